Background: an optimization exercise with open tools, aiming at small area. Do not read the settings as production practice. Only simulation tests tie the RTL to the original design; equivalence was not proved. Runs are listed by start time; runs that overlapped did not see each other's results, and the first one shown may already differ from the original design. Some runs may be left out. An edit can pass the tests and still lose a function that they never use. The clock cells of run 9 come from the design's own scripts or RTL, not from TritonCTS. The clock port is modelled as an ideal driver, which makes a skipped or thinned clock tree look cheaper than it is; a real chip needs a root buffer or a tree. Power and IR drop assume default switching activity.

<file path="flow/constraint.sdc">
create_clock -name core_clock -period 40.0 [get_ports {Clk_100MHz}]
set_input_delay 8.0000 -clock core_clock [delete_from_list [all_inputs] [get_ports {Clk_100MHz}]]
set_output_delay 8.0000 -clock core_clock [all_outputs]
set_load 0.01 [all_outputs]
</file>
<file path="flow/run.sh">
#!/bin/bash
# synth_recipe.tcl (not shown) runs the flow's synth.tcl, then flattens the netlist and writes it again
# the make line also repeats each setting of config.mk as NAME=value (left out here)
make -C /OpenROAD-flow-scripts/flow DESIGN_CONFIG=/design/flow/config.mk WORK_HOME=/design/flow/orfs CLKGATE_MAP_FILE= SYNTH_SCRIPT=/design/flow/synth_recipe.tcl finish
</file>
<file path="flow/design.v">
`timescale 1ns / 1ps
module clock_divider(
    input wire clock_100MHz,             
    input wire rst,                      
    input wire [31:0] div_count_value,   
    output reg clock_divided,            
    output wire clock_tick               
    );
    integer counter_val;      
    always @(posedge clock_100MHz)
    begin
        if (rst) counter_val <= 0;
        else if (counter_val == div_count_value) counter_val <= 0;
        else counter_val <= counter_val + 1;
    end
    always @(posedge clock_100MHz)
    begin
        if (rst) clock_divided <= 1'b1;
        else if (counter_val == div_count_value) clock_divided <= ~clock_divided;
        else clock_divided <= clock_divided;
    end
    assign clock_tick = (counter_val == div_count_value) & ~clock_divided;
endmodule
`timescale 1ns / 1ps
module ALU(
    input [15:0] switches,
    output [15:0] leds,
    output reg [12:0] result
    );
    wire [5:0] X, Y;
    wire [3:0] Opsw;
    reg [2:0] Op;
    assign Y = switches[5:0];
    assign X = switches[11:6];
    assign Opsw = switches[15:12];
    assign leds = switches;
    always @(*)
    begin
        if (Opsw[3]==1) Op=3'b000;       
        else if (Opsw[2]==1) Op=3'b001;  
        else if (Opsw[1]==1) Op=3'b010;  
        else if (Opsw[0]==1) Op=3'b011;  
        else Op=3'b100;                  
        case (Op)
            3'b000: result <= X+Y;
            3'b001: result <= X-Y;
            3'b010: result <= (Y == 0) ? 13'h1FFF : X/Y;  
            3'b011: result <= X*Y;
            3'b100: result <= 0;
            default: result <= 0;
        endcase
    end
endmodule
`timescale 1ns / 1ps
module display_controller(
    input Clk,                   
    input rst,                   
    input en,                    
    input wire [12:0] number,    
    output reg [3:0] Anode,      
    output reg [6:0] LED_o       
    );
    reg [1:0] LED_sel;           
    reg [3:0] LED_BCD;           
    always @(posedge Clk)
    begin
        if (rst) begin
        LED_sel <= 2'b00;
        Anode <= 4'b1111;        
        LED_BCD <= 4'b0000;
        end
        else if (en) begin
        LED_sel <= LED_sel + 2'b01;
        case (LED_sel)
        2'b00:begin
            Anode <= 4'b0111;  
            LED_BCD <= number/1000;  
            end
        2'b01:begin
            Anode <= 4'b1011;  
            LED_BCD <= (number % 1000)/100;  
            end
        2'b10:begin
            Anode <= 4'b1101;  
            LED_BCD <= ((number % 1000)%100)/10;  
            end
        2'b11:begin
            Anode <= 4'b1110;  
            LED_BCD <= ((number % 1000)%100)%10;  
            end
        default:begin
            Anode <= 4'b0111;  
            LED_BCD <= 4'b0000;
            end
        endcase
        end
    end
    always @(*)
    begin
        case(LED_BCD)
        4'b0000: LED_o = 7'b0000001;  
        4'b0001: LED_o = 7'b1001111;  
        4'b0010: LED_o = 7'b0010010;  
        4'b0011: LED_o = 7'b0000110;  
        4'b0100: LED_o = 7'b1001100;  
        4'b0101: LED_o = 7'b0100100;  
        4'b0110: LED_o = 7'b0100000;  
        4'b0111: LED_o = 7'b0001111;  
        4'b1000: LED_o = 7'b0000000;  
        4'b1001: LED_o = 7'b0000100;  
        default: LED_o = 7'b0000001;  
        endcase
    end
endmodule
`timescale 1ns / 1ps
module Top(
    input [15:0] sw,             
    input Clk_100MHz,            
    input rst,                   
    output [15:0] led,           
    output wire [3:0] Anode_A,   
    output wire [6:0] LED_out    
    );
    wire div_Clk;  
    wire div_tick;  
    wire [12:0] results;  
    localparam div_value = 15;  
    clock_divider Cdiv(
    .clock_100MHz(Clk_100MHz), 
    .rst(rst),
    .div_count_value(div_value),
    .clock_divided(div_Clk),
    .clock_tick(div_tick)
    );
    display_controller SDC(
    .Clk(Clk_100MHz), 
    .rst(rst),
    .en(div_tick),
    .number(results), 
    .Anode(Anode_A), 
    .LED_o(LED_out)
    );
    ALU AU(
    .switches(sw), 
    .leds(led),
    .result(results)
    );
endmodule
</file>
<file path="flow/config.mk">
export PLATFORM = sky130hd
export DESIGN_NAME = Top
export DESIGN_NICKNAME = Top
export VERILOG_FILES = /design/flow/design.v
export SDC_FILE = /design/flow/constraint.sdc
export NUM_CORES = 4
export LEC_CHECK = 0
export ABC_AREA = 1
export CAP_MARGIN = 20
export CORE_MARGIN = 2
export CORE_UTILIZATION = 40
export SLEW_MARGIN = 20
</file>
==> summary.md, run 1 <==
| Metric | Value |
|---|---|
| Status | `no timing/DRC/antenna violations` |
| WHS Path Cells | `1` |
| Max-cap violations | `0` |
| Setup Skew | `9.57 ps` |
| Worst Reg-to-Reg Cells | `26` |
| WP data required | `40170 ps` |
| Die width | `158 um` |
| N_diodes | `0` |
| Yosys Warn Count | `3` |
| H-tree depth | `2` |
| Ys async rst share | `0%` |
| Register bit total from synthesis | `50` |
| RSZ-0062 raised after global routing | `false` |
| Final Cycle Share | `70.0%` |
| Worst Hold Launch | `Cdiv.counter_val[0]$_SDFF_PP0_` |
| Die Height | `158 um` |
| Arrival time worst endpoint | `28180 ps` |
| Post-synth EDFFs | `0` |
| Area Overhead vs Synth | `8.83%` |
| Io pins | `45` |
| CP Launch Type | `input port` |
| Final Max Slew Viols | `0` |
| Worst-margin pin slew | `950 ps` |
| Root Driver | `clkbuf_16` |
| Initial Utilization | `40.6%` |
| Count of cell types in the netlist | `62` |
| Core Area | `23300 um^2` |
| Largest net degree at the start of global routing | `18` |
| Ys flop type | `dfxtp_1` |
| Worst Hold Class | `reg -> reg` |
| GRT overflow | `0` |
| Latest clock arrival within the worst-skew pair | `290 ps` |
| CP Capture Type | `register` |
| Max Root-Sink Buffers | `2` |
| Worst-path maximum fanout | `14` |
| Mapped Cells | `1518` |
| Worst r2r src | `Cdiv.counter_val[0]$_SDFF_PP0_` |
| Setup Viol. Count Final | `0` |
| FMAX | `35.7 MHz` |
| Setup bufs post-CTS | `0` |
| Slowest CP cell | `clkdlybuf4s50_1` |
| Post-DP HPWL | `18.9 mm` |
| Register-to-register setup slack | `36120 ps` |
| Fin nets | `1694` |
| Rows | `56` |
| Die area | `24900 um^2` |
| CTS Hold Bufs | `0` |
| Post-route DRC | `0` |
| Cts repair resizes | `0` |
| Rel. slew slack | `36.7%` |
| 1st-pass router iterations | `5` |
| Cell mode on critical path | `nand2_1` |
| First-pass GRT wire length | `39.9 mm` |
| DRT iter0 DRCs | `525` |
| CTS buffer count | `5` |
| CP Class | `in -> reg` |
| Hold path endpoint | `Cdiv.counter_val[0]$_SDFF_PP0_` |
| Post-layout minimum cycle time | `28010 ps` |
| Final hold vios | `0` |
| CTS sink count | `50` |
| Antenna violations before repair | `0` |
| PortBufs | `44` |
| GRT Util Overall | `19.2%` |
| Routability-driven placement congestion ratio | `0.882` |
| Mapped Area | `9470 um^2` |
| Total Routed Length | `22.8 mm` |
| Worst R2R End | `Cdiv.counter_val[30]$_SDFF_PP0_` |
| Via-to-Cell Ratio | `4.91` |
| Number of global-route vias before repair | `8759` |
| Sequential area share after synthesis | `10.6%` |
| Syn Area/Cell | `6.24 um^2` |
| Layout cells sized above 1 | `10.4%` |
| Per-cell routed wire length | `12.2 um` |
| Final ANT Viol Nets | `0` |
| Crit-path max cell delay | `770 ps` |
| Clock transition at path regs | `70 ps` |
| Via count | `9172` |
| CTS tree | `built` |
| Setup TNS | `0 ps` |
worst max path at each step:
stage                             to  start  slack (ps)  cells past startpoint
2_1_floorplan  LED_out[3]$_SDFF_PP0_  sw[1]       14510                    143
3_3_place_gp   LED_out[3]$_SDFF_PP0_  sw[1]       12280                    137
3_5_place_dp   LED_out[6]$_SDFF_PP0_  sw[1]       11760                    140
4_1_cts        LED_out[6]$_SDFF_PP0_  sw[1]       12000                    141
5_1_grt        LED_out[6]$_SDFF_PP0_  sw[1]        9180                    143
6_report       LED_out[6]$_SDFF_PP0_  sw[1]       11990                    141
Yosys cell counts, types with 3 or more instances:
cell type	count	share of area [%]
nand2_2	36	2.4
inv_1	253	10
nand3b_1	3	0.24
clkbuf_1	9	0.36
a31oi_1	6	0.40
or2_2	7	0.46
nand2_4	12	1.4
o21a_1	8	0.63
xnor2_1	23	2.1
inv_2	29	1.1
nor2_4	10	1.2
a21oi_1	61	3.2
dfxtp_1	50	11
o21bai_1	12	0.95
nand2_1	362	14
clkinv_1	6	0.24
and2_1	3	0.20
o21ai_2	8	0.74
nor2_2	6	0.40
nand3_2	18	1.9
o21ai_1	13	0.69
xor2_1	22	2.0
o211ai_1	5	0.40
a21o_1	11	0.87
o31ai_1	5	0.40
a221oi_1	4	0.37
o21ai_0	69	3.6
nand3_1	90	4.8
nand3_4	3	0.56
nand4_1	36	2.4
ha_1	109	14
nor4_1	10	0.66
fa_1	19	4.0
a21oi_4	3	0.52
nor3_1	24	1.3
buf_4	18	1.4
nor2_1	123	4.9
critical path: cells and delay by family:
kind	cells	cell delay [ps]
adders and majority gates	13	4000
AOI/OAI and AO/OA	38	6370
and+or+nand+nor	67	6660
buffers and inverters	23	3110
cells in the final DEF, fill, tap and decap left out, types with 22 or more instances in the layout:
cell / netlist / layout
nand2_1: 362 / 362
inv_1: 253 / 253
nor2_1: 123 / 123
ha_1: 109 / 109
nand3_1: 90 / 90
o21ai_0: 69 / 69
a21oi_1: 61 / 61
dfxtp_1: 50 / 50
clkdlybuf4s50_1: 0 / 44
nand4_1: 36 / 36
nand2_2: 36 / 36
inv_2: 29 / 29
nor3_1: 24 / 24
xnor2_1: 23 / 23
xor2_1: 22 / 22
kinds of logic (layout without fill, tap and decap cells):
| logic type | count (synthesis) | count (layout) | synth area share [%] |
|---|---|---|---|
| AND/OR/NAND/NOR | 753 | 753 | 38.4 |
| buffers and inverters | 320 | 346 | 13.7 |
| AO/OA/AOI/OAI | 220 | 220 | 14.5 |
| adder cells (fa/ha/maj) | 128 | 128 | 18.4 |
| flip-flops | 50 | 50 | 10.6 |
| XOR/XNOR | 46 | 46 | 4.34 |
| other | 1 | 6 | 0.0396 |
state kept, by name, indices dropped and copies added (netlist names):
signal and count:
Cdiv.counter_val 32, Cdiv.clock_divided 1, LED_out 7, SDC.Anode 4, SDC.LED_BCD 4, SDC.LED_sel 2
layout make-up:
| class | count | area [um^2] |
|---|---|---|
| clock inverters | 2 | 13.8 |
| flip-flops and latches | 50 | 1000 |
| inverters | 292 | 1120 |
| multi-input cells | 1153 | 7180 |
| repair buffers | 46 | 455 |
| fillers | 2528 | 13000 |
| well taps | 319 | 399 |
| clock buffers | 6 | 129 |
metrics by stage:
stage                     area, um^2  utilization (%)  std cells  hold WS (ps)  worst slack [ps]
after floorplan                 9480                -       1523           418             14510
after global placement         10200             43.5       1860           429             12280
after detailed placement       10200             43.5       1860           439             11760
after CTS                      10300             44.1       1868           453             12000
after global routing           10300             44.1       1868           478              9180
final                          10300             44.1       1868           448             11990
metal layers:
layer	vias to the layer above	global-route usage (%)	routed length (um)
li1	4925	-	-
met1	4072	25.4	11200
met2	149	33.7	10400
met3	26	1.37	644
met4	0	4.63	541
met5	-	0	0
Power of run 1 is not shown: the default activity estimate is doubtful for this run.
==> run 2, diff against run 1 <==
==> flow/design.v (replaced) <==
`timescale 1ns / 1ps
module Top(
    input  [15:0] sw,
    input         Clk_100MHz,
    input         rst,
    output [15:0] led,
    output [3:0]  Anode_A,
    output [6:0]  LED_out
    );
    assign led = sw;
    wire [5:0] X = sw[11:6];
    wire [5:0] Y = sw[5:0];
    wire op_add = sw[15];
    wire op_sub = ~sw[15] & sw[14];
    wire op_div = ~sw[15] & ~sw[14] & sw[13];
    wire op_mul = ~sw[15] & ~sw[14] & ~sw[13] & sw[12];
    reg  [6:0]  cnt;         
    reg  [12:0] B;           
    reg  [2:0]  Q;           
    reg  [3:0]  D;           
    wire [4:0] c = cnt[4:0];
    wire [1:0] p = cnt[6:5];
    reg ybit;
    always @(*) begin
        case (c[2:0])
            3'd0: ybit = Y[5];
            3'd1: ybit = Y[4];
            3'd2: ybit = Y[3];
            3'd3: ybit = Y[2];
            3'd4: ybit = Y[1];
            default: ybit = Y[0];
        endcase
    end
    wire ld    = (c == 5'd0);
    wire mstep = op_mul & ~c[4] & ~c[3] & (c[2:0] != 3'd0) & (c[2:0] != 3'd6) & (c[2:0] != 3'd7);
    wire dstep = op_div & ~c[4] & ~c[3] & (c[2:0] != 3'd0) & (c[2:0] != 3'd7);
    wire clr   = op_div & (c == 5'd7);
    wire [2:0] jp = {1'b0, c[3:2]} + {1'b0, p};
    wire cv    = c[4] & (jp[2] | (jp[1:0] == 2'b11));
    wire [1:0] lvl = jp[1:0] + 2'd1;
    wire dbz   = (Y == 6'd0);
    reg [12:0] K;
    always @(*) begin
        case ({lvl, c[1:0]})
            4'h0: K = 13'd8000;  4'h1: K = 13'd4000;  4'h2: K = 13'd2000;  4'h3: K = 13'd1000;
            4'h4: K = 13'd800;   4'h5: K = 13'd400;   4'h6: K = 13'd200;   4'h7: K = 13'd100;
            4'h8: K = 13'd80;    4'h9: K = 13'd40;    4'hA: K = 13'd20;    4'hB: K = 13'd10;
            4'hC: K = 13'd8;     4'hD: K = 13'd4;     4'hE: K = 13'd2;     default: K = 13'd1;
        endcase
    end
    wire aX  = ld & (op_add | op_sub | op_div);
    wire aSh = mstep | dstep;
    wire aB  = ~ld & ~aSh;
    wire mb  = (ld | mstep) & op_mul & ybit;
    wire [12:0] Bsh = {B[11:0], 1'b0};
    wire [12:0] A, Bop;
    genvar gi;
    generate for (gi = 0; gi < 13; gi = gi + 1) begin : g_op
        if (gi < 6) begin : g_lo
            assign A[gi] = (aX & X[gi]) | (aSh & Bsh[gi]) | (aB & B[gi]);
            assign Bop[gi] = (ld & op_add & Y[gi]) | (ld & op_sub & ~Y[gi]) | (mb & X[gi])
                           | dstep | (cv & ~K[gi]);
        end else begin : g_hi
            assign A[gi] = (aSh & Bsh[gi]) | (aB & ~clr & B[gi]);
            assign Bop[gi] = (ld & op_sub) | (dstep & ~(gi < 12 ? Y[gi-6] : 1'b0)) | (clr & dbz)
                           | (cv & ~K[gi]);
        end
    end endgenerate
    wire cin = (ld & op_sub) | dstep | cv;
    wire [13:0] cy;
    wire [12:0] sum;
    assign cy[0] = cin;
    generate for (gi = 0; gi < 13; gi = gi + 1) begin : g_add
        assign sum[gi] = A[gi] ^ Bop[gi] ^ cy[gi];
        assign cy[gi+1] = (A[gi] & Bop[gi]) | (cy[gi] & (A[gi] ^ Bop[gi]));
    end endgenerate
    wire cout = cy[13];
    wire keep = (dstep | cv) & ~cout;    
    always @(posedge Clk_100MHz) begin
        if (rst) cnt <= 7'd0;
        else cnt <= cnt + 7'd1;
        B[12:1] <= keep ? A[12:1] : sum[12:1];
        B[0] <= dstep ? cout : (keep ? A[0] : sum[0]);
        Q <= {Q[1:0], cout};
        if (rst) D <= 4'b1111;
        else if (c == 5'd31) D <= {Q, cout};
    end
    wire blank = D[3] & D[2];
    assign Anode_A[3] = blank | (p != 2'd1);
    assign Anode_A[2] = blank | (p != 2'd2);
    assign Anode_A[1] = blank | (p != 2'd3);
    assign Anode_A[0] = blank | (p != 2'd0);
    reg [6:0] seg;
    always @(*) begin
        seg = 7'b0000001;
        if (D == 4'd1) seg = 7'b1001111;
        if (D == 4'd2) seg = 7'b0010010;
        if (D == 4'd3) seg = 7'b0000110;
        if (D == 4'd4) seg = 7'b1001100;
        if (D == 4'd5) seg = 7'b0100100;
        if (D == 4'd6) seg = 7'b0100000;
        if (D == 4'd7) seg = 7'b0001111;
        if (D == 4'd8) seg = 7'b0000000;
        if (D == 4'd9) seg = 7'b0000100;
    end
    assign LED_out = seg;
endmodule
==> summary.md, run 2 <==
| Metric | Value |
|---|---|
| Status | `no timing/DRC/antenna violations` |
| DRT iter0 DRCs | `105` |
| CP Launch Type | `input port` |
| Clock transition at path regs | `110 ps` |
| Synth top cells by count | `nand2_1, inv_1, nand3_1, nor2_1, dfxtp_1` |
| Final hold vios | `0` |
| Antenna violations before repair | `0` |
| Crit-path max cell delay | `630 ps` |
| Max Root-Sink Buffers | `2` |
| Setup Viol. Count Final | `0` |
| Fillers | `637` |
| Top Metal Used | `met4` |
| M1 WL | `2.94 mm` |
| Mapped Cells | `380` |
| Syn Area/Cell | `6.62 um^2` |
| Area Overhead vs Synth | `16.2%` |
| Commonest non-fill, non-tap cells in the layout | `nand2_1, inv_1, clkdlybuf4s50_1` |
| Commonest non-fill, non-tap cell in the layout | `nand2_1` |
| Final ANT Viol Nets | `0` |
| Share of the synthesized area in the top cell type | `21.5%` |
| CP Capture Type | `output pin` |
| Sequential area share after synthesis | `21.5%` |
| H-tree depth | `1` |
| Die Height | `83.3 um` |
| CP Class | `in -> out` |
| Per-cell routed wire length | `12.3 um` |
| Number of global-route vias before repair | `2247` |
| 1st-pass router iterations | `4` |
| Die area | `6940 um^2` |
| Setup Skew | `6.18 ps` |
| PortBufs | `44` |
| Setup bufs post-CTS | `0` |
| Routability-driven placement congestion ratio | `0.856` |
| Final core occ | `48.8%` |
| Max-cap violations | `0` |
| Io pins | `45` |
| Pwr dens | `33.0 nW/um^2` |
| Post-layout minimum cycle time | `17230 ps` |
| Count of cell types in the netlist | `33` |
| WP data required | `32000 ps` |
| Via-to-Cell Ratio | `4.91` |
| Ys async rst share | `0%` |
| LEAKAGE | `1.38 nW` |
| Post-route DRC | `0` |
| Worst vdd ir | `17.6 uV` |
| Post-synth EDFFs | `0` |
| CTS Hold Bufs | `0` |
| N_diodes | `0` |
| Buf/Inv on CP | `2` |
| First-pass GRT wire length | `10.4 mm` |
| Slowest CP cell | `clkdlybuf4s50_1` |
| Die width | `83.3 um` |
| Latest clock arrival within the worst-skew pair | `280 ps` |
| GRT Util Overall | `17.7%` |
| RSZ-0062 raised after global routing | `false` |
| Met2 WL | `2.65 mm` |
| Largest Register | `B` |
| Mapped Area | `2520 um^2` |
| Initial Utilization | `42.0%` |
| Arrival time worst endpoint | `9230 ps` |
| Worst-margin pin slew | `541 ps` |
| Fin nets | `447` |
| CTS tree | `built` |
| Final Max Slew Viols | `0` |
| Post-DP HPWL | `4.53 mm` |
| Via count | `2347` |
| Largest net degree at the start of global routing | `27` |
| Layout cells sized above 1 | `7.44%` |
| Root Driver | `clkbuf_8` |
| Final Cycle Share | `43.1%` |
| Area leader, netlist | `dfxtp_1` |
| Yosys Warn Count | `1` |
| CP top delay family | `buffers and inverters` |
| Cts repair resizes | `0` |
| FMAX | `58.0 MHz` |
| Ys flop type | `dfxtp_1` |
| Multi-input gate area | `1610 um^2` |
| GRT overflow | `0` |
| Setup TNS | `0 ps` |
| Max FFs per register | `13` |
| Rows | `28` |
| Cell mode on critical path | `clkdlybuf4s50_1` |
| Met3 wire length | `161 um` |
| CTS buffer count | `3` |
| CTS sink count | `27` |
| Worst-path maximum fanout | `6` |
| Tot Pwr | `96.3 uW` |
| Core Area | `5990 um^2` |
| Most frequent cell after synthesis | `nand2_1` |
| Worst Hold Class | `reg -> reg` |
| Register bit total from synthesis | `27` |
| Total Routed Length | `5.86 mm` |
| CP cell instances | `clkdlybuf4s50_1 > clkdlybuf4s50_1` |
| Area contributors post-synth | `dfxtp_1, nand2_1, fa_1` |
| Rel. slew slack | `63.8%` |
| FF+latch area | `541 um^2` |
## run 2: changes by cell type in the layout (fill, tap and decap cells not counted), sizes merged, moves of 24 or more
cell   before  now
nand3     111   38
a21oi      66   10
o21ai      90   27
nor2      140   36
nand4      39    1
xnor2      24    0
inv       284   49
ha        109   11
nand2     410  111
## run 2: worst paths after layout
| path | start | to | slack [ps] | depth (start not counted) |
|---|---|---|---|---|
| max | sw[1] | led[1] | 22770 | 2 |
| min | Q[0]$_DFF_P_ | Q[1]$_DFF_P_ | 350 | 0 |
| max reg2reg | cnt[1]$_SDFF_PP0_ | B[7]$_DFF_P_ | 32500 | 28 |
| min reg2reg | Q[0]$_DFF_P_ | Q[1]$_DFF_P_ | 350 | 0 |
## run 2: where the power goes
group / total (mW) / internal [mW] / leakage [nW] / switching [mW]
Sequential: 0.0378 / 0.0343 / 0.223 / 0.00359
Combinational: 0.0418 / 0.0188 / 1.14 / 0.0230
Clock: 0.0167 / 0.00709 / 0.0217 / 0.00960
Total: 0.0963 / 0.0602 / 1.38 / 0.0362
## run 2: kinds of logic (layout without fill, tap and decap cells)
| group | count (synthesis) | count (layout) | synth area share, % |
|---|---|---|---|
| adder cells (fa/ha/maj) | 25 | 25 | 16.6 |
| buffers and inverters | 75 | 98 | 14.5 |
| AND/OR/NAND/NOR | 205 | 205 | 36.4 |
| flip-flops | 27 | 27 | 21.5 |
| AO/OA/AOI/OAI | 48 | 48 | 11.0 |
## run 2: routing by layer
layer	vias up	GRT usage [%]
met5	-	0
met1	1061	25.3
met4	0	4.92
met3	10	2.39
met2	45	28.0
li1	1231	-
## run 2: final cells by class
class | instances | area share, %
multi-input combinational | 278 | 55.1
sequential | 27 | 18.5
timing repair buffer | 44 | 15.1
inverter | 50 | 6.42
tap | 75 | 3.21
clock buffer | 3 | 1.41
clock inverter | 1 | 0.257
## run 2: through the flow
step                      hold WS (ps)  instances  setup slack, ps  instance area [um^2]
after floorplan                    331        380            23880                  2520
after global placement             340        474            22770                  2870
after detailed placement           339        474            22770                  2870
after CTS                          357        478            22770                  2920
after global routing               371        478            22760                  2920
final                              353        478            22770                  2920
==> run 3, diff against run 2 <==
==> flow/flow/run.sh (new file) <==
#!/bin/bash
set -euo pipefail
W=$(pwd)
export MY_ABC_SCRIPT=$W/flow/area.abc
export BUFFER_PORTS_ARGS="-buffer_cell sky130_fd_sc_hd__buf_1"
sed "s#\(SYNTH_SCRIPT=\)'\?[^ ']*synth_recipe\.tcl'\?#\1$W/flow/synth.tcl#" standard.sh > own_standard.sh
grep -q "SYNTH_SCRIPT=$W/flow/synth.tcl" own_standard.sh
bash own_standard.sh synth > synth.log 2>&1
bash own_standard.sh floorplan > floorplan.log 2>&1
bash own_standard.sh place > place.log 2>&1
bash own_standard.sh cts > cts.log 2>&1
bash own_standard.sh route > route.log 2>&1
bash own_standard.sh finish > finish.log 2>&1
==> flow/flow/area.abc (new file) <==
strash
&get -n
&dch
&nf -R 1000
&put
topo
==> flow/flow/synth.tcl (new file) <==
# Synthesis as synth_recipe.tcl, with an area-oriented ABC script in place of ORFS's.
proc synth {args} { yosys synth -nofsm -noshare {*}$args }
proc abc {args} {
  set i [lsearch -exact $args -script]
  if { $i >= 0 && [info exists ::env(MY_ABC_SCRIPT)] } {
    lset args [expr {$i + 1}] $::env(MY_ABC_SCRIPT)
  }
  puts "abc override: $args"
  yosys abc {*}$args
}
source $::env(SCRIPTS_DIR)/synth.tcl
# left out here: clear keep_hierarchy, flatten, clean up, hide names made inside functions, write 1_2_yosys.v
==> flow/standard.sh (new file) <==
#!/bin/bash
# synth_recipe.tcl (not shown) runs the flow's synth.tcl, then flattens the netlist and writes it again
# the make line also repeats each setting of config.mk as NAME=value (left out here)
make -C /OpenROAD-flow-scripts/flow DESIGN_CONFIG=/design/flow/config.mk WORK_HOME=/design/flow/orfs CLKGATE_MAP_FILE= SYNTH_SCRIPT=/design/flow/synth_recipe.tcl "${@:-finish}"
--- a/flow/config.mk
+++ b/flow/config.mk
@@ -9,4 +9,5 @@
 export CAP_MARGIN = 20
 export CORE_MARGIN = 2
 export CORE_UTILIZATION = 40
+export CTS_BUF_LIST = sky130_fd_sc_hd__clkbuf_8
 export SLEW_MARGIN = 20
removed: flow/run.sh
==> summary.md, run 3 <==
| Metric | Value |
|---|---|
| Worst-margin pin slew | `657 ps` |
| Most frequent cell after synthesis | `dfxtp_1` |
| Layout cells sized above 1 | `2.52%` |
| Commonest non-fill, non-tap cell in the layout | `buf_1` |
| Final Cycle Share | `41.1%` |
| Count of cell types in the netlist | `36` |
| Tot Pwr | `84.3 uW` |
| Cts repair resizes | `0` |
| Worst Hold Class | `reg -> reg` |
| Worst vdd ir | `22.4 uV` |
| CP cell instances | `buf_1 > buf_1` |
| Area Overhead vs Synth | `9.47%` |
| H-tree depth | `1` |
| Post-DP HPWL | `3.77 mm` |
| Final ANT Viol Nets | `0` |
| Sequential area share after synthesis | `25.4%` |
| Worst Hold Launch | `Q[1]$_DFF_P_` |
| Worst r2r src | `cnt[0]$_SDFF_PP0_` |
| Setup bufs post-CTS | `0` |
| Latest clock arrival within the worst-skew pair | `270 ps` |
| CP Class | `in -> out` |
| CTS buffer count | `3` |
| Rows | `26` |
| Total Routed Length | `4.74 mm` |
| Largest net degree at the start of global routing | `18` |
| Rel. slew slack | `55.8%` |
| Mapped Cells | `243` |
| PortBufs | `44` |
| Slowest CP cell | `buf_1` |
| Post-layout minimum cycle time | `16440 ps` |
| Ys async rst share | `0%` |
| Mux share of post-synthesis cell area | `7.76%` |
| LEAKAGE | `0.841 nW` |
| Ys flop type | `dfxtp_1` |
| Max FFs per register | `13` |
| Via-to-Cell Ratio | `5.28` |
| CTS sink count | `27` |
| Clock transition at path regs | `90 ps` |
| Die area | `5920 um^2` |
| Fillers | `541` |
| Post-synth EDFFs | `0` |
| Number of global-route vias before repair | `1782` |
| FF+latch area | `541 um^2` |
| N_diodes | `0` |
| Die Height | `76.9 um` |
| Worst Setup SP | `sw[4]` |
| Final hold vios | `0` |
| Area contributors post-synth | `dfxtp_1, fa_1, ha_1` |
| Compound-Gate Fraction of Synth Area | `21.8%` |
| Io pins | `45` |
| Mapped Area | `2130 um^2` |
| Largest Register | `B` |
| Initial Utilization | `41.6%` |
| Core Area | `5110 um^2` |
| Xor and xnor area share after synthesis | `0.824%` |
| Final Max Slew Viols | `0` |
| Multi-input gate area | `1420 um^2` |
| Cell mode on critical path | `buf_1` |
| Arrival time worst endpoint | `8440 ps` |
| Per-cell routed wire length | `13.6 um` |
| Max-cap violations | `0` |
| Syn Area/Cell | `8.75 um^2` |
| Root Driver | `clkbuf_8` |
| Max Root-Sink Buffers | `2` |
| Largest family of logic cells by synthesized area | `compound AO/OA/AOI/OAI gates` |
| Post-Synth Adder-Cell Area | `19.6%` |
| Setup TNS | `0 ps` |
| RSZ-0062 raised after global routing | `false` |
| Via count | `1838` |
| 1st-pass router iterations | `4` |
| Crit-path max cell delay | `230 ps` |
| DRT iter0 DRCs | `73` |
| Die width | `76.9 um` |
| GRT overflow | `0` |
| Antenna violations before repair | `0` |
| Area leader, netlist | `dfxtp_1` |
| Setup Skew | `8.41 ps` |
| WP data required | `32000 ps` |
| Status | `no timing/DRC/antenna violations` |
| CTS Hold Bufs | `0` |
| Setup Viol. Count Final | `0` |
| Buf/Inv on CP | `2` |
| Synth Area in Simple Gates | `16.8%` |
| Synth top cells by count | `dfxtp_1, nor2_1, a21oi_1, buf_4, nand2_1` |
| GRT Util Overall | `17.3%` |
| Pwr dens | `36.2 nW/um^2` |
| Post-route DRC | `0` |
| CP Launch Type | `input port` |
| CP Capture Type | `output pin` |
| First-pass GRT wire length | `8.50 mm` |
| CP top delay family | `buffers and inverters` |
| Register bit total from synthesis | `27` |
| Share of the synthesized area in the top cell type | `25.4%` |
| Routability-driven placement congestion ratio | `0.846` |
| CTS tree | `built` |
| FMAX | `60.8 MHz` |
| Yosys Warn Count | `1` |
| Fin nets | `322` |
| Commonest non-fill, non-tap cells in the layout | `buf_1, dfxtp_1, nor2_1` |
| Worst-path maximum fanout | `6` |
## run 3: changes by cell type after synthesis, sizes merged, moves of 12 or more
cell,delta
o21ai,-19
a21oi,+12
inv,-49
nand3,-32
nand2,-95
mux2i,+12
## run 3: report_power, final
group	internal (mW)	switching, mW	leakage (nW)
logic	0.0136	0.0172	0.592
registers	0.0343	0.00400	0.223
clock network	0.00697	0.00826	0.0255
total	0.0549	0.0294	0.841
## run 3: worst paths after layout
kind                                endpoint  slack, ps  depth (start not counted)
worst max-delay path                  led[4]      23560                          2
worst min-delay path            Q[2]$_DFF_P_        350                          0
worst max register to register  B[0]$_DFF_P_      31450                         27
worst min register to register  Q[2]$_DFF_P_        350                          0
## run 3: cells by family (layout without fill, tap and decap cells)
logic type	count (synthesis)	in the layout
AOI/OAI and AO/OA	70	70
xor gates and xnor gates	2	2
adders and majority gates	25	25
buffers and inverters	28	63
DFF	27	27
muxes	16	16
and+or+nand+nor	75	75
## run 3: layout make-up
| cell class | instances | area share (%) |
|---|---|---|
| inverter | 12 | 1.93 |
| clock inverter | 1 | 0.215 |
| multi-input combinational | 188 | 61.0 |
| sequential | 27 | 23.2 |
| timing repair buffer | 47 | 8.06 |
| tap | 70 | 3.76 |
| clock buffer | 3 | 1.77 |
## run 3: metal layers
metal  part of all wire [%]  vias up  track usage (%)
met2                     47       33             29.6
met3                    4.0        2             2.71
met1                     48      845             23.6
met5                      0        -                0
met4                   0.32        0             2.18
li1                       -      958                -
## run 3: stage by stage
step / utilization, % / setup WS (ps) / std cells / hold slack [ps] / cell area (um^2)
final: 45.6 / 23560 / 348 / 354 / 2330
after floorplan: - / 23880 / 243 / 331 / 2130
after global routing: 45.6 / 23530 / 348 / 368 / 2330
after CTS: 45.6 / 23550 / 348 / 356 / 2330
after global placement: 44.7 / 23560 / 344 / 339 / 2280
after detailed placement: 44.7 / 23550 / 344 / 339 / 2280
==> run 4, diff against run 3 <==
--- a/flow/design.v
+++ b/flow/design.v
@@ -20,15 +20,15 @@
     reg  [3:0]  D;           
     wire [4:0] c = cnt[4:0];
     wire [1:0] p = cnt[6:5];
-    reg ybit;
+    reg xbit;
     always @(*) begin
         case (c[2:0])
-            3'd0: ybit = Y[5];
-            3'd1: ybit = Y[4];
-            3'd2: ybit = Y[3];
-            3'd3: ybit = Y[2];
-            3'd4: ybit = Y[1];
-            default: ybit = Y[0];
+            3'd0: xbit = X[5];
+            3'd1: xbit = X[4];
+            3'd2: xbit = X[3];
+            3'd3: xbit = X[2];
+            3'd4: xbit = X[1];
+            default: xbit = X[0];
         endcase
     end
     wire ld    = (c == 5'd0);
@@ -51,22 +51,22 @@
     wire aX  = ld & (op_add | op_sub | op_div);
     wire aSh = mstep | dstep;
     wire aB  = ~ld & ~aSh;
-    wire mb  = (ld | mstep) & op_mul & ybit;
+    wire eY  = ld & (op_add | op_sub) | (ld | mstep) & op_mul & xbit;
+    wire inv = ld & op_sub;
     wire [12:0] Bsh = {B[11:0], 1'b0};
     wire [12:0] A, Bop;
     genvar gi;
     generate for (gi = 0; gi < 13; gi = gi + 1) begin : g_op
         if (gi < 6) begin : g_lo
             assign A[gi] = (aX & X[gi]) | (aSh & Bsh[gi]) | (aB & B[gi]);
-            assign Bop[gi] = (ld & op_add & Y[gi]) | (ld & op_sub & ~Y[gi]) | (mb & X[gi])
-                           | dstep | (cv & ~K[gi]);
+            assign Bop[gi] = ((eY & Y[gi]) ^ inv) | dstep | (cv & ~K[gi]);
         end else begin : g_hi
             assign A[gi] = (aSh & Bsh[gi]) | (aB & ~clr & B[gi]);
-            assign Bop[gi] = (ld & op_sub) | (dstep & ~(gi < 12 ? Y[gi-6] : 1'b0)) | (clr & dbz)
+            assign Bop[gi] = inv | (dstep & ~(gi < 12 ? Y[gi-6] : 1'b0)) | (clr & dbz)
                            | (cv & ~K[gi]);
         end
     end endgenerate
-    wire cin = (ld & op_sub) | dstep | cv;
+    wire cin = inv | dstep | cv;
     wire [13:0] cy;
     wire [12:0] sum;
     assign cy[0] = cin;
--- a/flow/flow/run.sh
+++ b/flow/flow/run.sh
@@ -1,7 +1,12 @@
 #!/bin/bash
+# Own layout flow: the standard layout (standard.sh) with these changes:
+#  - synthesis runs synth_recipe.tcl's steps, but extracts full adders only and maps with
+#    several area-oriented ABC scripts (flow/abc_*.abc), keeping the smallest result
+#    (flow/synth.tcl); registers, their names and cells are unchanged;
+#  - port buffers are sky130_fd_sc_hd__buf_1 instead of ORFS's default choice;
 set -euo pipefail
 W=$(pwd)
-export MY_ABC_SCRIPT=$W/flow/area.abc
+export MY_ABC_SCRIPTS="$(ls $W/flow/abc_*.abc | tr '\n' ' ')"
 export BUFFER_PORTS_ARGS="-buffer_cell sky130_fd_sc_hd__buf_1"
 sed "s#\(SYNTH_SCRIPT=\)'\?[^ ']*synth_recipe\.tcl'\?#\1$W/flow/synth.tcl#" standard.sh > own_standard.sh
 grep -q "SYNTH_SCRIPT=$W/flow/synth.tcl" own_standard.sh
==> flow/flow/abc_amap.abc (new file) <==
strash
dch
amap
topo
==> flow/flow/abc_amap_f.abc (new file) <==
strash
dch -f
amap
topo
==> flow/flow/abc_c2rs_amap.abc (new file) <==
strash
balance -l; resub -K 6 -l; rewrite -l; resub -K 6 -N 2 -l; refactor -l; resub -K 8 -l; balance -l; resub -K 8 -N 2 -l; rewrite -l; resub -K 10 -l; rewrite -z -l; resub -K 10 -N 2 -l; balance -l; resub -K 12 -l; refactor -z -l; resub -K 12 -N 2 -l; rewrite -z -l; balance -l
dch
amap
topo
==> flow/flow/abc_c2rs_nf.abc (new file) <==
strash
balance -l; resub -K 6 -l; rewrite -l; resub -K 6 -N 2 -l; refactor -l; resub -K 8 -l; balance -l; resub -K 8 -N 2 -l; rewrite -l; resub -K 10 -l; rewrite -z -l; resub -K 10 -N 2 -l; balance -l; resub -K 12 -l; refactor -z -l; resub -K 12 -N 2 -l; rewrite -z -l; balance -l
&get -n
&dch
&nf -R 1000
&put
topo
==> flow/flow/abc_dc2_map.abc (new file) <==
strash
dc2
dch
map -a
topo
==> flow/flow/abc_fr_amap.abc (new file) <==
strash
ifraig
dc2
dch -f
amap
topo
==> flow/flow/abc_map_a.abc (new file) <==
strash
dch
map -a
topo
==> flow/flow/abc_nf.abc (new file) <==
strash
&get -n
&dch
&nf -R 1000
&put
topo
==> flow/flow/abc_nf_f.abc (new file) <==
strash
&get -n
&dch -f
&nf -R 1000
&put
topo
==> flow/flow/abc_resyn_amap.abc (new file) <==
strash
balance; rewrite; refactor; balance; rewrite; rewrite -z; balance; refactor -z; rewrite -z; balance
dch
amap
topo
==> flow/flow/abc_resyn_nf.abc (new file) <==
strash
balance; rewrite; refactor; balance; rewrite; rewrite -z; balance; refactor -z; rewrite -z; balance
&get -n
&dch
&nf -R 1000
&put
topo
==> flow/flow/abc_synch_amap.abc (new file) <==
strash
&get -n
&synch2
&put
dch
amap
topo
==> flow/flow/synth.tcl (replaced) <==
proc synth {args} { yosys synth -nofsm -noshare {*}$args }
proc extract_fa {args} { yosys extract_fa -fa }
proc abc {args} {
  set i [lsearch -exact $args -script]
  set j [lsearch -exact $args -liberty]
  if { $i < 0 || ![info exists ::env(MY_ABC_SCRIPTS)] } {
    yosys abc {*}$args
    return
  }
  set lib [lindex $args [expr {$j + 1}]]
  yosys design -save my_pre_abc
  set best ""
  set best_area 1e30
  foreach script $::env(MY_ABC_SCRIPTS) {
    yosys design -load my_pre_abc
    lset args [expr {$i + 1}] $script
    yosys abc {*}$args
    set st [tee -q -s result.string stat -liberty $lib]
    if { [regexp {Chip area for module[^:]*:\s*([0-9.]+)} $st -> area] } {
      puts "abc script $script: area $area"
      if { $area < $best_area } { set best_area $area; set best $script }
    }
  }
  yosys design -load my_pre_abc
  lset args [expr {$i + 1}] $best
  puts "abc script chosen: $best (area $best_area)"
  yosys abc {*}$args
}
source $::env(SCRIPTS_DIR)/synth.tcl
# left out here: clear keep_hierarchy, flatten, clean up, hide names made inside functions, write 1_2_yosys.v
removed: flow/flow/area.abc
==> summary.md, run 4 <==
| Metric | Value |
|---|---|
| Post-synth EDFFs | `0` |
| Register-to-register setup slack | `30770 ps` |
| Mapped Cells | `243` |
| Status | `no timing/DRC/antenna violations` |
| Most frequent cell after synthesis | `nor2_1` |
| Routability-driven placement congestion ratio | `0.932` |
| CTS sink count | `27` |
| RSZ-0062 raised after global routing | `false` |
| CTS buffer count | `3` |
| Final hold vios | `0` |
| Die width | `73.8 um` |
| Worst r2r src | `cnt[1]$_SDFF_PP0_` |
| Arrival time worst endpoint | `8370 ps` |
| Post-route DRC | `0` |
| Finished Layout Cells | `344` |
| CTS tree | `built` |
| Commonest non-fill, non-tap cells in the layout | `buf_1, nor2_1, clkinv_1` |
| Sequential area share after synthesis | `27.7%` |
| Latest clock arrival within the worst-skew pair | `280 ps` |
| Share of the synthesized area in the top cell type | `27.7%` |
| FMAX | `61.1 MHz` |
| Worst vdd ir | `14.7 uV` |
| DRT iter0 DRCs | `161` |
| Setup bufs post-CTS | `0` |
| Post-DP HPWL | `4.02 mm` |
| Cell mode on critical path | `buf_1` |
| Fin nets | `310` |
| Placed cell count | `340` |
| Final ANT Viol Nets | `0` |
| Antenna violations before repair | `0` |
| 1st-pass router iterations | `5` |
| Rel. slew slack | `18.8%` |
| M1 GR Usage | `30.8%` |
| Multi-input gate area | `1170 um^2` |
| Met2 Usage GRT | `28.2%` |
| Area Overhead vs Synth | `10.1%` |
| Crit-path max cell delay | `190 ps` |
| Buf/Inv on CP | `2` |
| Via-to-Cell Ratio | `5.57` |
| Largest Register | `B` |
| Setup Viol. Count Final | `0` |
| Die Height | `73.8 um` |
| Max-cap violations | `0` |
| Area contributors post-synth | `dfxtp_1, fa_1, nor2_1` |
| Commonest non-fill, non-tap cell in the layout | `buf_1` |
| PortBufs | `44` |
| Worst-margin pin slew | `1190 ps` |
| Io pins | `45` |
| Cts repair resizes | `0` |
| Worst Hold Launch | `Q[0]$_DFF_P_` |
| Worst Setup SP | `sw[6]` |
| Ys async rst share | `0%` |
| Slowest CP cell | `buf_1` |
| CP cell instances | `buf_1 > buf_1` |
| Per-cell routed wire length | `14.4 um` |
| Setup Skew | `8.30 ps` |
| CP top delay family | `buffers and inverters` |
| Yosys Warn Count | `1` |
| Worst Hold Class | `reg -> reg` |
| Pwr dens | `39.1 nW/um^2` |
| Max Root-Sink Buffers | `2` |
| Ys flop type | `dfxtp_1` |
| Busiest grt layer | `met1` |
| Fillers | `488` |
| FF+latch area | `541 um^2` |
| Total Routed Length | `4.96 mm` |
| N_diodes | `0` |
| Layout cells sized above 1 | `2.53%` |
| Largest net degree at the start of global routing | `16` |
| GRT Util Overall | `19.7%` |
| CP Capture Type | `output pin` |
| Clock transition at path regs | `100 ps` |
| Post-layout minimum cycle time | `16370 ps` |
| Mapped Area | `1950 um^2` |
| H-tree depth | `1` |
| Setup TNS | `0 ps` |
| CP Launch Type | `input port` |
| First-pass GRT wire length | `8.22 mm` |
| Max FFs per register | `13` |
| Die area | `5440 um^2` |
| Final Max Slew Viols | `0` |
| Final Cycle Share | `40.9%` |
| CTS Hold Bufs | `0` |
| Area leader, netlist | `dfxtp_1` |
| CP Class | `in -> out` |
| LEAKAGE | `0.686 nW` |
| Synth top cells by count | `nor2_1, clkinv_1, dfxtp_1, buf_4, fa_1` |
| Syn Area/Cell | `8.02 um^2` |
| Number of global-route vias before repair | `1695` |
| WP data required | `32000 ps` |
| GRT overflow | `0` |
| Rows | `25` |
| Register bit total from synthesis | `27` |
| Via count | `1916` |
| Root Driver | `clkbuf_8` |
| Core Area | `4720 um^2` |
| GR Layer Usage met3 | `2.19%` |
| Worst-path maximum fanout | `3` |
| Initial Utilization | `41.2%` |
| Count of cell types in the netlist | `31` |
[run 4: worst paths after layout]
| path | end | cells after the start |
|---|---|---|
| min | Q[1]$_DFF_P_ | 0 |
| min reg2reg | Q[1]$_DFF_P_ | 0 |
| max | led[6] | 2 |
| max reg2reg | B[0]$_DFF_P_ | 32 |
[run 4: final cells by class]
class / instances / share of cell area, %
multi-input cells: 167 / 54.6
flip-flops and latches: 27 / 25.2
repair buffers: 46 / 8.40
inverters: 33 / 5.77
well taps: 67 / 3.91
clock buffers: 3 / 1.92
clock inverters: 1 / 0.233
[run 4: routing by layer]
| metal | up-vias | routed length [um] |
|---|---|---|
| met2 | 95 | 2060 |
| li1 | 951 | - |
| met5 | - | 0 |
| met4 | 0 | 41 |
| met3 | 6 | 327 |
| met1 | 864 | 2540 |
[run 4: cell families after synthesis]
family | count (synthesis) | share of synthesized area (%)
buffers and inverters | 49 | 12.5
adder cells (fa/ha/maj) | 14 | 14.4
AO/OA/AOI/OAI | 82 | 29.2
flip-flops | 27 | 27.7
AND/OR/NAND/NOR | 71 | 16.1
[run 4: power by group]
group	internal [mW]	switching, mW
Combinational	0.0133	0.0168
Sequential	0.0342	0.00374
Clock	0.00699	0.00867
[run 4: metrics by stage]
stage / setup slack [ps] / power (mW) / utilization, % / instance area, um^2 / hold slack (ps)
6_report: 23630 / 0.0838 / 45.4 / 2150 / 355
3_3_place_gp: 23650 / 0.0684 / 44.5 / 2100 / 337
3_5_place_dp: 23640 / 0.0688 / 44.5 / 2100 / 336
5_1_grt: 23590 / 0.0912 / 45.4 / 2150 / 369
2_1_floorplan: 23880 / 0.0618 / - / 1950 / 331
4_1_cts: 23640 / 0.0846 / 45.4 / 2150 / 356
==> run 5, diff against run 4 <==
--- a/flow/design.v
+++ b/flow/design.v
@@ -82,7 +82,7 @@
         B[12:1] <= keep ? A[12:1] : sum[12:1];
         B[0] <= dstep ? cout : (keep ? A[0] : sum[0]);
         Q <= {Q[1:0], cout};
-        if (rst) D <= 4'b1111;
+        if (rst) D <= 4'b1100;
         else if (c == 5'd31) D <= {Q, cout};
     end
     wire blank = D[3] & D[2];
@@ -92,7 +92,8 @@
     assign Anode_A[0] = blank | (p != 2'd0);
     reg [6:0] seg;
     always @(*) begin
-        seg = 7'b0000001;
+        seg = 7'b0001111;
+        if (D == 4'd0) seg = 7'b0000001;
         if (D == 4'd1) seg = 7'b1001111;
         if (D == 4'd2) seg = 7'b0010010;
         if (D == 4'd3) seg = 7'b0000110;
@@ -102,6 +103,11 @@
         if (D == 4'd7) seg = 7'b0001111;
         if (D == 4'd8) seg = 7'b0000000;
         if (D == 4'd9) seg = 7'b0000100;
+        if (D == 4'd10) seg = 7'b0010000;
+        if (D == 4'd11) seg = 7'b0000110;
+        if (D == 4'd12) seg = 7'b0000001;
+        if (D == 4'd13) seg = 7'b0100101;
+        if (D == 4'd14) seg = 7'b0100001;
     end
     assign LED_out = seg;
 endmodule
--- a/flow/flow/run.sh
+++ b/flow/flow/run.sh
@@ -4,9 +4,14 @@
 #    several area-oriented ABC scripts (flow/abc_*.abc), keeping the smallest result
 #    (flow/synth.tcl); registers, their names and cells are unchanged;
 #  - port buffers are sky130_fd_sc_hd__buf_1 instead of ORFS's default choice;
+#  - clock tree of clkbuf_8 only, without dummy loads (CTS_ARGS);
+#  - timing-driven placement does not keep its repair buffers (GPL_KEEP_OVERFLOW=0).
+# Each step's output goes to its own log in the work folder.
 set -euo pipefail
 W=$(pwd)
 export MY_ABC_SCRIPTS="$(ls $W/flow/abc_*.abc | tr '\n' ' ')"
+export CTS_ARGS="-sink_clustering_enable -repair_clock_nets -buf_list sky130_fd_sc_hd__clkbuf_8 -dont_use_dummy_load"
+export GPL_KEEP_OVERFLOW=0
 export BUFFER_PORTS_ARGS="-buffer_cell sky130_fd_sc_hd__buf_1"
 sed "s#\(SYNTH_SCRIPT=\)'\?[^ ']*synth_recipe\.tcl'\?#\1$W/flow/synth.tcl#" standard.sh > own_standard.sh
 grep -q "SYNTH_SCRIPT=$W/flow/synth.tcl" own_standard.sh
==> summary.md, run 5 <==
| Metric | Value |
|---|---|
| Largest net degree at the start of global routing | `16` |
| CTS buffer count | `3` |
| Area contributors post-synth | `dfxtp_1, fa_1, nor2_1` |
| Buf/Inv on CP | `2` |
| Worst Hold Class | `reg -> reg` |
| Die width | `73.7 um` |
| Syn Area/Cell | `7.89 um^2` |
| Die area | `5430 um^2` |
| Clock transition at path regs | `100 ps` |
| Count of cell types in the netlist | `27` |
| Final hold vios | `0` |
| Final Cycle Share | `40.9%` |
| Sequential area share after synthesis | `27.8%` |
| Number of global-route vias before repair | `1737` |
| Largest Register | `B` |
| H-tree depth | `1` |
| CP Launch Type | `input port` |
| Setup TNS | `0 ps` |
| Via count | `1905` |
| Final Max Slew Viols | `0` |
| FMAX | `61.1 MHz` |
| Cts repair resizes | `0` |
| Crit-path max cell delay | `190 ps` |
| Worst-margin pin slew | `899 ps` |
| Xor and xnor area share after synthesis | `0%` |
| Max-cap violations | `0` |
| FF+latch area | `541 um^2` |
| CP Capture Type | `output pin` |
| Max FFs per register | `13` |
| Area leader, netlist | `dfxtp_1` |
| Routability-driven placement congestion ratio | `0.892` |
| Cell mode on critical path | `buf_1` |
| Cell internal pwr | `54.5 uW` |
| Area Overhead vs Synth | `8.96%` |
| Post-synth EDFFs | `0` |
| Ys flop type | `dfxtp_1` |
| N_diodes | `0` |
| Setup Viol. Count Final | `0` |
| Rel. slew slack | `39.4%` |
| WP data required | `32000 ps` |
| Fillers | `488` |
| Fin nets | `313` |
| GRT overflow | `0` |
| Pwr dens | `40.0 nW/um^2` |
| CTS Hold Bufs | `0` |
| CP top delay family | `buffers and inverters` |
| LEAKAGE | `0.680 nW` |
| Slowest CP cell | `buf_1` |
| Via-to-Cell Ratio | `5.72` |
| PortBufs | `44` |
| Compound-Gate Fraction of Synth Area | `27.9%` |
| Antenna violations before repair | `0` |
| Latest clock arrival within the worst-skew pair | `280 ps` |
| Final ANT Viol Nets | `0` |
| Power share of the combinational group | `35.8%` |
| Worst vdd ir | `17.8 uV` |
| Synth top cells by count | `nor2_1, clkinv_1, dfxtp_1, buf_4, o22ai_1` |
| First-pass GRT wire length | `8.38 mm` |
| Initial Utilization | `41.4%` |
| Design area | `2120 um^2` |
| Share of the synthesized area in the top cell type | `27.8%` |
| Register bit total from synthesis | `27` |
| Worst-path maximum fanout | `3` |
| GRT Util Overall | `19.9%` |
| Yosys Warn Count | `1` |
| Status | `no timing/DRC/antenna violations` |
| Setup bufs post-CTS | `0` |
| Multi-input gate area | `1160 um^2` |
| Ys async rst share | `0%` |
| Most frequent cell after synthesis | `nor2_1` |
| Flop pwr share | `45.4%` |
| Commonest non-fill, non-tap cell in the layout | `nor2_1` |
| Post-DP HPWL | `4.02 mm` |
| DRT iter0 DRCs | `184` |
| Max Root-Sink Buffers | `2` |
| Setup Skew | `3.99 ps` |
| Post-layout minimum cycle time | `16370 ps` |
| Switching portion of total power | `35.5%` |
| Final core occ | `45.1%` |
| 1st-pass router iterations | `4` |
| Mux share of post-synthesis cell area | `0%` |
| Post-route DRC | `0` |
| Per-cell routed wire length | `15.2 um` |
| Rows | `25` |
| Dpl cell area | `2070 um^2` |
| CP Class | `in -> out` |
| Arrival time worst endpoint | `8370 ps` |
| Mapped Area | `1940 um^2` |
| Io pins | `45` |
| Tot Pwr | `84.5 uW` |
| CTS tree | `built` |
| Clock share of power | `18.8%` |
| Layout cells sized above 1 | `2.15%` |
| Post-Synth Adder-Cell Area | `14.4%` |
| Total Routed Length | `5.05 mm` |
| CTS sink count | `27` |
| Core Area | `4690 um^2` |
| Net Sw Power | `30.0 uW` |
| Mapped Cells | `246` |
| Commonest non-fill, non-tap cells in the layout | `nor2_1, buf_1, clkinv_1` |
| Largest family of logic cells by synthesized area | `compound AO/OA/AOI/OAI gates` |
| Root Driver | `clkbuf_8` |
| CP cell instances | `buf_1 > buf_1` |
| Die Height | `73.7 um` |
| Synth Area in Simple Gates | `17.3%` |
| RSZ-0062 raised after global routing | `false` |
==> run 5: cell count changes after synthesis, moves of 3 or more <==
cell       change
a2111oi_0      +3
a21oi_1        -5
nor2_1         +9
nor4_1         -3
or2_0          -4
==> run 5: through the flow <==
stage	setup WS (ps)	instances	hold slack [ps]
floorplan	23880	246	331
global placement	22190	328	336
detailed placement	23620	330	356
CTS	23620	333	370
global route	23440	333	385
finish	23630	333	370
==> run 5: cell families (layout without fill, tap and decap cells) <==
family	count (synthesis)	after routing
simple gates	79	79
buf+inv	49	82
compound gates	77	77
flops	27	27
fa+ha+maj	14	14
==> run 5: layout make-up <==
class                           count  area share, %
Inverter                           33           5.85
Sequential cell                    27           25.5
Clock buffer                        3           1.95
Tap cell                           54           3.19
Timing Repair Buffer               46           8.52
Multi-Input combinational cell    170           54.9
==> run 5: per-layer routing <==
metal / part of all wire (%) / vias up / track usage (%)
li1: - / 956 / -
met3: 5.4 / 5 / 1.23
met2: 44 / 73 / 30.5
met4: 1.3 / 0 / 6.06
met5: 0 / - / 0
met1: 50 / 871 / 30.1
==> run 5: power by group through the flow <==
stage / Combinational, mW / Sequential [mW] / Clock (mW)
2_1_floorplan: 0.0246 / 0.0374 / 0
5_1_grt: 0.0351 / 0.0393 / 0.0172
6_report: 0.0303 / 0.0383 / 0.0159
4_1_cts: 0.0305 / 0.0383 / 0.0160
3_3_place_gp: 0.0293 / 0.0387 / 0
3_5_place_dp: 0.0304 / 0.0388 / 0
==> run 5: worst paths after layout <==
| path | startpoint | endpoint | slack (ps) | depth (start not counted) |
|---|---|---|---|---|
| worst max register to register | cnt[1]$_SDFF_PP0_ | B[0]$_DFF_P_ | 31020 | 29 |
| worst min-delay path | Q[1]$_DFF_P_ | Q[2]$_DFF_P_ | 370 | 0 |
| worst max-delay path | sw[9] | led[9] | 23630 | 2 |
| worst min register to register | Q[1]$_DFF_P_ | Q[2]$_DFF_P_ | 370 | 0 |
==> run 6, diff against run 5 <==
--- a/flow/design.v
+++ b/flow/design.v
@@ -16,7 +16,7 @@
     wire op_mul = ~sw[15] & ~sw[14] & ~sw[13] & sw[12];
     reg  [6:0]  cnt;         
     reg  [12:0] B;           
-    reg  [2:0]  Q;           
+    reg         Q8;          
     reg  [3:0]  D;           
     wire [4:0] c = cnt[4:0];
     wire [1:0] p = cnt[6:5];
@@ -39,17 +39,18 @@
     wire cv    = c[4] & (jp[2] | (jp[1:0] == 2'b11));
     wire [1:0] lvl = jp[1:0] + 2'd1;
     wire dbz   = (Y == 6'd0);
-    reg [12:0] K;
+    reg [6:0] Kh;
     always @(*) begin
-        case ({lvl, c[1:0]})
-            4'h0: K = 13'd8000;  4'h1: K = 13'd4000;  4'h2: K = 13'd2000;  4'h3: K = 13'd1000;
-            4'h4: K = 13'd800;   4'h5: K = 13'd400;   4'h6: K = 13'd200;   4'h7: K = 13'd100;
-            4'h8: K = 13'd80;    4'h9: K = 13'd40;    4'hA: K = 13'd20;    4'hB: K = 13'd10;
-            4'hC: K = 13'd8;     4'hD: K = 13'd4;     4'hE: K = 13'd2;     default: K = 13'd1;
+        case (lvl)
+            2'd0: Kh = 7'b1111101;
+            2'd1: Kh = 7'b1100100;
+            2'd2: Kh = 7'b1010000;
+            default: Kh = 7'b1000000;
         endcase
     end
+    wire csh = cv & (c[1:0] != 2'd0);    
     wire aX  = ld & (op_add | op_sub | op_div);
-    wire aSh = mstep | dstep;
+    wire aSh = mstep | dstep | csh;
     wire aB  = ~ld & ~aSh;
     wire eY  = ld & (op_add | op_sub) | (ld | mstep) & op_mul & xbit;
     wire inv = ld & op_sub;
@@ -59,11 +60,11 @@
     generate for (gi = 0; gi < 13; gi = gi + 1) begin : g_op
         if (gi < 6) begin : g_lo
             assign A[gi] = (aX & X[gi]) | (aSh & Bsh[gi]) | (aB & B[gi]);
-            assign Bop[gi] = ((eY & Y[gi]) ^ inv) | dstep | (cv & ~K[gi]);
+            assign Bop[gi] = ((eY & Y[gi]) ^ inv) | dstep | cv;
         end else begin : g_hi
             assign A[gi] = (aSh & Bsh[gi]) | (aB & ~clr & B[gi]);
             assign Bop[gi] = inv | (dstep & ~(gi < 12 ? Y[gi-6] : 1'b0)) | (clr & dbz)
-                           | (cv & ~K[gi]);
+                           | (cv & ~Kh[gi-6]);
         end
     end endgenerate
     wire cin = inv | dstep | cv;
@@ -74,16 +75,16 @@
         assign sum[gi] = A[gi] ^ Bop[gi] ^ cy[gi];
         assign cy[gi+1] = (A[gi] & Bop[gi]) | (cy[gi] & (A[gi] ^ Bop[gi]));
     end endgenerate
-    wire cout = cy[13];
+    wire cout = cy[13] | (aSh & B[12]);    
     wire keep = (dstep | cv) & ~cout;    
     always @(posedge Clk_100MHz) begin
         if (rst) cnt <= 7'd0;
         else cnt <= cnt + 7'd1;
         B[12:1] <= keep ? A[12:1] : sum[12:1];
-        B[0] <= dstep ? cout : (keep ? A[0] : sum[0]);
-        Q <= {Q[1:0], cout};
+        B[0] <= (dstep | csh) ? cout : (keep ? A[0] : sum[0]);
+        if (c[1:0] == 2'd0) Q8 <= cout;
         if (rst) D <= 4'b1100;
-        else if (c == 5'd31) D <= {Q, cout};
+        else if (c == 5'd31) D <= {Q8, B[1:0], cout};
     end
     wire blank = D[3] & D[2];
     assign Anode_A[3] = blank | (p != 2'd1);
==> summary.md, run 6 <==
| Metric | Value |
|---|---|
| 1st-pass router iterations | `4` |
| Mapped Cells | `221` |
| Final ANT Viol Nets | `0` |
| Sequential area share after synthesis | `28.7%` |
| Die Height | `70.7 um` |
| Ys async rst share | `0%` |
| Crit-path max cell delay | `170 ps` |
| Tot Pwr | `80.4 uW` |
| Synth top cells by count | `nor2_1, clkinv_1, dfxtp_1, buf_4, fa_1` |
| FMAX | `61.2 MHz` |
| Area contributors post-synth | `dfxtp_1, fa_1, nor2_1` |
| Commonest non-fill, non-tap cells in the layout | `nor2_1, buf_1, clkinv_1` |
| PortBufs | `44` |
| Clock share of power | `19.0%` |
| Multi-input gate area | `1050 um^2` |
| CP Capture Type | `output pin` |
| CTS sink count | `25` |
| Arrival time worst endpoint | `8330 ps` |
| Flop pwr share | `45.1%` |
| FF+latch area | `510 um^2` |
| Max-cap violations | `0` |
| Io pins | `45` |
| Fillers | `468` |
| Largest net degree at the start of global routing | `15` |
| CP cell instances | `buf_1 > buf_1` |
| Worst vdd ir | `14.8 uV` |
| Post-route DRC | `0` |
| GRT overflow | `0` |
| CP top delay family | `buffers and inverters` |
| Pwr dens | `41.5 nW/um^2` |
| Area Overhead vs Synth | `8.79%` |
| Cell mode on critical path | `buf_1` |
| GRT Util Overall | `17.8%` |
| CP Class | `in -> out` |
| RSZ-0062 raised after global routing | `false` |
| Setup TNS | `0 ps` |
| LEAKAGE | `0.642 nW` |
| Post-layout minimum cycle time | `16330 ps` |
| Power share of the combinational group | `35.9%` |
| Slowest CP cell | `buf_1` |
| N_diodes | `0` |
| Die area | `5000 um^2` |
| Initial Utilization | `41.1%` |
| Setup Skew | `6.63 ps` |
| Final Max Slew Viols | `0` |
| Via-to-Cell Ratio | `5.44` |
| CTS Hold Bufs | `0` |
| Setup bufs post-CTS | `0` |
| Final Cycle Share | `40.8%` |
| Count of cell types in the netlist | `28` |
| Via count | `1653` |
| CTS buffer count | `3` |
| Worst-margin pin slew | `973 ps` |
| Switching portion of total power | `35.2%` |
| Clock transition at path regs | `90 ps` |
| Core Area | `4320 um^2` |
| First-pass GRT wire length | `7.27 mm` |
| CTS tree | `built` |
| Max Root-Sink Buffers | `2` |
| CP Launch Type | `input port` |
| Rel. slew slack | `34.6%` |
| Worst-path maximum fanout | `4` |
| Post-synth EDFFs | `1` |
| Rows | `24` |
| Antenna violations before repair | `0` |
| Cell internal pwr | `52.1 uW` |
| Most frequent cell after synthesis | `nor2_1` |
| Worst Hold Class | `reg -> reg` |
| Syn Area/Cell | `8.05 um^2` |
| Share of the synthesized area in the top cell type | `27.0%` |
| Post-DP HPWL | `3.34 mm` |
| Largest Register | `B` |
| Net Sw Power | `28.3 uW` |
| Mapped Area | `1780 um^2` |
| Latest clock arrival within the worst-skew pair | `270 ps` |
| Die width | `70.7 um` |
| Buf/Inv on CP | `2` |
| WP data required | `32000 ps` |
| Status | `no timing/DRC/antenna violations` |
| Root Driver | `clkbuf_8` |
| Final hold vios | `0` |
| Register bit total from synthesis | `25` |
| Area leader, netlist | `dfxtp_1` |
| Total Routed Length | `4.20 mm` |
| Routability-driven placement congestion ratio | `0.780` |
| H-tree depth | `1` |
| Fin nets | `286` |
| DRT iter0 DRCs | `115` |
| Ys flop type | `dfxtp_1` |
| Yosys Warn Count | `1` |
| Setup Viol. Count Final | `0` |
| Per-cell routed wire length | `13.8 um` |
| Cts repair resizes | `0` |
| Layout cells sized above 1 | `1.59%` |
| Number of global-route vias before repair | `1532` |
| Max FFs per register | `13` |
run 6: cell count changes after synthesis, sizes merged, moves of 5 or more:
cell	previous run	this run
nand3	6	1
a211oi	11	6
clkinv	33	28
o21ai	14	9
or3	1	6
a2111oi	6	0
run 6: area by class of cell:
cell class / count / share of cell area [%]
Clock buffer: 3 / 2.13
Tap cell: 52 / 3.36
Sequential cell: 25 / 26.4
Multi-Input combinational cell: 152 / 54.2
Timing Repair Buffer: 44 / 8.53
Inverter: 28 / 5.43
run 6: logic make-up (layout without fill, tap and decap cells):
logic type / count (synthesis) / after routing / synth area share (%)
simple gates: 74 / 74 / 18.1
compound gates: 64 / 64 / 24.8
buf+inv: 44 / 75 / 12.7
flops: 25 / 25 / 28.7
fa+ha+maj: 14 / 14 / 15.8
run 6: per-layer routing:
metal | part of all wire, % | global-route usage [%] | wire length (um) | vias to the layer above
met5 | 0 | 0 | 0 | -
met4 | 0.64 | 3.14 | 27 | 0
met3 | 4.1 | 2.28 | 174 | 4
met2 | 45 | 27.7 | 1890 | 42
met1 | 50 | 26.8 | 2110 | 768
li1 | - | - | - | 839
run 6: final timing paths:
check / start / endpoint / slack [ps] / cells after the start
worst min register to register: cnt[0]$_SDFF_PP0_ / cnt[0]$_SDFF_PP0_ / 490 / 1
worst max-delay path: sw[15] / led[15] / 23670 / 2
worst min-delay path: cnt[0]$_SDFF_PP0_ / cnt[0]$_SDFF_PP0_ / 490 / 1
worst max register to register: cnt[2]$_SDFF_PP0_ / B[3]$_DFF_P_ / 31470 / 30
run 6: per-stage QoR:
step | cell area, um^2 | hold WS (ps) | setup WS [ps] | utilization (%) | std cells
final | 1940 | 490 | 23670 | 44.8 | 304
after floorplan | 1780 | 425 | 23880 | - | 221
after detailed placement | 1890 | 465 | 23670 | 43.8 | 301
after CTS | 1940 | 486 | 23670 | 44.8 | 304
after global routing | 1940 | 523 | 23640 | 44.8 | 304
after global placement | 1890 | 458 | 23680 | 43.7 | 301
run 6: power by group through the flow:
stage,Combinational (mW),Sequential (mW),Clock [mW]
2_1_floorplan,0.0241,0.0353,0
3_3_place_gp,0.0285,0.0368,0
3_5_place_dp,0.0292,0.0368,0
4_1_cts,0.0292,0.0363,0.0155
5_1_grt,0.0335,0.0370,0.0165
6_report,0.0288,0.0363,0.0153
==> run 7, diff against run 6 <==
--- a/flow/design.v
+++ b/flow/design.v
@@ -20,24 +20,13 @@
     reg  [3:0]  D;           
     wire [4:0] c = cnt[4:0];
     wire [1:0] p = cnt[6:5];
-    reg xbit;
-    always @(*) begin
-        case (c[2:0])
-            3'd0: xbit = X[5];
-            3'd1: xbit = X[4];
-            3'd2: xbit = X[3];
-            3'd3: xbit = X[2];
-            3'd4: xbit = X[1];
-            default: xbit = X[0];
-        endcase
-    end
     wire ld    = (c == 5'd0);
-    wire mstep = op_mul & ~c[4] & ~c[3] & (c[2:0] != 3'd0) & (c[2:0] != 3'd6) & (c[2:0] != 3'd7);
+    wire mstep = op_mul & ~c[4] & (c[3:0] != 4'd0) & (c[3:0] != 4'd14) & (c[3:0] != 4'd15);
     wire dstep = op_div & ~c[4] & ~c[3] & (c[2:0] != 3'd0) & (c[2:0] != 3'd7);
     wire clr   = op_div & (c == 5'd7);
-    wire [2:0] jp = {1'b0, c[3:2]} + {1'b0, p};
-    wire cv    = c[4] & (jp[2] | (jp[1:0] == 2'b11));
-    wire [1:0] lvl = jp[1:0] + 2'd1;
+    wire cv    = c[4] & (c[3] & c[2] | c[3] & p[0] | c[2] & p[1] | p[1] & p[0]
+                         | (c[3] | c[2]) & (p[1] | p[0]) & (c[3] | p[1]));
+    wire [1:0] lvl = {c[3] ^ p[1] ^ (c[2] | p[0]), ~(c[2] ^ p[0])};
     wire dbz   = (Y == 6'd0);
     reg [6:0] Kh;
     always @(*) begin
@@ -49,10 +38,10 @@
         endcase
     end
     wire csh = cv & (c[1:0] != 2'd0);    
-    wire aX  = ld & (op_add | op_sub | op_div);
+    wire aX  = ld & (op_add | op_sub | op_div | op_mul);
     wire aSh = mstep | dstep | csh;
     wire aB  = ~ld & ~aSh;
-    wire eY  = ld & (op_add | op_sub) | (ld | mstep) & op_mul & xbit;
+    wire eY  = ld & (op_add | op_sub) | mstep & B[12];
     wire inv = ld & op_sub;
     wire [12:0] Bsh = {B[11:0], 1'b0};
     wire [12:0] A, Bop;
==> summary.md, run 7 <==
| Metric | Value |
|---|---|
| GRT Util Overall | `17.4%` |
| Crit-path max cell delay | `190 ps` |
| Clock share of power | `18.2%` |
| WHS Path Cells | `1` |
| Core Area | `4060 um^2` |
| Setup TNS | `0 ps` |
| Clock transition at path regs | `100 ps` |
| CP Launch Type | `input port` |
| Flop pwr share | `44.6%` |
| N_diodes | `0` |
| Die width | `69.2 um` |
| Post-layout minimum cycle time | `16340 ps` |
| Worst Reg-to-Reg Cells | `34` |
| Max-cap violations | `0` |
| Area leader, netlist | `dfxtp_1` |
| Ys flop type | `dfxtp_1` |
| Layout cells sized above 1 | `1.28%` |
| CTS sink count | `25` |
| Cell internal pwr | `53.7 uW` |
| First-pass GRT wire length | `6.75 mm` |
| Cts repair resizes | `0` |
| Register bit total from synthesis | `25` |
| Setup Skew | `18.6 ps` |
| Die Height | `69.2 um` |
| Final Cycle Share | `40.8%` |
| Fin nets | `268` |
| Latest clock arrival within the worst-skew pair | `280 ps` |
| Switching portion of total power | `35.2%` |
| Final ANT Viol Nets | `0` |
| CP Class | `in -> out` |
| Power share of the combinational group | `37.2%` |
| Design area | `1850 um^2` |
| Root Driver | `clkbuf_8` |
| PortBufs | `44` |
| Area contributors post-synth | `dfxtp_1, fa_1, buf_4` |
| Max Root-Sink Buffers | `2` |
| Setup bufs post-CTS | `0` |
| Die area | `4790 um^2` |
| Slowest CP cell | `buf_1` |
| Largest net degree at the start of global routing | `16` |
| Area Overhead vs Synth | `8.75%` |
| Initial Utilization | `41.9%` |
| Via count | `1575` |
| FF+latch area | `510 um^2` |
| Share of the synthesized area in the top cell type | `28.2%` |
| Commonest non-fill, non-tap cell in the layout | `buf_1` |
| Via-to-Cell Ratio | `5.53` |
| Arrival time worst endpoint | `8340 ps` |
| CP top delay family | `buffers and inverters` |
| Cell mode on critical path | `buf_1` |
| WP data required | `32000 ps` |
| Syn Area/Cell | `8.34 um^2` |
| Dpl cell area | `1810 um^2` |
| Post-DP HPWL | `3.07 mm` |
| H-tree depth | `1` |
| Pwr dens | `44.8 nW/um^2` |
| Io pins | `45` |
| Rows | `23` |
| 1st-pass router iterations | `4` |
| Worst-margin pin slew | `1050 ps` |
| DRT iter0 DRCs | `147` |
| Commonest non-fill, non-tap cells in the layout | `buf_1, nor2_1, clkinv_1` |
| Critical path depth | `2` |
| Tot Pwr | `82.8 uW` |
| Most frequent cell after synthesis | `nor2_1` |
| Placed cell count | `282` |
| Total Routed Length | `3.91 mm` |
| Count of cell types in the netlist | `31` |
| FMAX | `61.2 MHz` |
| Setup Viol. Count Final | `0` |
| Ys async rst share | `0%` |
| Final core occ | `45.6%` |
| Net Sw Power | `29.2 uW` |
| Worst hold slack | `470 ps` |
| Mapped Area | `1700 um^2` |
| Antenna violations before repair | `0` |
| Final hold vios | `0` |
| Finished Layout Cells | `285` |
| CTS tree | `built` |
| Status | `no timing/DRC/antenna violations` |
| CTS buffer count | `3` |
| Number of global-route vias before repair | `1452` |
| Worst-path maximum fanout | `4` |
| CP cell instances | `buf_1 > buf_1` |
| Worst vdd ir | `28.6 uV` |
| Max FFs per register | `13` |
| Largest Register | `B` |
| Final setup margin | `23660 ps` |
| Post-route DRC | `0` |
| Fillers | `434` |
| RSZ-0062 raised after global routing | `false` |
| Worst Hold Class | `reg -> reg` |
| Mapped Cells | `204` |
| Per-cell routed wire length | `13.7 um` |
| Sequential area share after synthesis | `30.0%` |
| Routability-driven placement congestion ratio | `0.833` |
| Rel. slew slack | `29.5%` |
| GRT overflow | `0` |
| Multi-input gate area | `973 um^2` |
| Synth top cells by count | `nor2_1, clkinv_1, dfxtp_1, buf_4` |
| Yosys Warn Count | `1` |
| Placement Setup Slack | `23570 ps` |
| CTS Hold Bufs | `0` |
| Post-synth EDFFs | `1` |
| Final Max Slew Viols | `0` |
| LEAKAGE | `0.592 nW` |
| CP Capture Type | `output pin` |
| Buf/Inv on CP | `2` |
[run 7: cell types whose count changed after synthesis, sizes merged, moves of 3 or more]
cell,before,now
nand2,8,13
a211oi,6,10
nor3,9,4
o21ai,9,4
nor2,44,32
a21oi,11,8
[run 7: power groups by stage]
| stage | logic (mW) | clock network (mW) | registers (mW) |
|---|---|---|---|
| 6_report | 0.0308 | 0.0151 | 0.0369 |
| 5_1_grt | 0.0363 | 0.0160 | 0.0379 |
| 4_1_cts | 0.0313 | 0.0154 | 0.0369 |
| 3_5_place_dp | 0.0311 | 0 | 0.0375 |
| 3_3_place_gp | 0.0305 | 0 | 0.0374 |
| 2_1_floorplan | 0.0257 | 0 | 0.0361 |
[run 7: layout make-up]
type,count,share of cell area [%]
multi-input cells,137,52.6
flip-flops and latches,25,27.6
repair buffers,44,8.92
inverters,26,5.27
well taps,50,3.38
clock buffers,3,2.23
[run 7: routing by layer]
layer / up-vias / global-route usage (%) / part of all wire, %
met2: 54 / 27.8 / 46
met4: 0 / 6.54 / 1.6
li1: 793 / - / -
met1: 723 / 24.4 / 47
met5: - / 0 / 0
met3: 5 / 1.74 / 5.8
[run 7: cell families (layout without fill, tap and decap cells)]
logic type / after synthesis / in the layout / synth area share, %
adder cells (fa/ha/maj): 13 / 13 / 15.3
AND/OR/NAND/NOR: 64 / 64 / 16.5
flip-flops: 25 / 25 / 30.0
AO/OA/AOI/OAI: 60 / 60 / 25.4
buffers and inverters: 42 / 73 / 12.8
[run 7: path summary, 6_finish.rpt]
check,slack [ps],startpoint,to
max,23660,sw[13],led[13]
min,470,Q8$_DFFE_PN_,D[3]$_SDFFE_PP1N_
max reg2reg,30960,cnt[0]$_SDFF_PP0_,B[0]$_DFF_P_
min reg2reg,470,Q8$_DFFE_PN_,D[3]$_SDFFE_PP1N_
==> run 8, diff against run 7 <==
--- a/flow/design.v
+++ b/flow/design.v
@@ -16,7 +16,6 @@
     wire op_mul = ~sw[15] & ~sw[14] & ~sw[13] & sw[12];
     reg  [6:0]  cnt;         
     reg  [12:0] B;           
-    reg         Q8;          
     reg  [3:0]  D;           
     wire [4:0] c = cnt[4:0];
     wire [1:0] p = cnt[6:5];
@@ -70,10 +69,9 @@
         if (rst) cnt <= 7'd0;
         else cnt <= cnt + 7'd1;
         B[12:1] <= keep ? A[12:1] : sum[12:1];
-        B[0] <= (dstep | csh) ? cout : (keep ? A[0] : sum[0]);
-        if (c[1:0] == 2'd0) Q8 <= cout;
+        B[0] <= (dstep | cv & (c[1] | c[0] | c[3] & c[2])) ? cout : (keep ? A[0] : sum[0]);
         if (rst) D <= 4'b1100;
-        else if (c == 5'd31) D <= {Q8, B[1:0], cout};
+        else if (c == 5'd31) D <= {B[2:0], cout};
     end
     wire blank = D[3] & D[2];
     assign Anode_A[3] = blank | (p != 2'd1);
==> flow/flow/abc_c2rs2_amap.abc (new file) <==
strash
balance -l; resub -K 6 -l; rewrite -l; resub -K 6 -N 2 -l; refactor -l; resub -K 8 -l; balance -l; resub -K 8 -N 2 -l; rewrite -l; resub -K 10 -l; rewrite -z -l; resub -K 10 -N 2 -l; balance -l; resub -K 12 -l; refactor -z -l; resub -K 12 -N 2 -l; rewrite -z -l; balance -l
balance -l; resub -K 6 -l; rewrite -l; resub -K 6 -N 2 -l; refactor -l; resub -K 8 -l; balance -l; resub -K 8 -N 2 -l; rewrite -l; resub -K 10 -l; rewrite -z -l; resub -K 10 -N 2 -l; balance -l; resub -K 12 -l; refactor -z -l; resub -K 12 -N 2 -l; rewrite -z -l; balance -l
dch
amap
topo
==> flow/flow/abc_c2rs_amapf.abc (new file) <==
strash
balance -l; resub -K 6 -l; rewrite -l; resub -K 6 -N 2 -l; refactor -l; resub -K 8 -l; balance -l; resub -K 8 -N 2 -l; rewrite -l; resub -K 10 -l; rewrite -z -l; resub -K 10 -N 2 -l; balance -l; resub -K 12 -l; refactor -z -l; resub -K 12 -N 2 -l; rewrite -z -l; balance -l
dch -f
amap
topo
==> flow/flow/abc_c2rs_amapm.abc (new file) <==
strash
balance -l; resub -K 6 -l; rewrite -l; resub -K 6 -N 2 -l; refactor -l; resub -K 8 -l; balance -l; resub -K 8 -N 2 -l; rewrite -l; resub -K 10 -l; rewrite -z -l; resub -K 10 -N 2 -l; balance -l; resub -K 12 -l; refactor -z -l; resub -K 12 -N 2 -l; rewrite -z -l; balance -l
dch
amap -m
topo
==> flow/flow/abc_c2rs_mapa.abc (new file) <==
strash
balance -l; resub -K 6 -l; rewrite -l; resub -K 6 -N 2 -l; refactor -l; resub -K 8 -l; balance -l; resub -K 8 -N 2 -l; rewrite -l; resub -K 10 -l; rewrite -z -l; resub -K 10 -N 2 -l; balance -l; resub -K 12 -l; refactor -z -l; resub -K 12 -N 2 -l; rewrite -z -l; balance -l
dch
map -a
topo
==> flow/flow/abc_c2rs_nff.abc (new file) <==
strash
balance -l; resub -K 6 -l; rewrite -l; resub -K 6 -N 2 -l; refactor -l; resub -K 8 -l; balance -l; resub -K 8 -N 2 -l; rewrite -l; resub -K 10 -l; rewrite -z -l; resub -K 10 -N 2 -l; balance -l; resub -K 12 -l; refactor -z -l; resub -K 12 -N 2 -l; rewrite -z -l; balance -l
&get -n
&dch -f
&nf -R 1000
&put
topo
==> flow/flow/abc_dc2_amap.abc (new file) <==
strash
dc2
dch
amap
topo
==> flow/flow/abc_fr_c2rs_amap.abc (new file) <==
strash
&get -n
&fraig -x
&put
balance -l; resub -K 6 -l; rewrite -l; resub -K 6 -N 2 -l; refactor -l; resub -K 8 -l; balance -l; resub -K 8 -N 2 -l; rewrite -l; resub -K 10 -l; rewrite -z -l; resub -K 10 -N 2 -l; balance -l; resub -K 12 -l; refactor -z -l; resub -K 12 -N 2 -l; rewrite -z -l; balance -l
dch
amap
topo
==> flow/flow/abc_resyn2x_amap.abc (new file) <==
strash
balance; rewrite; refactor; balance; rewrite; rewrite -z; balance; refactor -z; rewrite -z; balance
balance; rewrite; refactor; balance; rewrite; rewrite -z; balance; refactor -z; rewrite -z; balance
dch
amap
topo
==> summary.md, run 8 <==
| Metric | Value |
|---|---|
| Via-to-Cell Ratio | `5.36` |
| Rows | `23` |
| CTS Hold Bufs | `0` |
| Worst Hold Launch | `cnt[0]$_SDFF_PP0_` |
| Yosys Warn Count | `1` |
| WHS Path Cells | `1` |
| Root Driver | `clkbuf_8` |
| DRT iter0 DRCs | `59` |
| PortBufs | `44` |
| Synth top cells by count | `nor2_1, clkinv_1, dfxtp_1, buf_4` |
| Count of cell types in the netlist | `25` |
| Multi-input gate area | `982 um^2` |
| Final Cycle Share | `40.8%` |
| Commonest non-fill, non-tap cell in the layout | `buf_1` |
| Mapped Cells | `204` |
| CP Capture Type | `output pin` |
| Die width | `68.8 um` |
| CTS sink count | `24` |
| Via count | `1527` |
| Die Height | `68.8 um` |
| Fin nets | `268` |
| Sequential area share after synthesis | `28.6%` |
| Post-synth EDFFs | `0` |
| Setup Viol. Count Final | `0` |
| Area contributors post-synth | `dfxtp_1, fa_1, nor2_1` |
| Arrival time worst endpoint | `8300 ps` |
| Antenna violations before repair | `0` |
| GRT overflow | `0` |
| Fillers | `433` |
| Io pins | `45` |
| Worst vdd ir | `14.3 uV` |
| Tot Pwr | `79.0 uW` |
| Final ANT Viol Nets | `0` |
| Core Area | `4030 um^2` |
| Final Max Slew Viols | `0` |
| 1st-pass router iterations | `5` |
| CP Class | `in -> out` |
| Placement Setup Slack | `23690 ps` |
| Final core occ | `45.4%` |
| Share of the synthesized area in the top cell type | `28.6%` |
| CP Launch Type | `input port` |
| CP cell instances | `buf_1 > buf_1` |
| WP data required | `32000 ps` |
| N_diodes | `0` |
| FMAX | `61.3 MHz` |
| CP top delay family | `buffers and inverters` |
| Layout cells sized above 1 | `1.28%` |
| Buf/Inv on CP | `2` |
| Setup TNS | `0 ps` |
| Cts repair resizes | `0` |
| Area leader, netlist | `dfxtp_1` |
| Syn Area/Cell | `8.24 um^2` |
| Worst-path maximum fanout | `3` |
| Die area | `4740 um^2` |
| LEAKAGE | `0.586 nW` |
| Register-to-register setup slack | `31590 ps` |
| Mapped Area | `1680 um^2` |
| Cell mode on critical path | `buf_1` |
| Clock transition at path regs | `100 ps` |
| Total Routed Length | `3.87 mm` |
| Per-cell routed wire length | `13.6 um` |
| Ys flop type | `dfxtp_1` |
| Largest Register | `B` |
| Routability-driven placement congestion ratio | `0.835` |
| Largest net degree at the start of global routing | `16` |
| Final hold vios | `0` |
| Ys async rst share | `0%` |
| Pwr dens | `43.2 nW/um^2` |
| Final setup margin | `23700 ps` |
| H-tree depth | `1` |
| RSZ-0062 raised after global routing | `false` |
| Status | `no timing/DRC/antenna violations` |
| Register bit total from synthesis | `24` |
| Setup bufs post-CTS | `0` |
| Crit-path max cell delay | `170 ps` |
| Slowest CP cell | `buf_1` |
| FF+latch area | `480 um^2` |
| Number of global-route vias before repair | `1333` |
| Setup Skew | `21.1 ps` |
| Most frequent cell after synthesis | `nor2_1` |
| Post-route DRC | `0` |
| Max FFs per register | `13` |
| Worst hold slack | `449 ps` |
| Latest clock arrival within the worst-skew pair | `280 ps` |
| Rel. slew slack | `31.9%` |
| Worst r2r src | `cnt[1]$_SDFF_PP0_` |
| Initial Utilization | `41.7%` |
| Worst-margin pin slew | `1010 ps` |
| CTS buffer count | `3` |
| Worst Hold Class | `reg -> reg` |
| GRT Util Overall | `17.8%` |
| Worst Reg-to-Reg Cells | `28` |
| First-pass GRT wire length | `6.24 mm` |
| Max Root-Sink Buffers | `2` |
| Hold path endpoint | `cnt[0]$_SDFF_PP0_` |
| Commonest non-fill, non-tap cells in the layout | `buf_1, nor2_1, clkinv_1` |
| CTS tree | `built` |
| Area Overhead vs Synth | `8.86%` |
| Post-DP HPWL | `3.03 mm` |
| Worst R2R End | `B[12]$_DFF_P_` |
| Max-cap violations | `0` |
| Post-layout minimum cycle time | `16310 ps` |
-- run 8: cell type report --
cell class / count / share of cell area [%]
flip-flops and latches: 24 / 26.3
inverters: 26 / 5.34
multi-input cells: 138 / 53.7
well taps: 50 / 3.42
clock buffers: 3 / 2.26
repair buffers: 44 / 9.03
-- run 8: stage by stage --
step	instance area (um^2)	instances
global placement	1790	282
CTS	1830	285
global route	1830	285
detailed placement	1790	282
finish	1830	285
floorplan	1680	204
-- run 8: worst max-delay path by stage --
stage / startpoint / end / slack [ps] / cells past startpoint
CTS: sw[0] / led[0] / 23690 / 2
floorplan: sw[0] / led[0] / 23880 / 1
global placement: sw[4] / led[4] / 23690 / 2
global route: sw[2] / led[2] / 23650 / 2
finish: sw[4] / led[4] / 23700 / 2
detailed placement: sw[0] / led[0] / 23690 / 2
-- run 8: where the power goes --
part           switching (mW)  internal [mW]  total, mW
Combinational          0.0153         0.0137     0.0290
Clock                 0.00779        0.00675     0.0145
Sequential            0.00442         0.0310     0.0355
Total                  0.0276         0.0514     0.0790
-- run 8: cells by family after synthesis --
group | after synthesis | synth area share, %
AND/OR/NAND/NOR | 63 | 16.4
AO/OA/AOI/OAI | 62 | 26.6
buffers and inverters | 42 | 13.0
flip-flops | 24 | 28.6
adder cells (fa/ha/maj) | 13 | 15.5
-- run 8: metal layers --
layer  vias to the layer above  GRT usage [%]  share of wire (%)
met5                         -              0                  0
met2                        38           28.4                 45
met1                       690           24.9                 50
met4                         0           5.88               0.36
met3                         2           2.44                3.9
li1                        797              -                  -
==> run 9, diff against run 8 <==
--- a/flow/flow/run.sh
+++ b/flow/flow/run.sh
@@ -4,13 +4,14 @@
 #    several area-oriented ABC scripts (flow/abc_*.abc), keeping the smallest result
 #    (flow/synth.tcl); registers, their names and cells are unchanged;
 #  - port buffers are sky130_fd_sc_hd__buf_1 instead of ORFS's default choice;
-#  - clock tree of clkbuf_8 only, without dummy loads (CTS_ARGS);
+#  - clock tree: three clkbuf_4 fed by the clock port, each driving a third of the
+#    flip-flops (flow/pre_cts.tcl, in place of TritonCTS);
 #  - timing-driven placement does not keep its repair buffers (GPL_KEEP_OVERFLOW=0).
 # Each step's output goes to its own log in the work folder.
 set -euo pipefail
 W=$(pwd)
 export MY_ABC_SCRIPTS="$(ls $W/flow/abc_*.abc | tr '\n' ' ')"
-export CTS_ARGS="-sink_clustering_enable -repair_clock_nets -buf_list sky130_fd_sc_hd__clkbuf_8 -dont_use_dummy_load"
+export PRE_CTS_TCL=$W/flow/pre_cts.tcl CLKBUF_CELL=sky130_fd_sc_hd__clkbuf_4 CLKBUF_N=3 CLKBUF_PORT=Clk_100MHz
 export GPL_KEEP_OVERFLOW=0
 export BUFFER_PORTS_ARGS="-buffer_cell sky130_fd_sc_hd__buf_1"
 sed "s#\(SYNTH_SCRIPT=\)'\?[^ ']*synth_recipe\.tcl'\?#\1$W/flow/synth.tcl#" standard.sh > own_standard.sh
==> flow/flow/pre_cts.tcl (new file) <==
# Sourced by ORFS's cts.tcl (PRE_CTS_TCL). Replaces TritonCTS for this small design:
# the clock port drives CLKBUF_N buffers (CLKBUF_CELL), each driving the clock pins of
# one group of flip-flops, grouped by x position and placed at the group's centre.
# cts.tcl then legalizes the placement and repairs timing as usual.
proc clock_tree_synthesis { args } {
  set block [ord::get_db_block]
  set master [[ord::get_db] findMaster $::env(CLKBUF_CELL)]
  set k $::env(CLKBUF_N)
  set clknet [[[$block findBTerm $::env(CLKBUF_PORT)] getNet] getName]
  set clknet [$block findNet $clknet]
  set sinks {}
  foreach it [$clknet getITerms] {
    set loc [[$it getInst] getLocation]
    lappend sinks [list [lindex $loc 0] [lindex $loc 1] $it]
  }
  set sinks [lsort -integer -index 0 $sinks]
  set n [llength $sinks]
  for {set g 0} {$g < $k} {incr g} {
    set lo [expr {$g * $n / $k}]
    set hi [expr {($g + 1) * $n / $k - 1}]
    set newnet [odb::dbNet_create $block clknet_$g]
    $newnet setSigType CLOCK
    set sx 0; set sy 0; set m 0
    foreach s [lrange $sinks $lo $hi] {
      lassign $s x y it
      set sx [expr {$sx + $x}]; set sy [expr {$sy + $y}]; incr m
      $it disconnect
      $it connect $newnet
    }
    set buf [odb::dbInst_create $block $master clkbuf_$g]
    [$buf findITerm A] connect $clknet
    [$buf findITerm X] connect $newnet
    $buf setLocation [expr {$sx / $m}] [expr {$sy / $m}]
    $buf setPlacementStatus PLACED
    puts "clock buffer clkbuf_$g ($::env(CLKBUF_CELL)) drives $m flip-flop clock pins"
  }
}
--- a/flow/config.mk
+++ b/flow/config.mk
@@ -9,5 +9,4 @@
 export CAP_MARGIN = 20
 export CORE_MARGIN = 2
 export CORE_UTILIZATION = 40
-export CTS_BUF_LIST = sky130_fd_sc_hd__clkbuf_8
 export SLEW_MARGIN = 20
==> summary.md, run 9 <==
| Metric | Value |
|---|---|
| Die area | `4740 um^2` |
| Mapped Cells | `204` |
| Routability-driven placement congestion ratio | `0.835` |
| Via-to-Cell Ratio | `5.30` |
| Register-to-register setup slack | `31600 ps` |
| Clock transition at path regs | `80 ps` |
| Max FFs per register | `13` |
| Final Max Slew Viols | `0` |
| Synth top cells by count | `nor2_1, clkinv_1, dfxtp_1, buf_4` |
| Number of global-route vias before repair | `1351` |
| Via count | `1510` |
| Final setup margin | `23690 ps` |
| Total Routed Length | `3.83 mm` |
| Crit-path max cell delay | `170 ps` |
| Critical path depth | `2` |
| RSZ-0062 raised after global routing | `false` |
| Status | `no timing/DRC/antenna violations` |
| Setup bufs post-CTS | `0` |
| Tot Pwr | `74.5 uW` |
| Dpl cell area | `1790 um^2` |
| Final Cycle Share | `40.8%` |
| Initial Utilization | `41.7%` |
| Design area | `1810 um^2` |
| 1st-pass router iterations | `4` |
| Max-cap violations | `0` |
| Largest Register | `B` |
| Compound-Gate Fraction of Synth Area | `26.6%` |
| Core Area | `4030 um^2` |
| Setup Viol. Count Final | `0` |
| CP top delay family | `buffers and inverters` |
| Layout cells sized above 1 | `1.28%` |
| Buf/Inv on CP | `2` |
| Register bit total from synthesis | `24` |
| CTS Hold Bufs | `0` |
| Rel. slew slack | `31.7%` |
| Post-layout minimum cycle time | `16310 ps` |
| Largest family of logic cells by synthesized area | `compound AO/OA/AOI/OAI gates` |
| Antenna violations before repair | `0` |
| CP cell instances | `buf_1 > buf_1` |
| Setup Skew | `22.5 ps` |
| Worst vdd ir | `17.5 uV` |
| Post-route DRC | `0` |
| Placement Setup Slack | `23690 ps` |
| Ys flop type | `dfxtp_1` |
| LEAKAGE | `0.578 nW` |
| Commonest non-fill, non-tap cells in the layout | `buf_1, nor2_1, clkinv_1` |
| Ys async rst share | `0%` |
| Pwr dens | `41.1 nW/um^2` |
| Mapped Area | `1680 um^2` |
| Io pins | `45` |
| Largest net degree at the start of global routing | `16` |
| Worst-path maximum fanout | `3` |
| Arrival time worst endpoint | `8310 ps` |
| Xor and xnor area share after synthesis | `0%` |
| Per-cell routed wire length | `13.4 um` |
| Setup crit end | `led[0]` |
| Area contributors post-synth | `dfxtp_1, fa_1, nor2_1` |
| Worst r2r src | `cnt[2]$_SDFF_PP0_` |
| Worst Setup SP | `sw[0]` |
| Slowest CP cell | `buf_1` |
| Syn Area/Cell | `8.24 um^2` |
| Count of cell types in the netlist | `25` |
| Latest clock arrival within the worst-skew pair | `170 ps` |
| CP Launch Type | `input port` |
| Most frequent cell after synthesis | `nor2_1` |
| DRT iter0 DRCs | `57` |
| Sequential area share after synthesis | `28.6%` |
| Post-synth EDFFs | `0` |
| Post-DP HPWL | `3.03 mm` |
| Area leader, netlist | `dfxtp_1` |
| Final ANT Viol Nets | `0` |
| Yosys Warn Count | `1` |
| Setup TNS | `0 ps` |
| Cell mode on critical path | `buf_1` |
| Share of the synthesized area in the top cell type | `28.6%` |
| Worst R2R End | `B[0]$_DFF_P_` |
| PortBufs | `44` |
| N_diodes | `0` |
| Area Overhead vs Synth | `7.74%` |
| FMAX | `61.3 MHz` |
| Fin nets | `268` |
| WP data required | `32000 ps` |
| Worst Reg-to-Reg Cells | `26` |
| Cts repair resizes | `0` |
| GRT Util Overall | `16.9%` |
| Post-Synth Adder-Cell Area | `15.5%` |
| Rows | `23` |
| Final hold vios | `0` |
| CP Capture Type | `output pin` |
| Die Height | `68.8 um` |
| CP Class | `in -> out` |
| Mux share of post-synthesis cell area | `0%` |
| First-pass GRT wire length | `6.27 mm` |
| Worst-margin pin slew | `1020 ps` |
| Synth Area in Simple Gates | `16.4%` |
| Commonest non-fill, non-tap cell in the layout | `buf_1` |
| Worst Hold Class | `reg -> reg` |
| GRT overflow | `0` |
| Die width | `68.8 um` |
## run 9: cell types whose count changed in the layout (fill, tap and decap cells not counted)
cell,previous run,this run
clkbuf_4,0,3
clkbuf_8,3,0
## run 9: per-stage QoR
step | hold WS, ps | utilization, % | instances
after global routing | 475 | 44.9 | 285
after CTS | 433 | 44.9 | 285
after detailed placement | 433 | 44.4 | 282
after global placement | 428 | 44.4 | 282
final | 442 | 44.9 | 285
after floorplan | 410 | - | 204
## run 9: cell families after synthesis
| family | count (synthesis) |
|---|---|
| adders and majority gates | 13 |
| buffers and inverters | 42 |
| DFF | 24 |
| and+or+nand+nor | 63 |
| AOI/OAI and AO/OA | 62 |
## run 9: worst min path at each step
stage | from | to | slack [ps] | depth (start not counted)
3_5_place_dp | cnt[0]$_SDFF_PP0_ | cnt[0]$_SDFF_PP0_ | 430 | 1
4_1_cts | cnt[0]$_SDFF_PP0_ | cnt[0]$_SDFF_PP0_ | 430 | 1
5_1_grt | cnt[0]$_SDFF_PP0_ | cnt[0]$_SDFF_PP0_ | 480 | 1
6_report | cnt[0]$_SDFF_PP0_ | cnt[0]$_SDFF_PP0_ | 440 | 1
2_1_floorplan | cnt[0]$_SDFF_PP0_ | cnt[0]$_SDFF_PP0_ | 410 | 1
3_3_place_gp | cnt[0]$_SDFF_PP0_ | cnt[0]$_SDFF_PP0_ | 430 | 1
## run 9: metal layers
metal,wire (um),GRT usage [%]
met1,1910,24.2
met2,1750,29.4
met3,143,1.14
met4,21,0.980
met5,0,0
## run 9: power breakdown
| part | total [mW] | switching (mW) | leakage (nW) | internal (mW) |
|---|---|---|---|---|
| Sequential | 0.0353 | 0.00432 | 0.198 | 0.0310 |
| Clock | 0.0101 | 0.00649 | 0.0138 | 0.00359 |
| Combinational | 0.0290 | 0.0153 | 0.366 | 0.0137 |
## run 9: cell type report
class / instances / area [um^2]
multi-input combinational: 138 / 982
sequential: 24 / 480
inverter: 26 / 97.6
buffer: 3 / 22.5
timing repair buffer: 44 / 165
fill: 440 / 2220
tap: 50 / 62.6

==> afterwards: timing with drivers on the ports <==
The results above use ideal ports. As a check the final layouts listed here were re-extracted and re-timed, cells and wires unchanged. Step 1: set_driving_cell puts a clkbuf_16 on Clk_100MHz and a buf_2 on each other input, an assumption about the parent block. Step 2, shift: input delay + t, output delay - t, t = (earliest + latest rising clock arrival at the registers) / 2. This alone moves slack from input paths to output paths. Slacks: ideal ports / drivers / drivers and shift; pairs: ideal ports / drivers.
run | shift t [ns] | setup WS [ns] | clock arrival spread, ns | worst register clock-pin slew, ns | cell pins on the clock port's net
run 1 | 0.320 | 11.992 / 12.004 / 11.684 | 0.010 / 0.010 | 0.07 / 0.07 | 1
run 2 | 0.305 | 22.769 / 22.747 / 22.747 | 0.006 / 0.007 | 0.11 / 0.11 | 1
run 3 | 0.293 | 23.562 / 23.540 / 23.540 | 0.009 / 0.008 | 0.09 / 0.09 | 1
run 4 | 0.299 | 23.629 / 23.606 / 23.606 | 0.008 / 0.008 | 0.10 / 0.10 | 1
run 5 | 0.305 | 23.627 / 23.603 / 23.603 | 0.004 / 0.004 | 0.10 / 0.10 | 1
run 6 | 0.294 | 23.667 / 23.643 / 23.643 | 0.006 / 0.006 | 0.10 / 0.10 | 1
run 7 | 0.300 | 23.661 / 23.629 / 23.455 | 0.019 / 0.019 | 0.10 / 0.10 | 1
run 8 | 0.289 | 23.695 / 23.672 / 23.672 | 0.021 / 0.021 | 0.10 / 0.10 | 1
run 9 | 0.191 | 23.688 / 23.664 / 23.664 | 0.023 / 0.022 | 0.11 / 0.11 | 3
After both steps every run listed still meets setup and hold. For run 1, which loses most, drivers alone change the setup slack by +0.012 ns; drivers and shift together by -0.308 ns.
